This is an optimization exercise on Yosys and OpenROAD, whose aim is small area and a short achievable clock period, not a production implementation. Where RTL was checked, it was by simulation tests only, not by an equivalence proof against the original. The runs stand in the order in which they began. Some may have run side by side, so a run need not build on the results above it, and the first need not be the original design. Some runs may be left out. An edit can pass the tests and still lose a function that they never use. For runs 3 to 5, only the layout was checked, not whether the RTL still works. Power figures rest on the tool's default switching activity, not on a simulated workload.

===== flow/run.sh =====
#!/bin/bash
# synth_recipe.tcl (not shown) runs the flow's synth.tcl, then flattens the netlist and writes it again
# the make line also repeats each setting of config.mk as NAME=value (left out here)
make -C /OpenROAD-flow-scripts/flow DESIGN_CONFIG=/design/flow/config.mk WORK_HOME=/design/flow/orfs CLKGATE_MAP_FILE= SYNTH_SCRIPT=/design/flow/synth_recipe.tcl finish

===== flow/config.mk =====
export PLATFORM = sky130hd
export DESIGN_NAME = mips_cpu
export DESIGN_NICKNAME = mips_cpu
export VERILOG_FILES = /design/flow/design.v
export SDC_FILE = /design/flow/constraint.sdc
export NUM_CORES = 4
export LEC_CHECK = 0
export CAP_MARGIN = 20
export CORE_MARGIN = 2
export CORE_UTILIZATION = 40
export PLACE_DENSITY = 0.6
export SLEW_MARGIN = 20

===== flow/constraint.sdc =====
create_clock -name core_clock -period 10.5 [get_ports {clk}]
set_input_delay 2.1000 -clock core_clock [delete_from_list [all_inputs] [get_ports {clk}]]
set_output_delay 2.1000 -clock core_clock [all_outputs]
set_load 0.01 [all_outputs]

===== flow/design.v =====
module Adder(
	input [31:0] in1,
	input [31:0] in2, 
	output [31:0] out);
	assign out = in1+in2;
endmodule 
module And(
	input a,
	input b,
	output c);
	assign c = a&b;
endmodule 
module BranchPC (
	input [31:0] pcPlus4,
	input [31:0] imm,
	output reg [31:0] branchPc);
	always @(pcPlus4 or imm) begin
		branchPc = pcPlus4 + (imm<<2);
	end
endmodule
module JumpPC(
	input [31:0] nextPc,
	input [31:0] inst,
	output reg [31:0] jumpPc);
	always @(nextPc or inst) begin
		jumpPc[1:0] = 2'b00;
		jumpPc[27:2] = inst[25:0];
		jumpPc[31:28] = nextPc[31:28];
	end 
endmodule 
module Mux5 (
	input [4:0] in1,
	input [4:0] in2, 
	input sel,
	output reg [4:0] out);
	always @(in1 or in2 or sel) begin
		if(sel == 0) begin out = in1; end
		else begin out = in2; end
	end
endmodule 
module Mux32 (
	input [31:0] in1,
	input [31:0] in2, 
	input sel,
	output reg [31:0] out);
	always @(in1 or in2 or sel) begin
		if(sel == 0) begin out = in1; end
		else begin out = in2; end
	end
endmodule 
module SignExtend16(
	input [15:0] in,
	output reg [31:0] out);
	always @(in) begin
		out[15:0] = in;
		out[31:16] = {16{in[15]}};
	end
endmodule
module ALU_Control(
	input [5:0] opcode,
	input [5:0] funct,
	output reg[5:0] CONTROL_ALU_BITS);
	always @(opcode or funct) begin
		case(opcode)
			6'b000000:  
				begin CONTROL_ALU_BITS = funct; end
			6'b001000:  
				begin CONTROL_ALU_BITS = 6'b100000; end
			6'b001001:  
				begin CONTROL_ALU_BITS = 6'b100001; end
			6'b001100:  
				begin CONTROL_ALU_BITS = 6'b100100; end
			6'b001101:  
				begin CONTROL_ALU_BITS = 6'b100101; end
			6'b001010:  
				begin CONTROL_ALU_BITS = 6'b101010; end
			6'b001011:  
				begin CONTROL_ALU_BITS = 6'b101011; end
			6'b001110:  
				begin CONTROL_ALU_BITS = 6'b100110; end
			6'b100000, 6'b100011, 6'b101000, 6'b101011:  
				begin CONTROL_ALU_BITS = 6'b100001; end
			6'b001111:  
				begin CONTROL_ALU_BITS = 6'b111000; end
			6'b000100:  
				begin CONTROL_ALU_BITS = 6'b110000; end
			6'b000101:  
				begin CONTROL_ALU_BITS = 6'b110001; end
			6'b000111:  
				begin CONTROL_ALU_BITS = 6'b110010; end
			6'b000110:  
				begin CONTROL_ALU_BITS = 6'b110011; end
			6'b000001:  
				begin CONTROL_ALU_BITS = funct; end
			default: CONTROL_ALU_BITS = 6'b111111;
		endcase
	end
endmodule
module ALU (
	input signed [31:0] in1,
	input signed [31:0] in2,
	input [5:0] CONTROL_ALU_BITS,
	output reg[31:0] out, 
	output reg zero);
	reg [31:0] unsigned_in1;
	reg [31:0] unsigned_in2;
	always @(in1 or in2 or CONTROL_ALU_BITS) begin
		unsigned_in1 = in1;
		unsigned_in2 = in2;
		out = 32'd0; zero = 1'b0;
		case(CONTROL_ALU_BITS) 
			6'b100000:    
				begin out = in1 + in2; zero = 1'b0; end
			6'b100001:    
				begin out = in1 + in2; zero = 1'b0; end 
			6'b100100:    
				begin out = in1 & in2; zero = 1'b0; end
			6'b100101:    
				begin out = in1 | in2; zero = 1'b0; end
			6'b100110:    
				begin out = in1 ^ in2; zero = 1'b0; end
			6'b100010:    
				begin out = in1 - in2; zero = 1'b0; end
			6'b100011:    
				begin out = in1 - in2; zero = 1'b0; end
			6'b000000, 6'b000100:    
				begin out = unsigned_in1 << unsigned_in2; zero = 1'b0; end
			6'b000011:    
				begin out = unsigned_in1 >> unsigned_in2; zero = 1'b0; end
			6'b000010:    
				begin out = unsigned_in1 >> unsigned_in2; zero = 1'b0; end
			6'b000110:    
				begin out = unsigned_in1 >> unsigned_in2; zero = 1'b0; end
			6'b101010:   
				begin if (in1<in2) begin out = 32'd1; end else begin out = 32'd0; end zero=1'b0; end
			6'b101011:    
				begin 
					if (unsigned_in1<unsigned_in2) begin out = 32'd1; end else begin out = 32'd0; end zero=1'b0; end
			6'b001000:  
				begin out = in1; zero=1'b0; end
			6'b111000:  
				begin out = {in2[15:0], 16'd0}; zero=1'b0; end
			6'b110000:  
				begin out = 32'd0; zero = in1 == in2; end
			6'b110001:  
				begin out = 32'd0; zero = in1 != in2; end
			6'b110010:  
				begin out = 32'd0; zero = in1 > 0; end
			6'b110011:  
				begin out = 32'd0; zero = in1 <= 0; end
			6'b110100:  
				begin out = 32'd0; zero = in1 >= 0; end
			6'b110101:  
				begin out = 32'd0; zero = in1 < 0; end
			default: begin out = 32'd0; zero = 1'b0; end
		endcase
	end
endmodule 
module RegisterFile(
	input Clk,
	input Rst,
	input [4:0] readReg1,
	input [4:0] readReg2,
	input [4:0] writeReg,
	input [31:0] writeData,
	input CONTROL_REG_WRITE,
	output reg[31:0] readData1,
	output reg[31:0] readData2);
	reg [31:0] memory[7:0];
	integer i;
	always @(posedge Clk) begin
		if (Rst) begin
			for (i = 0; i < 8; i = i + 1) memory[i] <= (i == 1) ? 32'h00000001 : 32'h00000000;
		end else if (CONTROL_REG_WRITE == 1) begin
			memory[writeReg[2:0]] <= writeData;
		end
	end
	always @(*) begin
		readData1 = memory[readReg1[2:0]];
		readData2 = memory[readReg2[2:0]];
	end
endmodule 
module Core
(
  input Clk,
  input Rst,
  input [31:0] instruction,
  input [31:0] regData1,
  input [31:0] regData2,
  input [31:0] ramOutput,
  output reg CONTROL_REG_WRITE,
  output reg CONTROL_MEM_READ,
  output reg CONTROL_MEM_WRITE,
  output reg CONTROL_BRANCH,
  output reg [4:0] readReg1,
  output reg [4:0] readReg2,
  output [4:0] writeReg,
  output [31:0] aluOutput,
  output [31:0] writeRegData,
  output reg [31:0] PC
);
	reg CONTROL_REG_DST, CONTROL_ALU_SRC, CONTROL_MEM_TO_REG;
	reg CONTROL_JUMP, CONTROL_JUMP_REGISTER, CONTROL_LINK;
	wire CONTROL_BRANCH_SELECT;
	wire [5:0] CONTROL_ALU_BITS;
	reg [5:0] funct;
	wire [31:0] aluInput1;
	wire [31:0] aluInput2;
	wire aluZero;
	wire [31:0] pcPlus4;
	wire [31:0] jumpPc;
	wire [31:0] branchPc;
	wire [31:0] afterBranchPc;
	wire [31:0] nextPc;
	wire [31:0] afterJumpPc;
	reg [5:0]opcode;reg [4:0]s;reg [4:0]t;reg [4:0]d;reg [15:0]immediate;reg [4:0] shift;
	wire [31:0] signExtendedImmediate;
	Mux5 writeRegMux(t, d, CONTROL_REG_DST, writeReg);
	Mux32 alu1Mux(regData1, 32'd0, 1'b0, aluInput1);
	Mux32 alu2Mux(regData2, signExtendedImmediate, CONTROL_ALU_SRC, aluInput2);
	SignExtend16 immSignExtend(immediate, signExtendedImmediate);
	ALU_Control aluControl(opcode, funct, CONTROL_ALU_BITS);
	ALU alu(aluInput1, aluInput2, CONTROL_ALU_BITS, aluOutput, aluZero);
	wire [31:0] tempPc = PC;
	wire [31:0] tempIns = instruction;
	Adder pcAdder(tempPc, 32'h00000004, pcPlus4);
	JumpPC gettingJumpPc(pcPlus4, tempIns, jumpPc);
	BranchPC gettingBranchPc(pcPlus4, signExtendedImmediate, branchPc);
	And branchAnd(aluZero, CONTROL_BRANCH, CONTROL_BRANCH_SELECT);
	Mux32 branchSelectPC(pcPlus4, branchPc, CONTROL_BRANCH_SELECT, afterBranchPc);
	Mux32 jumpSelectPC(afterBranchPc, jumpPc, CONTROL_JUMP, afterJumpPc);
	Mux32 jumpRegisterSelectPC(afterJumpPc, aluOutput, CONTROL_JUMP_REGISTER, nextPc);
	wire[31:0] afterMemOutput;
	Mux32 writeRegDataMux(aluOutput, ramOutput, CONTROL_MEM_TO_REG, afterMemOutput);
	Mux32 writeLinkPCMux(afterMemOutput, pcPlus4, CONTROL_LINK, writeRegData);
	always @(posedge Clk) begin
		if (Rst) PC <= 32'h00000000;
		else PC <= nextPc;
	end
	always @(*) begin
		opcode = instruction[31:26];
		s = instruction[25:21];
		readReg1 = instruction[25:21];
		readReg2 = instruction[20:16];
		t = instruction[20:16];
		d = instruction[15:11];
		immediate = instruction[15:0];
		shift = instruction[10:6];
		funct = instruction[5:0];
		CONTROL_REG_DST = 0;
		CONTROL_ALU_SRC = 0;
		CONTROL_REG_WRITE = 0;
		CONTROL_MEM_TO_REG = 0;
		CONTROL_MEM_READ = 0;
		CONTROL_MEM_WRITE = 0;
		CONTROL_BRANCH = 0;
		CONTROL_JUMP = 0;
		CONTROL_LINK = 0;
		CONTROL_JUMP_REGISTER = 0;
		case(opcode)
			6'b000000:  begin      
				CONTROL_REG_DST = 1;
				if(funct == 6'b001000) begin CONTROL_JUMP_REGISTER = 1'b1; CONTROL_REG_WRITE = 1'b0; end
				else begin CONTROL_JUMP_REGISTER = 1'b0; CONTROL_REG_WRITE = 1'b1; end
				end
			6'b001000, 6'b001001, 6'b001100, 6'b001101, 6'b001010, 6'b001011, 6'b001110:  begin      
				CONTROL_ALU_SRC = 1;
				CONTROL_REG_WRITE = 1;
				end
			6'b100000, 6'b100011: begin   
				CONTROL_ALU_SRC = 1;
				CONTROL_REG_WRITE = 1;
				CONTROL_MEM_TO_REG = 1;
				CONTROL_MEM_READ = 1;
				end
			6'b101000, 6'b101011: begin   
				CONTROL_ALU_SRC = 1;
				CONTROL_MEM_WRITE = 1;
				end
			6'b001111: begin   
				CONTROL_ALU_SRC = 1;
				CONTROL_REG_WRITE = 1;
				end
			6'b000010: begin   
				CONTROL_JUMP = 1;
				end
			6'b000011: begin  
				d = 5'h1f;
				CONTROL_REG_DST = 1;
				CONTROL_REG_WRITE = 1;
				CONTROL_JUMP = 1;
				CONTROL_LINK = 1;
				end
			6'b000100, 6'b000111, 6'b000110, 6'b000101: begin  
				CONTROL_BRANCH = 1;
				end
			6'b000001: begin  
				funct = 6'b111111;
				if (t==5'b00000) begin CONTROL_BRANCH = 1; funct=6'b110100; end
				if (t==5'b10000) begin CONTROL_BRANCH = 1; CONTROL_LINK = 1; CONTROL_REG_WRITE = 1; CONTROL_REG_DST = 1; d = 5'h1f; funct=6'b110100; end
				if (t==5'b00001) begin CONTROL_BRANCH = 1; funct=6'b110101; end
				if (t==5'b10001) begin CONTROL_BRANCH = 1; CONTROL_LINK = 1; CONTROL_REG_WRITE = 1; CONTROL_REG_DST = 1; d = 5'h1f; funct=6'b110101; end
				end
			default: ;
		endcase
	end
endmodule
module mips_cpu (
  input         clk,
  input         rst,
  output [31:0] imem_addr,
  input  [31:0] imem_rdata,
  output [31:0] dmem_addr,
  output [31:0] dmem_wdata,
  output        dmem_we,
  output        dmem_re,
  input  [31:0] dmem_rdata,
  output        reg_we,
  output [4:0]  reg_waddr,
  output [31:0] reg_wdata
);
  wire [4:0] readReg1, readReg2;
  wire [31:0] regData1, regData2;
  wire branch;
  RegisterFile register(clk, rst, readReg1, readReg2, reg_waddr, reg_wdata, reg_we, regData1, regData2);
  Core core(clk, rst, imem_rdata, regData1, regData2, dmem_rdata, reg_we, dmem_re, dmem_we,
    branch, readReg1, readReg2, reg_waddr, dmem_addr, reg_wdata, imem_addr);
  assign dmem_wdata = regData2;
endmodule

==> results of run 1 <==
[per-layer routing]
layer | part of all wire | GRT usage | wire (um)
met5 | 0.00028 | 0 | 49
met4 | 0.077 | 0.274 | 13500
met3 | 0.13 | 0.148 | 22500
met1 | 0.38 | 0.583 | 65900
met2 | 0.41 | 0.671 | 72300
[power groups by stage]
stage	sequential [mW]	clock (mW)	combinational [mW]
final	1.32	1.20	2.26
after global routing	1.32	1.24	2.30
after CTS	1.32	1.20	2.13
after detailed placement	1.34	0	2.12
after global placement	1.34	0	2.15
after floorplan	1.33	0	1.09
[area by class of cell]
| type | count | area, um^2 |
|---|---|---|
| Clock inverter | 19 | 277 |
| Fill cell | 6905 | 36800 |
| Sequential cell | 288 | 8330 |
| Timing Repair Buffer | 522 | 4540 |
| Inverter | 118 | 443 |
| Multi-Input combinational cell | 2592 | 18900 |
| Clock buffer | 37 | 798 |
| Tap cell | 950 | 1190 |
| Antenna cell | 4 | 10.0 |
[synthesized netlist by cell type, types with 45 or more instances]
library cell and number:
and2_1 81, nor2_1 377, nand3_1 115, nand4_1 45, nor3_1 86, mux2i_1 95
edfxtp_1 256, mux4_2 96, a211oi_1 46, a21oi_1 197, nand2_1 229, ha_1 134
o211ai_1 85, mux2_2 77, clkbuf_1 161, o21ai_0 184, inv_1 107
[worst min-delay path: cells and delay by family (launching register included)]
family,cells,cell delay (ns)
flip-flops,1,0.34
AO/OA/AOI/OAI,1,0.08
AND/OR/NAND/NOR,1,0.08
[worst min-delay path by stage]
stage | start | end | slack (ns) | cells past startpoint
2_1_floorplan | core.PC[1]$_SDFFE_PP0P_ | core.PC[1]$_SDFFE_PP0P_ | 0.49 | 2
3_3_place_gp | core.PC[0]$_SDFFE_PP0P_ | core.PC[0]$_SDFFE_PP0P_ | 0.50 | 2
3_5_place_dp | core.PC[0]$_SDFFE_PP0P_ | core.PC[0]$_SDFFE_PP0P_ | 0.52 | 2
4_1_cts | core.PC[0]$_SDFFE_PP0P_ | core.PC[0]$_SDFFE_PP0P_ | 0.53 | 2
5_1_grt | core.PC[0]$_SDFFE_PP0P_ | core.PC[0]$_SDFFE_PP0P_ | 0.55 | 2
6_report | core.PC[0]$_SDFFE_PP0P_ | core.PC[0]$_SDFFE_PP0P_ | 0.53 | 2
[flip-flops by register name, indices dropped and copies added (netlist names)]
name	flops
register.memory	256
core.PC	32
[cells by family (layout without fill, tap and decap cells)]
family	count (synthesis)	after routing	synth area share
buffers and inverters	373	696	0.0551
AOI/OAI and AO/OA	983	983	0.240
other	0	4	0
xor gates and xnor gates	66	66	0.0202
DFF	288	288	0.291
and+or+nand+nor	1128	1128	0.190
adders and majority gates	137	137	0.0606
muxes	278	278	0.144
[what timing repair did]
| item | CTS | global route |
|---|---|---|
| gates resized for setup | 4 | 8 |
| gates cloned | 0 | 0 |
| pin swaps | 0 | 1 |
| hold buffers | 0 | 0 |
| setup endpoints to repair | 2 | 6 |
[through the flow]
step / util / cell area (um^2) / setup WS [ns] / hold WS [ns]
global route: 0.484 / 34500 / 0.0341 / 0.553
finish: 0.484 / 34500 / 0.134 / 0.533
floorplan: - / 28700 / 0.965 / 0.493
detailed placement: 0.468 / 33300 / -0.217 / 0.519
CTS: 0.483 / 34400 / 0.0578 / 0.534
global placement: 0.468 / 33300 / -0.279 / 0.498
==> summary.md, run 1 <==
| Metric | Value |
|---|---|
| Status | no timing/DRC/antenna violations |
| Worst path buffer plus inverter count | 7 |
| Core outline area | roughly 0.071 mm^2 |
| Clock network power share | 0.252 |
| DRT antenna net count | 0 |
| Pint | between 2 and 3 mW |
| Die X | about 270 um |
| Initial drt markers | 5803 |
| Mapped Cells | around 3300 |
| Req. time, crit path | 8.40 ns |
| Max Cap Viol | 0 |
| Number of synthesized flops with an enable pin | approximately 260 |
| IO Count | about 200 |
| WS Path Type | primary input to primary output |
| Sequential fraction of the synthesis area | 0.291 |
| Final Skew | just under 0.05 ns |
| Final HPWL from detailed placement | 134000 um |
| CTS tree | done |
| Clock Tree Buf Depth | 3 |
| Syn_area_per_cell | around 8.8 um^2 |
| Sink Count | 288 |
| Crit Reg-Reg Startpoint | register.memory[7][29]$_SDFFCE_PN0P_ |
| Flop-to-flop setup slack | 4.64 ns |
| Number of setup violations in the final report | 0 |
| Total power | roughly 4.8 mW |
| Crit. End Element | primary output |
| Final Hold Vio Count | 0 |
| Reg-to-Reg End | core.PC[26]$_SDFF_PP0_ |
| Post-DR vias/cell | roughly 7 |
| Total GRT Usage | 0.456 |
| Slowest library cell on the worst path | mux4_2 |
| Hold Crit Class | flop to flop |
| DRC violations left | 0 |
| Startpoint Class | primary input |
| WL/cell | slightly below 40 um |
| Worst-path clk slew | approximately 0.06 ns |
| Pin count of the biggest net entering global routing | 64 |
| Most frequent cells in the layout | 371 x nor2_1, 313 x buf_4, 256 x edfxtp_1 |
| Final Non-Filler Cells | between 4000 and 5000 |
| Worst R2R Path Depth | 17 |
| Die area | 0.0738 mm^2 |
| Initial antenna violation count | 9 |
| Fin nets | about 3800 |
| CP Cell Sequence | buf_8 -> buf_4 -> mux4_2 -> mux2i_2 -> buf_4 -> nand2_1 -> o21ai_1 -> ha_1 -> buf_4 -> a21oi_1 -> o31a_1 -> nand3b_1 -> a2111oi_2 -> buf_4 -> o211ai_1 -> a221oi_1 -> mux2_2 -> a211o_1 -> mux2i_4 -> buf_4 -> nand2_1 -> clkdlybuf4s50_1 |
| Dominant synthesized flop cell | edfxtp_1 |
| Final clock period utilization by the worst path | 0.987 |
| CP max stage delay | roughly 0.52 ns |
| Vias in the first global route | between 20000 and 30000 |
| Seq cells post-synth | 288 |
| Setup crit start | imem_rdata[16] |
| Rel. slew slack | 0.198 |
| First-pass GRT wire length | between 200000 and 250000 um |
| Combinational share of power | 0.472 |
| Setup crit end | reg_wdata[26] |
| Max Clock Freq | between 90 and 100 MHz |
| Final WL | between 150000 and 200000 um |
| Most frequent cell on the critical path | buf_4 |
| Max-slew violation total from the final report | 0 |
| Commonest non-fill, non-tap cell in the layout | nor2_1 |
| Crit-path max FO | 31 |
| Cell Area, Synth | 0.0287 mm^2 |
| Ratio of cells with drive above 1 in the final layout | 0.184 |
| Leakage | ~13 nW |
| Async SR Flop Fraction | 0 |
| Worst IR Drop VDD | about 0.18 mV |
| GP Congestion | around 1.1 |
| Root buf cell | clkbuf_16 |
| P_sw | between 2 and 2.5 mW |
| Critical path depth in cells | 22 |
| P per Cell Area | 139 mW/mm^2 |
| P&R area growth vs syn | 20.3% |
| Placed Cells | 4470 |
| H-tree levels | 1 |
| Row cnt | just under 100 |
| Worst path top cell family by delay | buffers and inverters |
| Drt pass-1 iters | 10 |
| Crit path DAT | 8.27 ns |
| RSZ-0062 raised after global routing | no |
| Synth area leader | edfxtp_1 |
| Yosys cell types | around 110 |
| CTS Buf Count | 31 |
| Post-Synthesis Net Count | 3456 |
| Setup TNS | 0 ns |
| Clock Latency Late Sink | between 0.6 and 0.7 ns |
| Fin crit period | ~10 ns |
| Worst-Margin Slew | about 1.2 ns |
| Vias | 31800 |
| I/O Buffers | ~200 |
| Die Height | 272 um |
| Grt total ovfl | 0 |
| Sw Share | 0.423 |
| Ys Warns | 9 |
| Area share of the largest cell type after synthesis | 0.268 |
| Initial Utilization | 0.402 |
| Synth area leaders | edfxtp_1 27%, mux4_2 7.5%, ha_1 5.8% |
| Register share of total power | 0.276 |
| # Post-CTS Setup Buffers | 0 |
==> run 2: changes to the inputs <==
==> flow/design.v (replaced) <==
module mips_cpu (
  input         clk,
  input         rst,
  output [31:0] imem_addr,
  input  [31:0] imem_rdata,
  output [31:0] dmem_addr,
  output [31:0] dmem_wdata,
  output        dmem_we,
  output        dmem_re,
  input  [31:0] dmem_rdata,
  output        reg_we,
  output [4:0]  reg_waddr,
  output [31:0] reg_wdata
);
  reg  [31:0] pc;
  wire [31:0] rf [0:7];
  wire [31:0] ins = imem_rdata;
  wire [5:0]  op  = ins[31:26];
  wire [5:0]  fn  = ins[5:0];
  wire [4:0]  rt  = ins[20:16];
  wire [31:0] se  = {{16{ins[15]}}, ins[15:0]};
  wire [31:0] a = rf[ins[23:21]];
  wire [31:0] b = rf[ins[18:16]];
  wire r_type  = (op == 6'h00);
  wire r_add   = r_type & (fn[5:1] == 5'b10000);
  wire r_sub   = r_type & (fn[5:1] == 5'b10001);
  wire r_and   = r_type & (fn == 6'h24);
  wire r_or    = r_type & (fn == 6'h25);
  wire r_xor   = r_type & (fn == 6'h26);
  wire r_sll   = r_type & (fn == 6'h00 || fn == 6'h04);
  wire r_srl   = r_type & (fn == 6'h02 || fn == 6'h03 || fn == 6'h06);
  wire r_slt   = r_type & (fn == 6'h2a);
  wire r_sltu  = r_type & (fn == 6'h2b);
  wire r_lui   = r_type & (fn == 6'h38);
  wire r_jr    = r_type & (fn == 6'h08);
  wire i_add   = (op[5:1] == 5'b00100);
  wire i_slt   = (op == 6'h0a);
  wire i_sltu  = (op == 6'h0b);
  wire i_and   = (op == 6'h0c);
  wire i_or    = (op == 6'h0d);
  wire i_xor   = (op == 6'h0e);
  wire i_lui   = (op == 6'h0f);
  wire i_alu   = (op[5:3] == 3'b001);
  wire ld      = (op == 6'h20 || op == 6'h23);
  wire st      = (op == 6'h28 || op == 6'h2b);
  wire jmp     = (op[5:1] == 5'b00001);
  wire jal     = (op == 6'h03);
  wire beq     = (op == 6'h04);
  wire bne     = (op == 6'h05);
  wire blez    = (op == 6'h06);
  wire bgtz    = (op == 6'h07);
  wire regimm  = (op == 6'h01);
  wire rim_ge  = regimm & (rt == 5'd0 || rt == 5'd16);
  wire rim_lt  = regimm & (rt == 5'd1 || rt == 5'd17);
  wire rim_lnk = regimm & (rt == 5'd16 || rt == 5'd17);
  wire link    = jal | rim_lnk;
  wire use_imm = i_alu | ld | st;
  wire use_b   = r_type | beq | bne;
  wire sub     = r_sub | r_slt | r_sltu | i_slt | i_sltu | beq | bne;
  wire [31:0] b2 = ({32{use_imm}} & se) | ({32{use_b}} & b);
  wire [32:0] sum = {1'b0, a} + {1'b0, b2 ^ {32{sub}}} + {32'd0, sub};
  wire [31:0] s   = sum[31:0];
  wire lt_s = (a[31] ^ b2[31]) ? a[31] : s[31];
  wire lt_u = ~sum[32];
  wire zero = (s == 32'd0);
  function [31:0] rev(input [31:0] x);
    integer k;
    for (k = 0; k < 32; k = k + 1) rev[k] = x[31-k];
  endfunction
  wire        big = |b[31:5];
  wire [31:0] shin = r_srl ? rev(a) : a;
  wire [31:0] shy  = shin << b[4:0];
  wire sel_add  = r_add | r_sub | i_add;
  wire sel_and  = r_and | i_and;
  wire sel_or   = r_or  | i_or;
  wire sel_xor  = r_xor | i_xor;
  wire sel_sll  = r_sll & ~big;
  wire sel_srl  = r_srl & ~big;
  wire sel_slt  = r_slt | i_slt;
  wire sel_sltu = r_sltu | i_sltu;
  wire sel_lui  = r_lui | i_lui;
  wire [31:0] pc4 = pc + 32'd4;
  assign reg_wdata = ({32{sel_add}} & s)
                   | ({32{sel_and}} & (a & b2))
                   | ({32{sel_or}}  & (a | b2))
                   | ({32{sel_xor}} & (a ^ b2))
                   | ({32{sel_sll}} & shy)
                   | ({32{sel_srl}} & rev(shy))
                   | {31'd0, sel_slt & lt_s | sel_sltu & lt_u}
                   | ({32{sel_lui}} & {b2[15:0], 16'd0})
                   | ({32{ld}} & dmem_rdata)
                   | ({32{link}} & pc4);
  assign reg_we    = (r_type & ~r_jr) | i_alu | ld | jal | rim_lnk;
  assign reg_waddr = link ? 5'd31 : r_type ? ins[15:11] : rt;
  assign dmem_re   = ld;
  assign dmem_we   = st;
  assign dmem_addr = s;
  assign dmem_wdata = b;
  assign imem_addr = pc;
  wire taken = (beq & zero) | (bne & ~zero) | (blez & (a[31] | zero))
             | (bgtz & ~a[31] & ~zero) | (rim_ge & ~a[31]) | (rim_lt & a[31]);
  wire [31:0] bt = pc4 + {se[29:0], 2'b00};
  wire [31:0] jt = {pc4[31:28], ins[25:0], 2'b00};
  wire [31:0] npc = r_jr ? a : jmp ? jt : taken ? bt : pc4;
  always @(posedge clk) begin
    if (rst) pc <= 32'd0;
    else pc <= npc;
  end
  wire [2:0]  wa = reg_waddr[2:0];
  wire [31:0] wd = reg_wdata & {32{~rst}};
  genvar i;
  generate
    for (i = 0; i < 8; i = i + 1) begin : g_rf
      reg [31:0] q;
      wire en = rst | (reg_we & (wa == i));
      always @(posedge clk) begin
        if (en) q <= (i == 1) ? {wd[31:1], wd[0] | rst} : wd;
      end
      assign rf[i] = q;
    end
  endgenerate
endmodule
==> run 2 against run 1 <==
Effect of this change:
- synthesized cell count decreased by 23%
- hold slack better by 0.030 ns
- non-clock buffer count shrank 140
- critical path type unchanged
- largest cell class unchanged
- highest routed layer unchanged
==> summary.md, run 2 <==
| Metric | Value |
|---|---|
| Die Height | 245 um (-9.9%) |
| Number of synthesized flops with an enable pin | 256 (unchanged) |
| Ratio of cells with drive above 1 in the final layout | 0.131 (-0.0531) |
| Post-Synthesis Net Count | 2686 (-22%) |
| Synth area leaders | edfxtp_1 33%, ha_1 6.7%, mux2i_1 5.3% |
| Pint | 2.52 mW (-8.6%) |
| Most frequent cell on the critical path | clkdlybuf4s50_1 |
| Die X | 245 um (-9.9%) |
| Clock Latency Late Sink | 0.56 ns (-0.05 ns) |
| Commonest non-fill, non-tap cell in the layout | edfxtp_1 |
| Min Hold Slack | 0.563 ns (+0.0304 ns) |
| DRT antenna net count | 0 (unchanged) |
| Synth area leader | edfxtp_1 |
| Register share of total power | 0.345 (+0.069) |
| Final Hold Vio Count | 0 (unchanged) |
| Initial Utilization | 0.404 (+0.00128) |
| Vias in the first global route | 22100 (-25%) |
| IO Count | 202 (unchanged) |
| Regs by FF count | g_rf.q x256, pc x32 |
| Met2 WL | 53200 um (-26%) |
| Async SR Flop Fraction | 0 (unchanged) |
| Crit path DAT | 8.06 ns (-0.21 ns) |
| P per Cell Area | 139 mW/mm^2 (+0.30%) |
| Setup crit start | imem_rdata[30] |
| Syn_area_per_cell | 9.31 um^2 (+5.6%) |
| Worst path top cell family by delay | compound AO/OA/AOI/OAI gates |
| Final WL | 120000 um (-31%) |
| Crit. End Element | primary output |
| Combinational share of power | 0.341 (-0.131) |
| Final Skew | 0.0236 ns (-0.0261 ns) |
| Fin nets | 2938 (-22%) |
| CP max stage delay | 0.67 ns (+0.15 ns) |
| Sequential fraction of the synthesis area | 0.359 (+0.0684) |
| CTS tree | done |
| Slowest library cell on the worst path | clkdlybuf4s50_1 |
| Crit Reg-Reg Startpoint | g_rf[7].q[0]$_DFFE_PP_ |
| I/O Buffers | 201 (unchanged) |
| Most common cell in the synthesized netlist | edfxtp_1 |
| Die area | 0.0599 mm^2 (-19%) |
| Placed cell area | 0.0270 mm^2 (-19%) |
| M1 WL | 48800 um (-26%) |
| Sw Share | 0.356 (-0.0677) |
| Cts hold-fix bufs | 0 (unchanged) |
| Synth cell count leaders | 256 x edfxtp_1, 228 x nor2_1, 181 x a21oi_1 |
| Final HPWL from detailed placement | 92000 um (-31%) |
| Number of setup violations in the final report | 0 (unchanged) |
| Status | no timing/DRC/antenna violations |
| Dominant synthesized flop cell | edfxtp_1 |
| Post-DR vias/cell | 6.55 (-6.8%) |
| Worst path buffer plus inverter count | 2 (-5) |
| Clock Tree Buf Depth | 3 (unchanged) |
| Cell Area, Synth | 0.0232 mm^2 (-19%) |
| Final setup margin | 0.340 ns (+0.206 ns) |
| Total GRT Usage | 0.389 (-0.0668) |
| # Post-CTS Setup Buffers | 0 (unchanged) |
| First-pass GRT wire length | 167000 um (-30%) |
| Hold Crit Class | flop to flop |
| Ys Warns | 1 (-8) |
| Sink Count | 288 (unchanged) |
| Row cnt | 88 (-10%) |
| Fill cell count | 5446 (-21%) |
| Initial drt markers | 3230 (-44%) |
| Hold wc startpoint | pc[0]$_SDFFE_PP0P_ |
| Worst-path clk slew | 0.06 ns (about the same) |
| WL/cell | 33.8 um (-12%) |
| Met3 wire len | 10400 um (-54%) |
| Pre-CTS worst setup slack | 0.0676 ns (+0.284 ns) |
| Final instance area | 0.0281 mm^2 (-18%) |
| CP Cell Sequence | clkdlybuf4s50_1 -> nor2_1 -> and3_1 -> a31oi_1 -> and2_4 -> xor2_1 -> ha_1 -> nand2_1 -> a2111oi_2 -> mux2i_4 -> a211oi_1 -> a311oi_1 -> xnor2_1 -> a221oi_1 -> o21ai_0 -> clkdlybuf4s50_1 |
| P_sw | 1.39 mW (-31%) |
| Rel. slew slack | 0.238 (+0.0399) |
| Core outline area | 0.0575 mm^2 (-19%) |
| Worst-Margin Slew | 1.14 ns (-0.0472 ns) |
| Max-slew violation total from the final report | 0 (unchanged) |
| Most flops, register | g_rf.q |
| WS Path Type | primary input to primary output |
| DRC violations left | 0 (unchanged) |
| Startpoint Class | primary input |
| Max Cap Viol | 0 (unchanged) |
| Root buf cell | clkbuf_16 |
| P&R area growth vs syn | 21.2% |
| Final clock period utilization by the worst path | 0.968 (-0.0196) |
| Req. time, crit path | 8.40 ns (about the same) |
| Worst IR Drop VDD | 0.149 mV (-15%) |
| Fin crit period | 10.16 ns (-0.206 ns) |
| Vias | 23200 (-27%) |
| Most frequent cells in the layout | 256 x edfxtp_1, 226 x nor2_1, 194 x clkdlybuf4s50_1 |
| Flop-to-flop setup slack | 3.24 ns (-1.40 ns) |
| Max reg flops | 256 (unchanged) |
| Max Clock Freq | 98.4 MHz (+2.0%) |
| Leakage | 11.2 nW (-15%) |
| Setup TNS | 0 ns (unchanged) |
| Drt pass-1 iters | 8 (-2) |
| Pin count of the biggest net entering global routing | 54 (-16%) |
| Max layer used | met5 |
| H-tree levels | 2 (+1) |
| Mapped Cells | 2493 (-23%) |
| Grt total ovfl | 0 (unchanged) |
| Initial antenna violation count | 5 (-4) |
| Yosys cell types | 94 (-11%) |
| Area share of the largest cell type after synthesis | 0.331 (+0.0632) |
| Crit-path max FO | 12 (-61%) |
| Clock network power share | 0.314 (+0.062) |
| GP Congestion | 1.04 (-4.1%) |
| CTS Buf Count | 34 (+9.7%) |
| Seq cells post-synth | 288 (unchanged) |
run 2: cell count changes in the layout (fill, tap and decap cells not counted), moves of 50 or more:
cell      change
and2_1       -71
nor3_1       -62
o211ai_1     -70
mux4_2       -72
nand2_1      -50
nor2b_1      +61
nor2_1      -145
nand3_1      -91
buf_4       -137
run 2: cell families (layout without fill, tap and decap cells):
| kind of cell | Yosys count | after routing | synth area share |
|---|---|---|---|
| other | 0 | 3 | 0 |
| DFF | 288 | 288 | 0.359 |
| AOI/OAI and AO/OA | 769 | 769 | 0.228 |
| adders and majority gates | 127 | 127 | 0.0691 |
| xor gates and xnor gates | 107 | 107 | 0.0404 |
| and+or+nand+nor | 702 | 702 | 0.149 |
| buffers and inverters | 295 | 573 | 0.0497 |
| muxes | 205 | 205 | 0.105 |
run 2: cell type report:
class / count / area, um^2 / area share
antenna: 3 / 7.51 / 0.000267
clock buffer: 35 / 855 / 0.0304
clock inverter: 27 / 284 / 0.0101
inverter: 129 / 484 / 0.0172
multi-input combinational: 1910 / 13800 / 0.491
sequential: 288 / 8330 / 0.296
tap: 765 / 957 / 0.0340
timing repair buffer: 382 / 3400 / 0.121
run 2: power groups by stage:
stage | clock network, mW | registers (mW) | logic, mW
floorplan | 0 | 1.36 | 0.682
global placement | 0 | 1.37 | 1.29
detailed placement | 0 | 1.37 | 1.29
CTS | 1.23 | 1.35 | 1.30
global route | 1.28 | 1.35 | 1.39
finish | 1.23 | 1.35 | 1.33
run 2: worst paths after layout:
kind	cells past startpoint	to
min reg2reg	2	pc[0]$_SDFFE_PP0P_
max reg2reg	22	pc[10]$_SDFF_PP0_
max	16	reg_wdata[17]
min	2	pc[0]$_SDFFE_PP0P_
run 2: worst register-to-register path, stage by stage, from the launching register on:
cell,delay [ns]
edfxtp_1,0.38
mux2_1,0.30
a221o_1,0.34
a211oi_2,0.53
nor2_2,0.20
o21ai_0,0.26
inv_1,0.10
fa_1,0.45
nand2b_1,0.17
a211o_1,0.30
a21oi_1,0.38
o21ai_0,0.27
a222oi_1,0.70
nand4_1,0.15
or4_1,0.42
nor4_1,0.31
nand4_1,0.13
nand4b_4,0.29
nor2b_1,0.22
nor3_4,0.11
buf_4,0.48
mux2_1,0.41
a221oi_1,0.23
run 2: per-layer routing:
layer | vias up | global-route usage
li1 | 9967 | -
met1 | 11500 | 0.516
met2 | 1394 | 0.614
met3 | 288 | 0.0666
met4 | 2 | 0.194
met5 | - | 0
run 2: metrics by stage:
| step | std cells | util | power, mW |
|---|---|---|---|
| after floorplan | 2493 | - | 2.04 |
| after global placement | 3472 | 0.469 | 2.66 |
| after detailed placement | 3474 | 0.469 | 2.66 |
| after CTS | 3536 | 0.489 | 3.87 |
| after global routing | 3537 | 0.489 | 4.02 |
| final | 3539 | 0.489 | 3.91 |
run 2: timing repair:
item,CTS,global route
hold endpoints to repair,0,0
resized for setup,0,3
setup endpoints to repair,0,4
==> run 3: changes to the inputs <==
--- a/flow/design.v
+++ b/flow/design.v
@@ -55,13 +55,13 @@
   wire rim_lnk = regimm & (rt == 5'd16 || rt == 5'd17);
   wire link    = jal | rim_lnk;
-  wire use_imm = i_alu | ld | st;
-  wire use_b   = r_type | beq | bne;
-  wire sub     = r_sub | r_slt | r_sltu | i_slt | i_sltu | beq | bne;
-  wire [31:0] b2 = ({32{use_imm}} & se) | ({32{use_b}} & b);
+  wire use_imm = op[5] | op[3];
+  wire sub     = r_type ? fn[1] : (~op[5] & (op[3] ? op[1] : op[2]));
+  wire [31:0] b2 = use_imm ? se : b;
   wire [32:0] sum = {1'b0, a} + {1'b0, b2 ^ {32{sub}}} + {32'd0, sub};
   wire [31:0] s   = sum[31:0];
   wire lt_s = (a[31] ^ b2[31]) ? a[31] : s[31];
   wire lt_u = ~sum[32];
-  wire zero = (s == 32'd0);
+  wire eq   = (s == 32'd0);
+  wire az   = (a == 32'd0);
   function [31:0] rev(input [31:0] x);
     integer k;
@@ -98,6 +98,6 @@
   assign dmem_wdata = b;
   assign imem_addr = pc;
-  wire taken = (beq & zero) | (bne & ~zero) | (blez & (a[31] | zero))
-             | (bgtz & ~a[31] & ~zero) | (rim_ge & ~a[31]) | (rim_lt & a[31]);
+  wire taken = (beq & eq) | (bne & ~eq) | (blez & (a[31] | az))
+             | (bgtz & ~a[31] & ~az) | (rim_ge & ~a[31]) | (rim_lt & a[31]);
   wire [31:0] bt = pc4 + {se[29:0], 2'b00};
   wire [31:0] jt = {pc4[31:28], ins[25:0], 2'b00};
--- a/flow/config.mk
+++ b/flow/config.mk
@@ -10,3 +10,4 @@
 export CORE_UTILIZATION = 40
 export PLACE_DENSITY = 0.6
+export SETUP_SLACK_MARGIN = 3.5
 export SLEW_MARGIN = 20
==> run 3 against run 2 <==
Effect of this change:
- still clean on timing, DRC and antenna
- routed wire length rose by 10%
- clock power barely moved
- cell count rose by 9.0%
- first-iteration DRC count rose by 8.6%
- synthesized cell count barely moved
- clock-buffer cell count rose by 10
- via count rose by 9.9%
- sequential share of layout area fell by 5.7 points
- power rose by 35%
- sequential power barely moved
- global-route usage rose by 2.8 points
- clock skew rose by 0.024 ns
- highest routed layer unchanged
==> summary.md, run 3 <==
| Metric | Value |
|---|---|
| Final clock period utilization by the worst path | 0.806 (-0.162) |
| Adder-Cell Fraction of Synth Area | 0.0689 (-0.000208) |
| Sw Share | 0.397 (+0.0414) |
| Status | no timing/DRC/antenna violations |
| Crit. End Element | primary output |
| Most common cell in the synthesized netlist | edfxtp_1 |
| Max reg flops | 256 (unchanged) |
| Clock Latency Late Sink | 0.59 ns (+0.03 ns) |
| Initial Utilization | 0.404 (+0.000445) |
| Worst R2R Path Depth | 27 (+23%) |
| Register share of total power | 0.257 (-0.088) |
| Final Skew | 0.0481 ns (+0.0245 ns) |
| Sink Count | 288 (unchanged) |
| Crit path DAT | 6.36 ns (-1.70 ns) |
| Post-DR vias/cell | 6.60 (+0.82%) |
| Compound-Gate Fraction of Synth Area | 0.230 (+0.00227) |
| Worst IR Drop VDD | 0.169 mV (+13%) |
| Leakage | 13.9 nW (+24%) |
| WL/cell | 34.2 um (+1.2%) |
| Worst path top cell family by delay | compound AO/OA/AOI/OAI gates |
| Fin crit period | 8.46 ns (-1.70 ns) |
| Die area | 0.0601 mm^2 (+0.30%) |
| P_sw | 2.10 mW (+51%) |
| Clock network power share | 0.228 (-0.086) |
| Main combinational cell family by area after synthesis | compound AO/OA/AOI/OAI gates |
| Root buf cell | clkbuf_16 |
| WS Path Type | primary input to primary output |
| Worst path buffer plus inverter count | 7 (+5) |
| Area share of the largest cell type after synthesis | 0.330 (-0.000998) |
| Clock Tree Buf Depth | 3 (unchanged) |
| Synth cell count leaders | 256 x edfxtp_1, 234 x nand2_1, 187 x nor2_1 |
| Max Clock Freq | 118 MHz (+20%) |
| Max-slew violation total from the final report | 0 (unchanged) |
| Number of synthesized flops with an enable pin | 256 (unchanged) |
| Pint | 3.19 mW (+27%) |
| P per Cell Area | 152 mW/mm^2 (+9.5%) |
| Cell Area, Synth | 0.0233 mm^2 (+0.30%) |
| Worst-path clk slew | 0.06 ns (about the same) |
| Slowest library cell on the worst path | mux4_2 |
| IO Count | 202 (unchanged) |
| H-tree levels | 2 (unchanged) |
| Hold Crit Class | flop to flop |
| RSZ-0062 raised after global routing | yes |
| Dominant synthesized flop cell | edfxtp_1 |
| Core outline area | 0.0576 mm^2 (+0.19%) |
| GP Congestion | 1.09 (+4.1%) |
| Most frequent cell on the critical path | buf_6 |
| Ratio of cells with drive above 1 in the final layout | 0.369 (+0.239) |
| Commonest non-fill, non-tap cell in the layout | buf_4 |
| Vias | 25500 (+9.9%) |
| Setup TNS | 0 ns (unchanged) |
| Startpoint Class | primary input |
| Total power | 5.30 mW (+35%) |
| Die X | 245 um (+0.15%) |
| Regs by FF count | g_rf.q x256, pc x32 |
| Cts hold-fix bufs | 0 (unchanged) |
| Drt pass-1 iters | 6 (-2) |
| P&R area growth vs syn | 49.5% |
| Initial antenna violation count | 4 (-1) |
| # diodes | 0 (-3) |
| Final WL | 132000 um (+10%) |
| Placed cell area | 0.0275 mm^2 (+1.8%) |
| DRT antenna net count | 0 (unchanged) |
| Mux cell area share after synthesis | 0.0997 (-0.00532) |
| CTS Buf Count | 36 (+5.9%) |
| Most frequent cells in the layout | 359 x buf_4, 256 x edfxtp_1, 200 x nand2_1 |
| Worst-Margin Slew | 1.09 ns (-0.0533 ns) |
| Max Cap Viol | 0 (unchanged) |
| First-pass GRT wire length | 179000 um (+7.1%) |
| Combinational share of power | 0.516 (+0.175) |
| Async SR Flop Fraction | 0 (unchanged) |
| Sequential fraction of the synthesis area | 0.358 (-0.00108) |
| Rel. slew slack | 0.267 (+0.0290) |
| Xor and xnor area share after synthesis | 0.0440 (+0.00364) |
| CTS tree | done |
| Final Hold Vio Count | 0 (unchanged) |
| Vias in the first global route | 23900 (+8.4%) |
| I/O Buffers | 201 (unchanged) |
| Total GRT Usage | 0.418 (+0.0282) |
| Die Height | 245 um (+0.15%) |
| Number of setup violations in the final report | 0 (unchanged) |
| Post-Synthesis Net Count | 2684 (-0.074%) |
| Yosys cell types | 100 (+6.4%) |
| Pin count of the biggest net entering global routing | 60 (+11%) |
| Most flops, register | g_rf.q |
| CP max stage delay | 0.50 ns (-0.17 ns) |
| Syn_area_per_cell | 9.34 um^2 (+0.38%) |
| Mapped Cells | 2491 (-0.080%) |
| Seq cells post-synth | 288 (unchanged) |
| Fin nets | 3258 (+11%) |
| Final HPWL from detailed placement | 92700 um (+0.74%) |
| Row cnt | 88 (unchanged) |
| Synth area leader | edfxtp_1 |
| Fill cell count | 4815 (-12%) |
| Hold path depth | 2 (unchanged) |
| Ys Warns | 1 (unchanged) |
| Req. time, crit path | 8.40 ns (about the same) |
| Crit-path max FO | 6 (-6) |
| Final instance area | 0.0348 mm^2 (+24%) |
| CP Cell Sequence | buf_16 -> buf_12 -> mux4_2 -> and2_4 -> o22a_1 -> inv_2 -> o21ai_4 -> xnor2_2 -> ha_4 -> or2b_4 -> buf_6 -> buf_6 -> a21oi_2 -> or2b_1 -> a211oi_2 -> nor3_1 -> buf_4 -> a222oi_1 -> o211ai_1 -> a21oi_1 -> o21ai_2 -> buf_2 |
| Synth area leaders | edfxtp_1 33%, ha_1 6.7%, mux2i_1 5.8% |
| Simple-Gate Fraction of Synth Area | 0.144 (-0.00480) |
| Initial drt markers | 3509 (+8.6%) |
| DRC violations left | 0 (unchanged) |
| Critical path depth in cells | 22 (+6) |
| Grt total ovfl | 0 (unchanged) |
==> run 3: power groups by stage <==
stage / logic, mW / registers [mW] / clock network [mW]
floorplan: 0.970 / 1.37 / 0
global placement: 1.84 / 1.38 / 0
detailed placement: 1.84 / 1.38 / 0
CTS: 2.37 / 1.36 / 1.21
global route: 2.79 / 1.37 / 1.26
finish: 2.73 / 1.36 / 1.20
==> run 3: metrics by stage <==
stage	util	hold slack [ns]	std cells	setup slack, ns
2_1_floorplan	-	0.502	2491	2.32
3_3_place_gp	0.477	0.571	3484	0.652
3_5_place_dp	0.477	0.577	3484	0.535
4_1_cts	0.570	0.585	3758	2.19
5_1_grt	0.604	0.611	3858	1.99
6_report	0.604	0.594	3858	2.04
==> run 3: kinds of logic after synthesis <==
group / after synthesis
buffers and inverters: 289
DFF: 288
AOI/OAI and AO/OA: 770
muxes: 196
xor gates and xnor gates: 117
and+or+nand+nor: 704
adders and majority gates: 127
==> run 3: area by class of cell <==
| class | instances | area (um^2) | area share |
|---|---|---|---|
| Multi-Input combinational cell | 1921 | 17300 | 0.498 |
| Sequential cell | 288 | 8330 | 0.239 |
| Timing Repair Buffer | 684 | 6520 | 0.187 |
| Tap cell | 765 | 957 | 0.0275 |
| Clock buffer | 45 | 935 | 0.0269 |
| Inverter | 134 | 533 | 0.0153 |
| Clock inverter | 21 | 193 | 0.00554 |
==> run 3: per-layer routing <==
| layer | GRT usage | share of wire |
|---|---|---|
| met1 | 0.528 | 0.37 |
| met3 | 0.0998 | 0.12 |
| met2 | 0.640 | 0.43 |
| met4 | 0.265 | 0.082 |
| met5 | 0 | 0.00025 |
==> run 3: path summary, 6_finish.rpt <==
check                               from                 end  slack [ns]
hold / removal        pc[0]$_SDFFE_PP0P_  pc[0]$_SDFFE_PP0P_        0.59
setup reg to reg  g_rf[7].q[2]$_DFFE_PP_   pc[25]$_SDFF_PP0_        4.16
setup / recovery          imem_rdata[16]        reg_wdata[6]        2.04
hold reg to reg       pc[0]$_SDFFE_PP0P_  pc[0]$_SDFFE_PP0P_        0.59
==> run 3: worst reg2reg max path, cell delays in order (launching register included) <==
cell	delay [ns]
edfxtp_1	0.39
mux4_2	0.49
and2_4	0.15
o22a_1	0.23
inv_2	0.17
o21ai_4	0.10
xnor2_2	0.21
ha_4	0.23
or2b_4	0.23
a21oi_4	0.08
buf_6	0.13
buf_6	0.10
buf_6	0.11
buf_6	0.11
or3_4	0.34
a21oi_4	0.22
xnor2_4	0.15
or4_1	0.44
or4b_4	0.55
nor4_2	0.22
nand4_1	0.21
nor4_4	0.21
buf_6	0.19
mux2i_4	0.26
buf_12	0.18
nand2_8	0.13
mux2i_4	0.29
o21ai_1	0.17
==> run 3: repair_timing <==
action / in CTS / in global routing
gates resized for setup: 781 / 254
setup buffers: 197 / 95
endpoints found under the setup margin: 198 / 98
pin swaps: 146 / 131
cloned: 11 / 5
==> run 4: changes to the inputs <==
--- a/flow/config.mk
+++ b/flow/config.mk
@@ -10,4 +10,4 @@
 export CORE_UTILIZATION = 40
 export PLACE_DENSITY = 0.6
-export SETUP_SLACK_MARGIN = 3.5
+export SETUP_SLACK_MARGIN = 2
 export SLEW_MARGIN = 20
==> run 4 against run 3 <==
Effect of this change:
- core utilization decreased by 5.2 points
- die area unchanged
- via count decreased by 3.8%
- synthesized area unchanged
- design area decreased by 8.6%
- maximum frequency decreased by 1.6%
- sequential share of layout area increased by 2.3 points
- critical path type unchanged
- clock skew decreased by 0.023 ns
- sequential power about the same
- highest routed layer unchanged
- worst setup slack got worse by 0.14 ns
- largest cell class unchanged
- global-route usage decreased by 1.6 points
- critical path depth unchanged
==> summary.md, run 4 <==
| Metric | Value |
|---|---|
| Fin crit period | 8.60 ns (+0.140 ns) |
| DRT antenna net count | 0 (unchanged) |
| Main combinational cell family by area after synthesis | compound AO/OA/AOI/OAI gates |
| Cell Area, Synth | 0.0233 mm^2 (unchanged) |
| Total power | 4.83 mW (-8.7%) |
| Flop-to-flop setup slack | 3.54 ns (-0.62 ns) |
| Max-slew violation total from the final report | 0 (unchanged) |
| Final Non-Filler Cells | 3735 (-3.2%) |
| Rel. slew slack | 0.142 (-0.125) |
| Register share of total power | 0.281 (+0.024) |
| Grt total ovfl | 0 (unchanged) |
| Vias in the first global route | 22900 (-4.1%) |
| Final HPWL from detailed placement | 92600 um (about the same) |
| Max Clock Freq | 116 MHz (-1.6%) |
| Number of setup violations in the final report | 0 (unchanged) |
| Ratio of cells with drive above 1 in the final layout | 0.281 (-0.0887) |
| P per Cell Area | 152 mW/mm^2 (about the same) |
| H-tree levels | 2 (unchanged) |
| Die Height | 245 um (unchanged) |
| Pre-CTS worst setup slack | 0.415 ns (-0.120 ns) |
| Most flops, register | g_rf.q |
| Final setup margin | 1.90 ns (-0.140 ns) |
| Final clock period utilization by the worst path | 0.819 (+0.0133) |
| Final WL | 125000 um (-5.4%) |
| Hold wc startpoint | pc[1]$_SDFFE_PP0P_ |
| P&R area growth vs syn | 36.6% |
| Simple-Gate Fraction of Synth Area | 0.144 (unchanged) |
| Total GRT Usage | 0.402 (-0.0156) |
| Core outline area | 0.0576 mm^2 (unchanged) |
| Root buf cell | clkbuf_16 |
| Yosys cell types | 100 (unchanged) |
| Final instance area | 0.0318 mm^2 (-8.6%) |
| Cts hold-fix bufs | 0 (unchanged) |
| Setup crit start | imem_rdata[22] |
| Leakage | 12.9 nW (-7.5%) |
| Number of synthesized flops with an enable pin | 256 (unchanged) |
| GP Congestion | 1.12 (+2.7%) |
| Final core occ | 0.552 (-0.0522) |
| P_sw | 1.88 mW (-10%) |
| Post-DR vias/cell | 6.56 (-0.59%) |
| Status | no timing/DRC/antenna violations |
| Commonest non-fill, non-tap cell in the layout | buf_4 |
| Min Hold Slack | 0.564 ns (-0.0299 ns) |
| Compound-Gate Fraction of Synth Area | 0.230 (unchanged) |
| First-pass GRT wire length | 172000 um (-3.8%) |
| Syn_area_per_cell | 9.34 um^2 (unchanged) |
| Die X | 245 um (unchanged) |
| Async SR Flop Fraction | 0 (unchanged) |
| Ys Warns | 1 (unchanged) |
| Pint | 2.95 mW (-7.6%) |
| Mapped Cells | 2491 (unchanged) |
| Hold Crit Class | flop to flop |
| Fin nets | 3139 (-3.7%) |
| Dominant synthesized flop cell | edfxtp_1 |
| Adder-Cell Fraction of Synth Area | 0.0689 (unchanged) |
| RSZ-0062 raised after global routing | yes |
| Initial antenna violation count | 6 (+2) |
| Final Hold Vio Count | 0 (unchanged) |
| Row cnt | 88 (unchanged) |
| Clock Tree Buf Depth | 3 (unchanged) |
| Crit. End Element | primary output |
| I/O Buffers | 201 (unchanged) |
| Sw Share | 0.390 (-0.00749) |
| Startpoint Class | primary input |
| Final Skew | 0.0249 ns (-0.0233 ns) |
| Setup TNS | 0 ns (unchanged) |
| Pin count of the biggest net entering global routing | 60 (unchanged) |
| Initial Utilization | 0.404 (unchanged) |
| Most common cell in the synthesized netlist | edfxtp_1 |
| Vias | 24500 (-3.8%) |
| Max Cap Viol | 0 (unchanged) |
| Area share of the largest cell type after synthesis | 0.330 (unchanged) |
| Placed Cells | 3534 (+1.4%) |
| Req. time, crit path | 8.40 ns (about the same) |
| Crit-path max FO | 37 (+31) |
| DRC violations left | 0 (unchanged) |
| WS Path Type | primary input to primary output |
| WL/cell | 33.4 um (-2.3%) |
| Synth area leaders | edfxtp_1 33%, ha_1 6.7%, mux2i_1 5.8% |
| Clock network power share | 0.251 (+0.023) |
| Worst IR Drop VDD | 0.149 mV (-12%) |
| Initial drt markers | 3168 (-9.7%) |
| Max reg flops | 256 (unchanged) |
| Worst-Margin Slew | 1.28 ns (+0.186 ns) |
| CTS tree | done |
| Placed cell area | 0.0275 mm^2 (about the same) |
| Mux cell area share after synthesis | 0.0997 (unchanged) |
| Xor and xnor area share after synthesis | 0.0440 (unchanged) |
| Synth cell count leaders | 256 x edfxtp_1, 234 x nand2_1, 187 x nor2_1 |
| Die area | 0.0601 mm^2 (unchanged) |
| IO Count | 202 (unchanged) |
| Crit path DAT | 6.50 ns (+0.14 ns) |
| Sequential fraction of the synthesis area | 0.358 (unchanged) |
| Sink Count | 288 (unchanged) |
| Clock Latency Late Sink | 0.57 ns (-0.02 ns) |
| Post-Synthesis Net Count | 2684 (unchanged) |
| Combinational share of power | 0.468 (-0.048) |
| Most frequent cells in the layout | 332 x buf_4, 256 x edfxtp_1, 214 x nand2_1 |
| Worst-path clk slew | 0.05 ns (about the same) |
| Drt pass-1 iters | 9 (+3) |
| Crit Reg-Reg Startpoint | g_rf[6].q[2]$_DFFE_PP_ |
| Regs by FF count | g_rf.q x256, pc x32 |
| Synth area leader | edfxtp_1 |
| Seq cells post-synth | 288 (unchanged) |
| CTS Buf Count | 34 (-5.6%) |
-- run 4: layout make-up --
class / instances / area, um^2
well taps: 765 / 957
multi-input cells: 1916 / 15700
clock inverters: 19 / 223
clock buffers: 40 / 895
repair buffers: 572 / 5170
diodes: 1 / 2.50
inverters: 134 / 515
flip-flops and latches: 288 / 8330
fillers: 5161 / 25800
-- run 4: what timing repair did --
action                     CTS  global route
resized for setup          352           190
setup buffers              100            35
pin swaps                   71            65
setup endpoints to repair   85            80
cloned                       5             0
-- run 4: worst paths after layout --
check                                              end  cells after the start
worst max register to register  g_rf[6].q[3]$_DFFE_PP_                     40
worst min register to register      pc[1]$_SDFFE_PP0P_                      2
worst min-delay path                pc[1]$_SDFFE_PP0P_                      2
worst max-delay path                      reg_wdata[9]                     22
-- run 4: logic make-up (layout without fill, tap and decap cells) --
| family | Yosys count | in the layout |
|---|---|---|
| buf+inv | 289 | 765 |
| compound gates | 770 | 770 |
| fa+ha+maj | 127 | 127 |
| mux | 196 | 196 |
| flops | 288 | 288 |
| other cells | 0 | 1 |
| simple gates | 704 | 706 |
| xor+xnor | 117 | 117 |
-- run 4: critical path, stage by stage --
cell and delay (ns):
buf_12 0.19, buf_12 0.19, mux2_2 0.35, a221oi_2 0.27, a21oi_1 0.09, o22ai_1 0.20
buf_4 0.22, inv_1 0.14, ha_1 0.33, buf_4 0.16, nand4_1 0.17, buf_4 0.19
nor4_4 0.28, nor3_4 0.09, o21bai_1 0.17, xor2_1 0.09, buf_4 0.16, a221oi_2 0.25
buf_4 0.19, o21ai_2 0.10, buf_4 0.19, dlygate4sd2_1 0.29
-- run 4: metal layers --
metal / vias to the layer above / GRT usage / routed length [um]
met5: - / 0 / 46
met4: 8 / 0.240 / 9490
met3: 422 / 0.0984 / 14500
met2: 1751 / 0.629 / 54900
met1: 12000 / 0.502 / 45900
li1: 10400 / - / -
-- run 4: power groups by stage --
stage / combinational, mW / clock [mW] / sequential, mW
2_1_floorplan: 0.908 / 0 / 1.37
3_3_place_gp: 1.83 / 0 / 1.38
3_5_place_dp: 1.83 / 0 / 1.38
4_1_cts: 2.08 / 1.23 / 1.36
5_1_grt: 2.34 / 1.27 / 1.37
6_report: 2.26 / 1.21 / 1.36
==> run 5: changes to the inputs <==
--- a/flow/design.v
+++ b/flow/design.v
@@ -20,6 +20,17 @@
   wire [4:0]  rt  = ins[20:16];
   wire [31:0] se  = {{16{ins[15]}}, ins[15:0]};
-  wire [31:0] a = rf[ins[23:21]];
-  wire [31:0] b = rf[ins[18:16]];
+  wire [7:0] dec_s, dec_t;
+  genvar j;
+  generate
+    for (j = 0; j < 8; j = j + 1) begin : g_dec
+      assign dec_s[j] = (ins[23:21] == j);
+      assign dec_t[j] = (ins[18:16] == j);
+    end
+  endgenerate
+  wire [31:0] a, b;
+  rf_read rd_a (.sel(dec_s), .r0(rf[0]), .r1(rf[1]), .r2(rf[2]), .r3(rf[3]),
+                .r4(rf[4]), .r5(rf[5]), .r6(rf[6]), .r7(rf[7]), .q(a));
+  rf_read rd_b (.sel(dec_t), .r0(rf[0]), .r1(rf[1]), .r2(rf[2]), .r3(rf[3]),
+                .r4(rf[4]), .r5(rf[5]), .r6(rf[6]), .r7(rf[7]), .q(b));
   wire r_type  = (op == 6'h00);
   wire r_add   = r_type & (fn[5:1] == 5'b10000);
@@ -58,8 +69,8 @@
   wire sub     = r_type ? fn[1] : (~op[5] & (op[3] ? op[1] : op[2]));
   wire [31:0] b2 = use_imm ? se : b;
-  wire [32:0] sum = {1'b0, a} + {1'b0, b2 ^ {32{sub}}} + {32'd0, sub};
-  wire [31:0] s   = sum[31:0];
+  wire [33:0] sum = {1'b0, a, 1'b1} + {1'b0, b2 ^ {32{sub}}, sub};
+  wire [31:0] s   = sum[32:1];
   wire lt_s = (a[31] ^ b2[31]) ? a[31] : s[31];
-  wire lt_u = ~sum[32];
+  wire lt_u = ~sum[33];
   wire eq   = (s == 32'd0);
   wire az   = (a == 32'd0);
@@ -121,2 +132,11 @@
   endgenerate
 endmodule
+module rf_read (
+  input  [7:0]  sel,
+  input  [31:0] r0, r1, r2, r3, r4, r5, r6, r7,
+  output [31:0] q
+);
+  assign q = ({32{sel[0]}} & r0) | ({32{sel[1]}} & r1) | ({32{sel[2]}} & r2)
+           | ({32{sel[3]}} & r3) | ({32{sel[4]}} & r4) | ({32{sel[5]}} & r5)
+           | ({32{sel[6]}} & r6) | ({32{sel[7]}} & r7);
+endmodule
==> flow/flow/run.sh (new file) <==
#!/bin/bash
# The standard layout, with the port buffers made of plain buffers instead of
# delay cells.
set -euo pipefail
export BUFFER_PORTS_ARGS="-buffer_cell sky130_fd_sc_hd__buf_2"
bash standard.sh > standard.log 2>&1
==> flow/standard.sh (new file) <==
#!/bin/bash
# synth_recipe.tcl (not shown) runs the flow's synth.tcl, then flattens the netlist and writes it again
# the make line also repeats each setting of config.mk as NAME=value (left out here)
make -C /OpenROAD-flow-scripts/flow DESIGN_CONFIG=/design/flow/config.mk WORK_HOME=/design/flow/orfs CLKGATE_MAP_FILE= SYNTH_SCRIPT=/design/flow/synth_recipe.tcl "${@:-finish}"
--- a/flow/config.mk
+++ b/flow/config.mk
@@ -10,4 +10,4 @@
 export CORE_UTILIZATION = 40
 export PLACE_DENSITY = 0.6
-export SETUP_SLACK_MARGIN = 2
 export SLEW_MARGIN = 20
+export SYNTH_HIERARCHICAL = 1
removed: flow/run.sh
==> run 5 against run 4 <==
Effect of this change:
- largest power group unchanged
- clock skew rose by 0.0061 ns
- flip-flop and latch count unchanged
- worst setup slack lost 1.3 ns
- first-iteration DRC count is 19% higher
- clock power shrank 13%
- critical endpoint is now reg_wdata[27]
- still clean
- clock-buffer cell count down 3
- sequential share of layout area grew 7.1 points
- power shrank 20%
- register-to-register slack about the same
- synthesized area fell by 5.6%
- critical path type unchanged
==> summary.md, run 5 <==
| Metric | Value |
|---|---|
| # Post-CTS Setup Buffers | 0 (-100%) |
| Number of setup violations in the final report | 0 (unchanged) |
| Max Cap Viol | 0 (unchanged) |
| Synth cell count leaders | 283 x a22oi_1, 256 x edfxtp_1, 139 x nand2_1 |
| First-pass GRT wire length | 148000 um (-14%) |
| Final setup margin | 0.562 ns (-1.34 ns) |
| Row cnt | 85 (-3.4%) |
| Fin nets | 2621 (-17%) |
| Initial Utilization | 0.407 (+0.00248) |
| Vias | 22100 (-9.8%) |
| Final Skew | 0.0310 ns (+0.00612 ns) |
| Cts hold-fix bufs | 0 (unchanged) |
| H-tree levels | 1 (-1) |
| Met2 WL | 45200 um (-18%) |
| Setup TNS | 0 ns (unchanged) |
| Commonest non-fill, non-tap cell in the layout | a22oi_1 |
| Final Hold Vio Count | 0 (unchanged) |
| Max Clock Freq | 101 MHz (-13%) |
| Cell Area, Synth | 0.0220 mm^2 (-5.6%) |
| Pin count of the biggest net entering global routing | 57 (-5.0%) |
| Grt total ovfl | 0 (unchanged) |
| Rel. slew slack | 0.235 (+0.0936) |
| I/O Buffers | 201 (unchanged) |
| Total power | 3.89 mW (-20%) |
| Worst-path clk slew | 0.06 ns (about the same) |
| Ys Warns | 7 (+6) |
| Sequential fraction of the synthesis area | 0.379 (+0.0212) |
| Vias in the first global route | 20600 (-10%) |
| Initial drt markers | 3758 (+19%) |
| CTS tree | done |
| IO Count | 202 (unchanged) |
| Seq cells post-synth | 288 (unchanged) |
| RSZ-0062 raised after global routing | no |
| Met3 wire len | 12800 um (-12%) |
| Max layer used | met5 |
| Clock network power share | 0.269 (+0.018) |
| Most common cell in the synthesized netlist | a22oi_1 |
| Most frequent cells in the layout | 283 x a22oi_1, 256 x edfxtp_1, 201 x buf_2 |
| Post-DR vias/cell | 7.01 (+6.9%) |
| Total GRT Usage | 0.359 (-0.0430) |
| CTS Buf Count | 31 (-8.8%) |
| DRC violations left | 0 (unchanged) |
| Pre-CTS worst setup slack | 0.718 ns (+0.303 ns) |
| Root buf cell | clkbuf_16 |
| Status | no timing/DRC/antenna violations |
| Regs by FF count | g_rf.q x256, pc x32 |
| Area share of the largest cell type after synthesis | 0.350 (+0.0196) |
| P per Cell Area | 155 mW/mm^2 (+2.2%) |
| Combinational share of power | 0.383 (-0.085) |
| Crit path DAT | 7.84 ns (+1.34 ns) |
| Core outline area | 0.0540 mm^2 (-6.2%) |
| Syn_area_per_cell | 9.78 um^2 (+4.7%) |
| Startpoint Class | primary input |
| Fin crit period | 9.94 ns (+1.34 ns) |
| WS Path Type | primary input to primary output |
| Yosys cell types | 86 (-14%) |
| Synth area leaders | edfxtp_1 35%, a22oi_1 9.7%, ha_1 7.3% |
| WL/cell | 33.5 um (+0.28%) |
| P&R area growth vs syn | 13.9% |
| Synth area leader | edfxtp_1 |
| Crit-path max FO | 14 (-62%) |
| Die X | 238 um (-2.8%) |
| Ratio of cells with drive above 1 in the final layout | 0.165 (-0.115) |
| P_sw | 1.53 mW (-19%) |
| Final core occ | 0.463 (-0.0887) |
| Leakage | 9.98 nW (-22%) |
| Dominant synthesized flop cell | edfxtp_1 |
| Number of synthesized flops with an enable pin | 256 (unchanged) |
| M1 WL | 40100 um (-13%) |
| Mapped Cells | 2245 (-9.9%) |
| Fill cell count | 5128 (-0.64%) |
| DRT antenna net count | 0 (unchanged) |
| Clock Tree Buf Depth | 3 (unchanged) |
| Max-slew violation total from the final report | 0 (unchanged) |
| Sink Count | 288 (unchanged) |
| Hold Crit Class | flop to flop |
| Final HPWL from detailed placement | 79100 um (-15%) |
| Initial antenna violation count | 5 (-1) |
| Async SR Flop Fraction | 0 (unchanged) |
| Min Hold Slack | 0.545 ns (-0.0187 ns) |
| Clock Latency Late Sink | 0.61 ns (+0.04 ns) |
| Die area | 0.0568 mm^2 (-5.5%) |
| Most flops, register | g_rf.q |
| Pint | 2.36 mW (-20%) |
| Max reg flops | 256 (unchanged) |
| # resized after CTS | 0 (-100%) |
| Final clock period utilization by the worst path | 0.947 (+0.128) |
| Register share of total power | 0.348 (+0.067) |
| GP Congestion | 1.10 (-1.8%) |
| Post-Synthesis Net Count | 2441 (-9.1%) |
| Sw Share | 0.394 (+0.00458) |
| Final WL | 106000 um (-15%) |
| Worst-Margin Slew | 1.14 ns (-0.132 ns) |
| Drt pass-1 iters | 7 (-2) |
| Req. time, crit path | 8.40 ns (about the same) |
| Die Height | 238 um (-2.8%) |
| Worst IR Drop VDD | 0.151 mV (+1.3%) |
| Crit. End Element | primary output |
==> run 5: changes by cell type after synthesis, moves of 22 or more <==
cell | previous run | this run
inv_1 | 129 | 82
a221oi_1 | 65 | 16
mux4_2 | 25 | 3
nor2_1 | 187 | 109
nand4_1 | 17 | 78
nand2_1 | 234 | 139
a22o_1 | 24 | 1
a21oi_1 | 158 | 118
o21ai_0 | 161 | 69
a22oi_1 | 39 | 283
mux2_2 | 36 | 10
==> run 5: area by class of cell <==
| type | instances | area, um^2 | area share |
|---|---|---|---|
| timing repair buffer | 298 | 1780 | 0.0710 |
| inverter | 85 | 319 | 0.0128 |
| multi-input combinational | 1721 | 12800 | 0.510 |
| tap | 696 | 871 | 0.0348 |
| sequential | 288 | 8330 | 0.333 |
| clock inverter | 20 | 153 | 0.00610 |
| clock buffer | 37 | 798 | 0.0319 |
| antenna | 6 | 15.0 | 0.000600 |
==> run 5: power by group through the flow <==
stage | logic (mW) | clock network (mW) | registers (mW)
2_1_floorplan | 0.826 | 0 | 1.37
3_3_place_gp | 1.43 | 0 | 1.37
3_5_place_dp | 1.43 | 0 | 1.37
4_1_cts | 1.43 | 1.05 | 1.35
5_1_grt | 1.55 | 1.10 | 1.36
6_report | 1.49 | 1.05 | 1.35
==> run 5: worst max-delay path, cell delays in order <==
cell	delay [ns]
buf_2	0.21
nor3b_2	0.60
buf_4	0.37
a22oi_1	0.14
nand4_1	0.31
mux2i_1	0.36
xnor2_1	0.32
ha_1	0.37
a21oi_1	0.44
o21ai_1	0.28
nor4_1	0.32
nor2_1	0.13
a31oi_1	0.44
o21ai_0	0.20
xor2_1	0.60
a221o_1	0.43
buf_2	0.18
==> run 5: kinds of logic (layout without fill, tap and decap cells) <==
family,count (synthesis),count (layout),synth area share
buf+inv,236,440,0.0499
compound gates,757,757,0.249
fa+ha+maj,130,130,0.0744
xor+xnor,111,111,0.0446
simple gates,583,583,0.137
other cells,0,6,0
mux,140,140,0.0661
flops,288,288,0.379
==> run 5: path summary, 6_finish.rpt <==
check | slack, ns | depth (start not counted) | to | from
hold / removal | 0.54 | 2 | pc[1]$_SDFFE_PP0P_ | pc[1]$_SDFFE_PP0P_
hold reg to reg | 0.54 | 2 | pc[1]$_SDFFE_PP0P_ | pc[1]$_SDFFE_PP0P_
setup / recovery | 0.56 | 17 | reg_wdata[27] | imem_rdata[17]
setup reg to reg | 3.53 | 18 | pc[12]$_SDFF_PP0_ | g_rf[6].q[8]$_DFFE_PP_
==> run 5: modules after synthesis, one instance, submodules excluded <==
module	area (um^2)	copies in the design	flops+latches
rf_read	1340	2	0
mips_cpu	19300	1	288
==> run 5: per-layer routing <==
| layer | global-route usage | up-vias |
|---|---|---|
| met5 | 0 | - |
| met2 | 0.537 | 1686 |
| met4 | 0.211 | 4 |
| met3 | 0.0827 | 320 |
| met1 | 0.474 | 10800 |
| li1 | - | 9245 |
==> run 5: per-stage QoR <==
step,instance area [um^2],instances
CTS,25000,3144
detailed placement,24000,3087
floorplan,22000,2245
finish,25000,3151
global placement,24000,3087
global route,25000,3145
==> run 6: changes to the inputs <==
--- a/flow/design.v
+++ b/flow/design.v
@@ -67,9 +67,11 @@
   wire link    = jal | rim_lnk;
   wire use_imm = op[5] | op[3];
-  wire sub     = r_type ? fn[1] : (~op[5] & (op[3] ? op[1] : op[2]));
+  wire sub     = r_type ? (fn[1] & ~fn[2])
+                        : (~op[5] & (op[3] ? (op[1] & ~op[2]) : op[2]));
   wire [31:0] b2 = use_imm ? se : b;
-  wire [33:0] sum = {1'b0, a, 1'b1} + {1'b0, b2 ^ {32{sub}}, sub};
+  wire [31:0] bx = b2 ^ {32{sub}};
+  wire [33:0] sum = {1'b0, a, 1'b1} + {1'b0, bx, sub};
   wire [31:0] s   = sum[32:1];
-  wire lt_s = (a[31] ^ b2[31]) ? a[31] : s[31];
+  wire lt_s = ~(a[31] ^ b2[31]) ^ sum[33];
   wire lt_u = ~sum[33];
   wire eq   = (s == 32'd0);
@@ -82,24 +84,36 @@
   wire [31:0] shin = r_srl ? rev(a) : a;
   wire [31:0] shy  = shin << b[4:0];
-  wire sel_add  = r_add | r_sub | i_add;
-  wire sel_and  = r_and | i_and;
-  wire sel_or   = r_or  | i_or;
-  wire sel_xor  = r_xor | i_xor;
-  wire sel_sll  = r_sll & ~big;
-  wire sel_srl  = r_srl & ~big;
-  wire sel_slt  = r_slt | i_slt;
-  wire sel_sltu = r_sltu | i_sltu;
-  wire sel_lui  = r_lui | i_lui;
-  wire [31:0] pc4 = pc + 32'd4;
+  wire nr       = ~rst;
+  wire sel_add  = (r_add | r_sub | i_add) & nr;
+  wire sel_and  = (r_and | i_and) & nr;
+  wire sel_or   = (r_or  | i_or) & nr;
+  wire sel_xor  = (r_xor | i_xor) & nr;
+  wire sel_sll  = r_sll & ~big & nr;
+  wire sel_srl  = r_srl & ~big & nr;
+  wire sel_slt  = (r_slt | i_slt) & nr;
+  wire sel_sltu = (r_sltu | i_sltu) & nr;
+  wire sel_lui  = (r_lui | i_lui) & nr;
+  wire sel_ld   = ld & nr;
+  wire sel_link = link & nr;
+  wire [13:0] pc_hi = pc[31:18];
+  wire [13:0] hinc  = pc_hi + 14'd1;
+  wire [13:0] hdec  = pc_hi - 14'd1;
+  wire [16:0] lo4   = {1'b0, pc[17:2]} + 17'd1;
+  wire [31:0] pc4   = {lo4[16] ? hinc : pc_hi, lo4[15:0], pc[1:0]};
+  wire [17:0] lob   = {1'b0, pc[17:2], 1'b1} + {1'b0, ins[15:0], 1'b1};
+  wire        bc    = lob[17];
+  wire        bs    = ins[15];
+  wire [13:0] bhi   = (bc & ~bs) ? hinc : (~bc & bs) ? hdec : pc_hi;
+  wire [31:0] bt    = {bhi, lob[16:1], pc[1:0]};
   assign reg_wdata = ({32{sel_add}} & s)
-                   | ({32{sel_and}} & (a & b2))
-                   | ({32{sel_or}}  & (a | b2))
-                   | ({32{sel_xor}} & (a ^ b2))
+                   | ({32{sel_and}} & (a & bx))
+                   | ({32{sel_or}}  & (a | bx))
+                   | ({32{sel_xor}} & (a ^ bx))
                    | ({32{sel_sll}} & shy)
                    | ({32{sel_srl}} & rev(shy))
                    | {31'd0, sel_slt & lt_s | sel_sltu & lt_u}
-                   | ({32{sel_lui}} & {b2[15:0], 16'd0})
-                   | ({32{ld}} & dmem_rdata)
-                   | ({32{link}} & pc4);
+                   | ({32{sel_lui}} & {bx[15:0], 16'd0})
+                   | ({32{sel_ld}} & dmem_rdata)
+                   | ({32{sel_link}} & pc4);
   assign reg_we    = (r_type & ~r_jr) | i_alu | ld | jal | rim_lnk;
   assign reg_waddr = link ? 5'd31 : r_type ? ins[15:11] : rt;
@@ -111,13 +125,14 @@
   wire taken = (beq & eq) | (bne & ~eq) | (blez & (a[31] | az))
              | (bgtz & ~a[31] & ~az) | (rim_ge & ~a[31]) | (rim_lt & a[31]);
-  wire [31:0] bt = pc4 + {se[29:0], 2'b00};
   wire [31:0] jt = {pc4[31:28], ins[25:0], 2'b00};
-  wire [31:0] npc = r_jr ? a : jmp ? jt : taken ? bt : pc4;
-  always @(posedge clk) begin
-    if (rst) pc <= 32'd0;
-    else pc <= npc;
-  end
+  wire s_jr  = r_jr & nr;
+  wire s_j   = jmp & nr;
+  wire s_bt  = taken & nr;
+  wire s_seq = ~(r_jr | jmp | taken) & nr;
+  wire [31:0] npc = ({32{s_jr}} & a) | ({32{s_j}} & jt) | ({32{s_bt}} & bt)
+                  | ({32{s_seq}} & pc4);
+  always @(posedge clk) pc <= npc;
   wire [2:0]  wa = reg_waddr[2:0];
-  wire [31:0] wd = reg_wdata & {32{~rst}};
+  wire [31:0] wd = reg_wdata;
   genvar i;
   generate
@@ -137,6 +152,15 @@
   output [31:0] q
 );
-  assign q = ({32{sel[0]}} & r0) | ({32{sel[1]}} & r1) | ({32{sel[2]}} & r2)
-           | ({32{sel[3]}} & r3) | ({32{sel[4]}} & r4) | ({32{sel[5]}} & r5)
-           | ({32{sel[6]}} & r6) | ({32{sel[7]}} & r7);
+  wire [31:0] n0, n1, n2;
+  aoi3 g0 (.s0(sel[0]), .s1(sel[1]), .s2(sel[2]), .r0(r0), .r1(r1), .r2(r2), .qn(n0));
+  aoi3 g1 (.s0(sel[3]), .s1(sel[4]), .s2(sel[5]), .r0(r3), .r1(r4), .r2(r5), .qn(n1));
+  assign n2 = ~(({32{sel[6]}} & r6) | ({32{sel[7]}} & r7));
+  assign q = ~(n0 & n1 & n2);
 endmodule
+module aoi3 (
+  input         s0, s1, s2,
+  input  [31:0] r0, r1, r2,
+  output [31:0] qn
+);
+  assign qn = ~(({32{s0}} & r0) | ({32{s1}} & r1) | ({32{s2}} & r2));
+endmodule
--- a/flow/config.mk
+++ b/flow/config.mk
@@ -8,6 +8,8 @@
 export CAP_MARGIN = 20
 export CORE_MARGIN = 2
-export CORE_UTILIZATION = 40
-export PLACE_DENSITY = 0.6
+export CORE_UTILIZATION = 50
+export PLACE_DENSITY = 0.65
+export SETUP_SLACK_MARGIN = 2
 export SLEW_MARGIN = 20
 export SYNTH_HIERARCHICAL = 1
+export TNS_END_PERCENT = 0
==> run 6 against run 5 <==
Effect of this change:
- register-to-register slack improved by 0.44 ns
- power rose by 4.6%
- first-iteration DRC count increased by 5.6%
- core utilization rose by 15 points
- clock skew shrank 0.0046 ns
- critical path depth unchanged
- largest power group unchanged
- highest routed layer unchanged
==> summary.md, run 6 <==
| Metric | Value |
|---|---|
| Max-slew violation total from the final report | 0 (unchanged) |
| Total power | 4.07 mW (+4.6%) |
| Main combinational cell family by area after synthesis | compound AO/OA/AOI/OAI gates |
| Area share of the largest cell type after synthesis | 0.368 (+0.0180) |
| Min Hold Slack | 0.550 ns (+0.00526 ns) |
| WS Path Type | primary input to primary output |
| Total GRT Usage | 0.432 (+0.0728) |
| Hold path depth | 1 (-1) |
| Final Skew | 0.0264 ns (-0.00459 ns) |
| Initial antenna violation count | 4 (-1) |
| Commonest non-fill, non-tap cell in the layout | edfxtp_1 |
| Simple-Gate Fraction of Synth Area | 0.138 (+0.000406) |
| Vias in the first global route | 20000 (-3.0%) |
| Final WL | 97900 um (-7.3%) |
| Cts hold-fix bufs | 0 (unchanged) |
| Fin crit period | 8.75 ns (-1.18 ns) |
| Worst-path clk slew | 0.06 ns (about the same) |
| Synth area leaders | edfxtp_1 37%, a222oi_1 6.9%, mux2i_1 5.9% |
| IO Count | 202 (unchanged) |
| Max Clock Freq | 114 MHz (+14%) |
| Pin count of the biggest net entering global routing | 44 (-23%) |
| CTS Buf Count | 31 (unchanged) |
| Setup TNS | 0 ns (unchanged) |
| Initial Utilization | 0.509 (+0.103) |
| Post-DR vias/cell | 7.45 (+6.2%) |
| Hold Crit Class | flop to flop |
| Hold wc startpoint | pc[1]$_DFF_P_ |
| Crit. End Element | primary output |
| Crit-path max FO | 6 (-8) |
| Async SR Flop Fraction | 0 (unchanged) |
| H-tree levels | 1 (unchanged) |
| Worst-Margin Slew | 1.15 ns (+0.00335 ns) |
| GP Congestion | 1.07 (-2.3%) |
| Die area | 0.0434 mm^2 (-24%) |
| P per Cell Area | 161 mW/mm^2 (+3.3%) |
| P&R area growth vs syn | 21.2% |
| Worst R2R Path Depth | 21 (+3) |
| Final core occ | 0.618 (+0.154) |
| Worst IR Drop VDD | 0.162 mV (+7.4%) |
| Die X | 208 um (-13%) |
| Synth cell count leaders | 256 x edfxtp_1, 144 x a222oi_1, 125 x nand3_1 |
| Most flops, register | g_rf.q |
| Req. time, crit path | 8.40 ns (about the same) |
| Final HPWL from detailed placement | 70200 um (-11%) |
| DRC violations left | 0 (unchanged) |
| Mux cell area share after synthesis | 0.0637 (-0.00235) |
| WL/cell | 33.7 um (+0.50%) |
| Most frequent cells in the layout | 256 x edfxtp_1, 196 x buf_2, 153 x buf_4 |
| RSZ-0062 raised after global routing | yes |
| Reg area | 0.00833 mm^2 (unchanged) |
| Compound-Gate Fraction of Synth Area | 0.244 (-0.00465) |
| CP max stage delay | 0.70 ns (+0.10 ns) |
| Xor and xnor area share after synthesis | 0.0436 (-0.00100) |
| Die Height | 208 um (-13%) |
| First-pass GRT wire length | 138000 um (-6.6%) |
| Fin nets | 2498 (-4.7%) |
| Number of setup violations in the final report | 0 (unchanged) |
| Leakage | 10.2 nW (+2.2%) |
| Yosys cell types | 89 (+3.5%) |
| Status | no timing/DRC/antenna violations |
| Max Cap Viol | 0 (unchanged) |
| Clock Tree Buf Depth | 3 (unchanged) |
| Reg-to-Reg End | pc[25]$_DFF_P_ |
| Crit Reg-Reg Startpoint | g_rf[3].q[3]$_DFFE_PP_ |
| Fill cell count | 3469 (-32%) |
| Rel. slew slack | 0.235 (about the same) |
| Clock Latency Late Sink | 0.58 ns (-0.03 ns) |
| Vias | 21600 (-2.0%) |
| CP Cell Sequence | buf_12 -> nor3b_4 -> buf_4 -> a222oi_1 -> nand3_2 -> buf_4 -> nor4_1 -> nand3_1 -> nor2_1 -> nand3_1 -> nor3_2 -> buf_4 -> a222oi_1 -> o211ai_1 -> a31oi_1 -> o21ai_4 -> buf_4 |
| Dominant synthesized flop cell | edfxtp_1 |
| Initial drt markers | 3969 (+5.6%) |
| DRT antenna net count | 0 (unchanged) |
| Slowest library cell on the worst path | nor4_1 |
| Row cnt | 74 (-13%) |
| Synth area leader | edfxtp_1 |
| Ys Warns | 7 (unchanged) |
| Mapped Cells | 2103 (-6.3%) |
| I/O Buffers | 201 (unchanged) |
| Adder-Cell Fraction of Synth Area | 0.0507 (-0.0237) |
| Startpoint Class | primary input |
| Max reg flops | 256 (unchanged) |
| Core outline area | 0.0410 mm^2 (-24%) |
| Cell Area, Synth | 0.0209 mm^2 (-4.9%) |
| Drt pass-1 iters | 10 (+3) |
| Multi-input logic area | 0.0125 mm^2 (-2.1%) |
| Most common cell in the synthesized netlist | edfxtp_1 |
| Seq cells post-synth | 288 (unchanged) |
| Post-Synthesis Net Count | 2253 (-7.7%) |
| Crit path DAT | 6.65 ns (-1.19 ns) |
| CTS tree | done |
| Hold EP | pc[1]$_DFF_P_ |
| Sink Count | 288 (unchanged) |
| Sequential fraction of the synthesis area | 0.399 (+0.0195) |
| Final clock period utilization by the worst path | 0.834 (-0.113) |
| Regs by FF count | g_rf.q x256, pc x32 |
| Flop-to-flop setup slack | 3.97 ns (+0.44 ns) |
| Final Hold Vio Count | 0 (unchanged) |
| Root buf cell | clkbuf_16 |
| Syn_area_per_cell | 9.93 um^2 (+1.5%) |
| Grt total ovfl | 0 (unchanged) |
| Most frequent cell on the critical path | buf_4 |
| Number of synthesized flops with an enable pin | 256 (unchanged) |
| Ratio of cells with drive above 1 in the final layout | 0.269 (+0.104) |
run 6: cell count changes in the layout (fill, tap and decap cells not counted), sizes merged, moves of 16 or more:
| cell | delta |
|---|---|
| a22oi | -190 |
| nand2 | -16 |
| ha | -46 |
| a222oi | +121 |
| o221ai | +24 |
| nand3 | +73 |
| nand4 | -60 |
| and2 | -31 |
| inv | +19 |
| buf | +70 |
run 6: worst max-delay path by stage:
stage	start	to	depth (start not counted)
3_5_place_dp	imem_rdata[17]	reg_wdata[0]	19
5_1_grt	imem_rdata[17]	dmem_addr[29]	22
6_report	imem_rdata[18]	reg_wdata[0]	17
4_1_cts	imem_rdata[17]	reg_wdata[26]	19
3_3_place_gp	imem_rdata[16]	reg_wdata[0]	20
2_1_floorplan	imem_rdata[16]	reg_wdata[0]	22
run 6: through the flow:
stage,instance area (um^2),std cells,setup slack [ns]
2_1_floorplan,20900,2103,1.86
3_3_place_gp,22500,2763,0.376
3_5_place_dp,22500,2763,0.243
4_1_cts,24300,2850,1.83
5_1_grt,25300,2899,1.80
6_report,25300,2906,1.75
run 6: final cells by class:
cell class                 instances  area share
multi-input combinational       1553       0.493
tap                              532      0.0263
inverter                         103      0.0154
antenna                            7    0.000691
clock buffer                      39      0.0318
clock inverter                    13     0.00494
timing repair buffer             371      0.0986
sequential                       288       0.329
run 6: critical path: cells and delay by family:
| kind | cells | cell delay [ns] |
|---|---|---|
| AND/OR/NAND/NOR | 7 | 2.49 |
| buffers and inverters | 5 | 0.86 |
| AO/OA/AOI/OAI | 5 | 1.18 |
run 6: kinds of logic after synthesis:
group,after synthesis
AOI/OAI and AO/OA,668
xor gates and xnor gates,104
adders and majority gates,84
buffers and inverters,263
DFF,288
muxes,129
and+or+nand+nor,567
run 6: repair_timing:
item | in CTS | in global routing
cloned | 1 | 3
buffers inserted | 34 | 46
resized for setup | 130 | 121
pin swaps | 40 | 68
setup endpoints to repair | 75 | 46
run 6: modules after synthesis (local to each module, per instance):
module / copies in the design / cell area, um^2 / flip-flops and latches / cells
rf_read: 2 / 452 / 0 / 70
aoi3: 4 / 403 / 0 / 41
mips_cpu: 1 / 18400 / 288 / 1799
run 6: power by group:
group	total, mW	switching (mW)	internal, mW
registers	1.39	0.0588	1.33
clock network	1.03	0.441	0.588
logic	1.65	1.08	0.570
total	4.07	1.58	2.48
run 6: layer usage:
metal	up-vias	track usage	routed length, um
met5	-	0	13
met4	2	0.252	7310
met3	400	0.106	14000
met2	1873	0.642	41300
met1	10400	0.574	35300
li1	8943	-	-
==> run 7: changes to the inputs <==
--- a/flow/design.v
+++ b/flow/design.v
@@ -70,9 +70,9 @@
                         : (~op[5] & (op[3] ? (op[1] & ~op[2]) : op[2]));
   wire [31:0] b2 = use_imm ? se : b;
-  wire [31:0] bx = b2 ^ {32{sub}};
-  wire [33:0] sum = {1'b0, a, 1'b1} + {1'b0, bx, sub};
-  wire [31:0] s   = sum[32:1];
-  wire lt_s = ~(a[31] ^ b2[31]) ^ sum[33];
-  wire lt_u = ~sum[33];
+  wire [31:0] ax = a ^ {32{sub}};
+  wire [32:0] sum = {1'b0, ax} + {1'b0, b2};
+  wire [31:0] s   = sum[31:0] ^ {32{sub}};
+  wire lt_s = a[31] ^ b2[31] ^ sum[32];
+  wire lt_u = sum[32];
   wire eq   = (s == 32'd0);
   wire az   = (a == 32'd0);
@@ -107,11 +107,11 @@
   wire [31:0] bt    = {bhi, lob[16:1], pc[1:0]};
   assign reg_wdata = ({32{sel_add}} & s)
-                   | ({32{sel_and}} & (a & bx))
-                   | ({32{sel_or}}  & (a | bx))
-                   | ({32{sel_xor}} & (a ^ bx))
+                   | ({32{sel_and}} & (ax & b2))
+                   | ({32{sel_or}}  & (ax | b2))
+                   | ({32{sel_xor}} & (ax ^ b2))
                    | ({32{sel_sll}} & shy)
                    | ({32{sel_srl}} & rev(shy))
                    | {31'd0, sel_slt & lt_s | sel_sltu & lt_u}
-                   | ({32{sel_lui}} & {bx[15:0], 16'd0})
+                   | ({32{sel_lui}} & {b2[15:0], 16'd0})
                    | ({32{sel_ld}} & dmem_rdata)
                    | ({32{sel_link}} & pc4);
==> run 7 against run 6 <==
Effect of this change:
- still clean on timing, DRC and antenna
- via count fell by 2.5%
- sequential share of layout area rose by 0.86 points
- power rose by 0.77%
- sequential power barely moved
- clock skew fell by 0.010 ns
- non-clock buffer count fell by 60
- synthesized cell count fell by 1.0%
- largest power group unchanged
- highest routed layer unchanged
==> summary.md, run 7 <==
| Metric | Value |
|---|---|
| Simple-Gate Fraction of Synth Area | 0.127 (-0.0104) |
| Pin count of the biggest net entering global routing | 39 (-11%) |
| DRT antenna net count | 0 (unchanged) |
| Clock Latency Late Sink | 0.58 ns (about the same) |
| Syn_area_per_cell | 10.1 um^2 (+1.3%) |
| Async SR Flop Fraction | 0 (unchanged) |
| Synth area leaders | edfxtp_1 37%, a222oi_1 7.1%, mux2i_1 6.2% |
| RSZ-0062 raised after global routing | yes |
| Fin crit period | 8.77 ns (+0.0188 ns) |
| I/O Buffers | 201 (unchanged) |
| Max Cap Viol | 0 (unchanged) |
| Xor and xnor area share after synthesis | 0.0571 (+0.0135) |
| Most flops, register | g_rf.q |
| Cell Area, Synth | 0.0209 mm^2 (+0.25%) |
| Die Height | 209 um (+0.12%) |
| Ys Warns | 7 (unchanged) |
| Vias | 21100 (-2.5%) |
| Max-slew violation total from the final report | 0 (unchanged) |
| Crit path DAT | 6.67 ns (+0.02 ns) |
| H-tree levels | 1 (unchanged) |
| Most frequent cells in the layout | 256 x edfxtp_1, 197 x buf_2, 148 x a222oi_1 |
| P per Cell Area | 166 mW/mm^2 (+3.4%) |
| Final Skew | 0.0162 ns (-0.0102 ns) |
| CTS tree | done |
| Worst-Margin Slew | 1.01 ns (-0.133 ns) |
| Worst IR Drop VDD | 0.152 mV (-6.2%) |
| Seq cells post-synth | 288 (unchanged) |
| Drt pass-1 iters | 11 (+1) |
| Worst-path clk slew | 0.06 ns (about the same) |
| Compound-Gate Fraction of Synth Area | 0.242 (-0.00233) |
| Post-Synthesis Net Count | 2232 (-0.93%) |
| Startpoint Class | primary input |
| Min Hold Slack | 0.593 ns (+0.0430 ns) |
| Leakage | 9.96 nW (-2.4%) |
| Crit-path max FO | 15 (+9) |
| WS Path Type | primary input to primary output |
| Number of setup violations in the final report | 0 (unchanged) |
| Slowest library cell on the worst path | nor4_2 |
| GP Congestion | 1.02 (-5.1%) |
| Sequential fraction of the synthesis area | 0.398 (-0.000976) |
| DRC violations left | 0 (unchanged) |
| Core outline area | 0.0411 mm^2 (+0.23%) |
| Initial antenna violation count | 4 (unchanged) |
| Final WL | 95900 um (-2.1%) |
| CTS Buf Count | 30 (-3.2%) |
| Adder-Cell Fraction of Synth Area | 0.0515 (+0.000832) |
| Total GRT Usage | 0.422 (-0.0102) |
| Mux cell area share after synthesis | 0.0675 (+0.00379) |
| Critical path depth in cells | 12 (-5) |
| Fin nets | 2427 (-2.8%) |
| Clock Tree Buf Depth | 3 (unchanged) |
| Post-DR vias/cell | 7.45 (about the same) |
| Number of synthesized flops with an enable pin | 256 (unchanged) |
| Initial drt markers | 4173 (+5.1%) |
| CP max stage delay | 0.72 ns (+0.02 ns) |
| Worst path top cell family by delay | simple AND/OR/NAND/NOR gates |
| WL/cell | 33.9 um (+0.48%) |
| P&R area growth vs syn | 17.9% |
| Max reg flops | 256 (unchanged) |
| Final Hold Vio Count | 0 (unchanged) |
| Hold path depth | 1 (unchanged) |
| Die area | 0.0435 mm^2 (+0.24%) |
| Most common cell in the synthesized netlist | edfxtp_1 |
| Max Clock Freq | 114 MHz (-0.21%) |
| First-pass GRT wire length | 136000 um (-1.8%) |
| CP Cell Sequence | clkbuf_4 -> and3b_4 -> buf_4 -> a222oi_1 -> nand3_1 -> nor4_2 -> nand4_1 -> nor2_1 -> nand3_1 -> nor3_2 -> a221o_1 -> buf_2 |
| Hold Crit Class | flop to flop |
| IO Count | 202 (unchanged) |
| Status | no timing/DRC/antenna violations |
| Cts hold-fix bufs | 0 (unchanged) |
| Mapped Cells | 2081 (-1.0%) |
| Rel. slew slack | 0.322 (+0.0864) |
| Ratio of cells with drive above 1 in the final layout | 0.240 (-0.0290) |
| Synth cell count leaders | 256 x edfxtp_1, 148 x a222oi_1, 138 x nand2_1 |
| Commonest non-fill, non-tap cell in the layout | edfxtp_1 |
| Sink Count | 288 (unchanged) |
| Die X | 209 um (+0.12%) |
| Grt total ovfl | 0 (unchanged) |
| Regs by FF count | g_rf.q x256, pc x32 |
| Yosys cell types | 91 (+2.2%) |
| Worst path buffer plus inverter count | 3 (-2) |
| Initial Utilization | 0.509 (about the same) |
| Vias in the first global route | 19500 (-2.3%) |
| Root buf cell | clkbuf_16 |
| Final clock period utilization by the worst path | 0.835 (+0.00179) |
| Most frequent cell on the critical path | nand3_1 |
| Setup TNS | 0 ns (unchanged) |
| Dominant synthesized flop cell | edfxtp_1 |
| Area share of the largest cell type after synthesis | 0.367 (-0.000901) |
| Final HPWL from detailed placement | 69700 um (-0.76%) |
| Main combinational cell family by area after synthesis | compound AO/OA/AOI/OAI gates |
| Row cnt | 74 (unchanged) |
| Req. time, crit path | 8.40 ns (about the same) |
| Synth area leader | edfxtp_1 |
| Worst R2R Path Depth | 18 (-14%) |
| Crit. End Element | primary output |
## run 7: cell types whose count changed after synthesis, moves of 8 or more
cell,previous run,this run
xnor2_1,69,103
nand3_1,125,107
a21o_1,14,31
nand2_1,122,138
a22oi_1,94,79
nor2_1,113,100
nor3_1,31,43
a21oi_1,121,110
o21ai_0,62,73
a221oi_1,20,30
a211oi_1,28,19
o21a_1,14,5
and3_1,28,20
## run 7: repair_timing
action	4_1_cts	5_1_grt
endpoints found under the setup margin	44	40
setup buffers	11	22
gates resized for setup	68	100
gates cloned	2	1
pin swaps	16	36
## run 7: worst paths after layout
| kind | from | end | slack [ns] |
|---|---|---|---|
| max | imem_rdata[17] | reg_wdata[7] | 1.73 |
| min | pc[22]$_DFF_P_ | pc[22]$_DFF_P_ | 0.59 |
| max reg2reg | g_rf[3].q[0]$_DFFE_PP_ | pc[18]$_DFF_P_ | 4.10 |
| min reg2reg | pc[22]$_DFF_P_ | pc[22]$_DFF_P_ | 0.59 |
## run 7: where the power goes
part	internal, mW	total (mW)	switching (mW)
Sequential	1.33	1.40	0.0663
Clock	0.588	1.04	0.456
Combinational	0.568	1.66	1.09
Total	2.49	4.10	1.62
## run 7: logic make-up (layout without fill, tap and decap cells)
kind of cell	Yosys count	in the layout
compound gates	649	651
simple gates	537	538
flops	288	288
buf+inv	248	463
mux	139	139
xor+xnor	135	135
fa+ha+maj	85	85
other cells	0	1
## run 7: through the flow
stage          cell area [um^2]   util  setup slack (ns)  power, mW  instances
2_1_floorplan             21000      -              1.95       2.31       2081
3_3_place_gp              22600  0.550              1.03       2.88       2740
3_5_place_dp              22600  0.550             0.956       2.89       2740
4_1_cts                   24000  0.583              1.67       3.96       2808
5_1_grt                   24700  0.600              1.72       4.22       2831
6_report                  24700  0.600              1.73       4.10       2832
## run 7: area by class of cell
class | instances | area (um^2)
Fill cell | 3564 | 16400
Clock inverter | 22 | 184
Sequential cell | 288 | 8330
Clock buffer | 33 | 783
Tap cell | 532 | 666
Timing Repair Buffer | 311 | 1920
Inverter | 97 | 364
Multi-Input combinational cell | 1548 | 12400
Antenna cell | 1 | 2.50
## run 7: per-layer routing
layer  vias to the layer above  track usage  share of wire
met2                      1780        0.624           0.42
met1                     10200        0.568           0.37
li1                       8730            -              -
met5                         -      0.00445        0.00038
met3                       355        0.109           0.14
met4                         6        0.225          0.065
## run 7: per-module statistics from Yosys (local to each module, per instance)
module    cells  area, um^2
aoi3         41         403
mips_cpu   1777       18400
rf_read      70         452
==> run 8: changes to the inputs <==
--- a/flow/design.v
+++ b/flow/design.v
@@ -81,5 +81,11 @@
     for (k = 0; k < 32; k = k + 1) rev[k] = x[31-k];
   endfunction
-  wire        big = |b[31:5];
+  wire [7:0]  bigr;
+  generate
+    for (j = 0; j < 8; j = j + 1) begin : g_big
+      assign bigr[j] = |rf[j][31:5];
+    end
+  endgenerate
+  wire        big = |(bigr & dec_t);
   wire [31:0] shin = r_srl ? rev(a) : a;
   wire [31:0] shy  = shin << b[4:0];
==> run 8 against run 7 <==
Effect of this change:
- synthesized cell count increased by 2.1%
- global-route usage increased by 0.31 points
- clock power about the same
- routed wire length increased by 2.1%
- clock skew increased by 0.0067 ns
- critical path depth increased by 8
- flip-flop and latch count unchanged
- clock-buffer cell count increased by 5
- synthesized area increased by 2.1%
- sequential power about the same
==> summary.md, run 8 <==
| Metric | Value |
|---|---|
| Worst-Margin Slew | 1.17 ns (+0.154 ns) |
| Drt pass-1 iters | 13 (+2) |
| Most common cell in the synthesized netlist | edfxtp_1 |
| Mapped Cells | 2124 (+2.1%) |
| Final Non-Filler Cells | 2857 (+0.88%) |
| Sink Count | 288 (unchanged) |
| Post-Synthesis Net Count | 2275 (+1.9%) |
| Crit-path max FO | 9 (-6) |
| Crit path DAT | 6.69 ns (+0.02 ns) |
| Final Skew | 0.0229 ns (+0.00671 ns) |
| Die X | 211 um (+1.0%) |
| Worst R2R Path Depth | 18 (unchanged) |
| CP Cell Sequence | buf_4 -> inv_4 -> and3_4 -> buf_12 -> a222oi_1 -> nand3_2 -> mux2i_4 -> inv_1 -> ha_1 -> o21a_1 -> o21a_1 -> a41o_2 -> a21oi_4 -> nand2_1 -> a31oi_1 -> o21bai_1 -> a21oi_2 -> mux2_4 -> o221ai_4 -> buf_4 |
| Ratio of cells with drive above 1 in the final layout | 0.215 (-0.0248) |
| Synth area leader | edfxtp_1 |
| Hold wc startpoint | pc[1]$_DFF_P_ |
| Vias | 21500 (+1.9%) |
| Most flops, register | g_rf.q |
| Clock Latency Late Sink | 0.59 ns (about the same) |
| # diodes | 0 (-1) |
| Number of synthesized flops with an enable pin | 256 (unchanged) |
| Final HPWL from detailed placement | 71900 um (+3.2%) |
| Clock Tree Buf Depth | 3 (unchanged) |
| Hold path depth | 1 (unchanged) |
| Core outline area | 0.0420 mm^2 (+2.3%) |
| Die Height | 211 um (+1.0%) |
| Yosys cell types | 86 (-5.5%) |
| Synth cell count leaders | 256 x edfxtp_1, 146 x a222oi_1, 125 x mux2i_1 |
| Dominant synthesized flop cell | edfxtp_1 |
| Pin count of the biggest net entering global routing | 43 (+10%) |
| Slowest library cell on the worst path | a222oi_1 |
| Sequential fraction of the synthesis area | 0.389 (-0.00814) |
| Crit Reg-Reg Startpoint | g_rf[0].q[6]$_DFFE_PP_ |
| Status | no timing/DRC/antenna violations |
| Commonest non-fill, non-tap cell in the layout | edfxtp_1 |
| Most frequent cells in the layout | 256 x edfxtp_1, 197 x buf_2, 146 x a222oi_1 |
| Row cnt | 75 (+1.4%) |
| P per Cell Area | 158 mW/mm^2 (-4.6%) |
| Number of setup violations in the final report | 0 (unchanged) |
| Final WL | 97900 um (+2.1%) |
| I/O Buffers | 201 (unchanged) |
| Seq cells post-synth | 288 (unchanged) |
| Leakage | 9.49 nW (-4.7%) |
| Final Hold Vio Count | 0 (unchanged) |
| RSZ-0062 raised after global routing | yes |
| Area share of the largest cell type after synthesis | 0.360 (-0.00752) |
| Regs by FF count | g_rf.q x256, pc x32 |
| Flop-to-flop setup slack | 4.23 ns (+0.13 ns) |
| Hold Crit Class | flop to flop |
| Worst path top cell family by delay | compound AO/OA/AOI/OAI gates |
| H-tree levels | 1 (unchanged) |
| Die area | 0.0444 mm^2 (+2.1%) |
| Max Clock Freq | 114 MHz (-0.18%) |
| Final clock period utilization by the worst path | 0.837 (+0.00147) |
| Vias in the first global route | 19400 (-0.37%) |
| Grt total ovfl | 0 (unchanged) |
| CTS Buf Count | 31 (+3.3%) |
| CP max stage delay | 0.38 ns (-0.34 ns) |
| Fill cell count | 3674 (+3.1%) |
| IO Count | 202 (unchanged) |
| Reg-to-Reg End | pc[30]$_DFF_P_ |
| Fin nets | 2446 (+0.78%) |
| Total GRT Usage | 0.425 (+0.00311) |
| Setup TNS | 0 ns (unchanged) |
| Final instance area | 0.0246 mm^2 (-0.42%) |
| Hold EP | pc[1]$_DFF_P_ |
| Fin crit period | 8.79 ns (+0.0154 ns) |
| P&R area growth vs syn | 15.0% |
| WS Path Type | primary input to primary output |
| WL/cell | 34.3 um (+1.2%) |
| Worst-path clk slew | 0.06 ns (about the same) |
| Total power | 3.90 mW (-5.0%) |
| Cell Area, Synth | 0.0214 mm^2 (+2.1%) |
| Async SR Flop Fraction | 0 (unchanged) |
| First-pass GRT wire length | 137000 um (+1.2%) |
| Initial Utilization | 0.509 (-0.000864) |
| Initial drt markers | 4398 (+5.4%) |
| Rel. slew slack | 0.222 (-0.100) |
| Max reg flops | 256 (unchanged) |
| Max-slew violation total from the final report | 0 (unchanged) |
| GP Congestion | 1.03 (+1.1%) |
| Root buf cell | clkbuf_16 |
| CTS tree | done |
| Placed cell area | 0.0229 mm^2 (+1.2%) |
| Startpoint Class | primary input |
| Ys Warns | 7 (unchanged) |
| Worst path buffer plus inverter count | 5 (+2) |
| Post-DR vias/cell | 7.53 (+1.1%) |
| DRT antenna net count | 0 (unchanged) |
| Crit. End Element | primary output |
| Syn_area_per_cell | 10.1 um^2 (about the same) |
| Synth area leaders | edfxtp_1 36%, a222oi_1 6.8%, mux2i_1 5.9% |
| DRC violations left | 0 (unchanged) |
| Initial antenna violation count | 1 (-3) |
| Worst IR Drop VDD | 0.135 mV (-11%) |
| Req. time, crit path | 8.40 ns (about the same) |
| Placed Cells | 2765 (+0.91%) |
| Max Cap Viol | 0 (unchanged) |
-- run 8: cell count changes after synthesis, moves of 15 or more --
cell	before	now
a21o_1	31	10
a21oi_1	110	83
xnor2_1	103	121
nor4_1	20	65
o21ai_0	73	56
nand2_1	138	116
o211ai_1	21	47
o221ai_1	28	13
-- run 8: metrics by stage --
step	hold WS, ns	util	setup WS, ns
2_1_floorplan	0.544	-	2.00
3_3_place_gp	0.610	0.544	1.16
3_5_place_dp	0.615	0.544	1.09
4_1_cts	0.634	0.574	1.68
5_1_grt	0.656	0.585	1.64
6_report	0.634	0.585	1.71
-- run 8: per-layer routing --
| metal | vias up | wire length [um] | track usage |
|---|---|---|---|
| met3 | 331 | 14200 | 0.120 |
| li1 | 8863 | - | - |
| met2 | 1890 | 39900 | 0.602 |
| met1 | 10400 | 37300 | 0.591 |
| met4 | 2 | 6460 | 0.217 |
| met5 | - | 50 | 0.00890 |
-- run 8: kinds of logic (layout without fill, tap and decap cells) --
kind of cell / after synthesis / after routing / share of synthesized area
AO/OA/AOI/OAI: 618 / 618 / 0.225
AND/OR/NAND/NOR: 580 / 581 / 0.140
flip-flops: 288 / 288 / 0.389
buffers and inverters: 265 / 458 / 0.0618
XOR/XNOR: 146 / 146 / 0.0598
multiplexers: 142 / 142 / 0.0737
adder cells (fa/ha/maj): 85 / 85 / 0.0504
-- run 8: how the worst max path moves through the flow --
stage          cells after the start             to            from  slack (ns)
4_1_cts                           16  reg_wdata[30]  imem_rdata[23]        1.68
2_1_floorplan                     23   reg_wdata[0]  imem_rdata[18]        2.00
3_5_place_dp                      19   reg_wdata[0]  imem_rdata[23]        1.09
3_3_place_gp                      19   reg_wdata[0]  imem_rdata[23]        1.16
6_report                          20   reg_wdata[0]  imem_rdata[18]        1.71
5_1_grt                           16  reg_wdata[28]  imem_rdata[23]        1.64
-- run 8: worst register-to-register path, delay by kind of cell (launching register included) --
| family | cells | cell delay, ns |
|---|---|---|
| AOI/OAI and AO/OA | 8 | 2.34 |
| and+or+nand+nor | 5 | 2.02 |
| DFF | 1 | 0.44 |
| buffers and inverters | 2 | 0.42 |
| muxes | 1 | 0.35 |
| adders and majority gates | 1 | 0.35 |
| xor gates and xnor gates | 1 | 0.19 |
-- run 8: area by class of cell --
| class | instances | area [um^2] | area share |
|---|---|---|---|
| Multi-Input combinational cell | 1572 | 12400 | 0.506 |
| Timing Repair Buffer | 306 | 1870 | 0.0759 |
| Clock buffer | 38 | 802 | 0.0326 |
| Clock inverter | 18 | 115 | 0.00468 |
| Tap cell | 539 | 674 | 0.0274 |
| Sequential cell | 288 | 8330 | 0.339 |
| Inverter | 96 | 365 | 0.0149 |
-- run 8: what timing repair did --
action,in CTS,in global routing
hold endpoints to repair,0,0
endpoints found under the setup margin,47,44
buffers inserted,10,25
pin swaps,13,32
gates cloned,1,0
hold buffers,0,0
resized for setup,52,66
-- run 8: modules after synthesis, one instance, submodules excluded --
module | cells inside | times used
mips_cpu | 1820 | 1
rf_read | 70 | 2
aoi3 | 41 | 4
-- run 8: where the power goes --
group,switching (mW),internal (mW)
combinational,0.992,0.509
clock,0.451,0.562
sequential,0.0598,1.32
==> run 9: changes to the inputs <==
--- a/flow/design.v
+++ b/flow/design.v
@@ -81,11 +81,5 @@
     for (k = 0; k < 32; k = k + 1) rev[k] = x[31-k];
   endfunction
-  wire [7:0]  bigr;
-  generate
-    for (j = 0; j < 8; j = j + 1) begin : g_big
-      assign bigr[j] = |rf[j][31:5];
-    end
-  endgenerate
-  wire        big = |(bigr & dec_t);
+  wire        big = |b[31:5];
   wire [31:0] shin = r_srl ? rev(a) : a;
   wire [31:0] shy  = shin << b[4:0];
--- a/flow/config.mk
+++ b/flow/config.mk
@@ -8,6 +8,6 @@
 export CAP_MARGIN = 20
 export CORE_MARGIN = 2
-export CORE_UTILIZATION = 50
-export PLACE_DENSITY = 0.65
+export CORE_UTILIZATION = 55
+export PLACE_DENSITY = 0.7
 export SETUP_SLACK_MARGIN = 2
 export SLEW_MARGIN = 20
==> run 9 against run 8 <==
Effect of this change:
- die area is 11% lower
- routed wire length is 2.4% lower
- sequential power about the same
- critical path depth down 3
- design area grew 0.72%
- cell count down 0.88%
- via count down 0.11%
- maximum frequency down 0.81%
- clock-buffer cell count unchanged
- sequential share of layout area down 0.24 points
- core utilization increased by 7.4 points
- critical endpoint is now reg_wdata[27]
- largest cell class unchanged
- largest power group unchanged
==> summary.md, run 9 <==
| Metric | Value |
|---|---|
| Die Height | 199 um (-5.5%) |
| Final setup margin | 1.64 ns (-0.0721 ns) |
| Clock Tree Buf Depth | 3 (unchanged) |
| Setup TNS | 0 ns (unchanged) |
| Req. time, crit path | 8.40 ns (about the same) |
| Seq cells post-synth | 288 (unchanged) |
| Flop-to-flop setup slack | 3.51 ns (-0.72 ns) |
| Crit. End Element | primary output |
| Ys Warns | 7 (unchanged) |
| Sink Count | 288 (unchanged) |
| Rel. slew slack | 0.147 (-0.0743) |
| Worst IR Drop VDD | 0.162 mV (+20%) |
| Row cnt | 71 (-5.3%) |
| P per Cell Area | 167 mW/mm^2 (+5.2%) |
| Synth area leaders | edfxtp_1 37%, a222oi_1 7.1%, mux2i_1 6.2% |
| Regs by FF count | g_rf.q x256, pc x32 |
| Dominant synthesized flop cell | edfxtp_1 |
| H-tree levels | 1 (unchanged) |
| Leakage | 10.1 nW (+6.0%) |
| Max Cap Viol | 0 (unchanged) |
| Cts hold-fix bufs | 0 (unchanged) |
| Crit-path max FO | 31 (+22) |
| Max reg flops | 256 (unchanged) |
| Max-slew violation total from the final report | 0 (unchanged) |
| Area share of the largest cell type after synthesis | 0.367 (+0.00752) |
| Final HPWL from detailed placement | 68600 um (-4.6%) |
| Total power | 4.13 mW (+5.9%) |
| Hold Crit Class | flop to flop |
| Final core occ | 0.659 (+0.0741) |
| Post-DR vias/cell | 7.59 (+0.77%) |
| I/O Buffers | 201 (unchanged) |
| Mapped Cells | 2081 (-2.0%) |
| Fin nets | 2445 (-0.041%) |
| Final Skew | 0.0292 ns (+0.00630 ns) |
| DRC violations left | 0 (unchanged) |
| Final clock period utilization by the worst path | 0.844 (+0.00686) |
| CTS Buf Count | 31 (unchanged) |
| DRT antenna net count | 0 (unchanged) |
| Fill cell count | 3016 (-18%) |
| Crit path DAT | 6.76 ns (+0.07 ns) |
| Core outline area | 0.0376 mm^2 (-11%) |
| Placed cell area | 0.0225 mm^2 (-1.4%) |
| CP max stage delay | 0.66 ns (+0.28 ns) |
| Final WL | 95600 um (-2.4%) |
| Vias | 21500 (-0.11%) |
| Number of setup violations in the final report | 0 (unchanged) |
| Status | no timing/DRC/antenna violations |
| Synth area leader | edfxtp_1 |
| Most common cell in the synthesized netlist | edfxtp_1 |
| Initial Utilization | 0.557 (+0.0488) |
| Final Non-Filler Cells | 2832 (-0.88%) |
| P&R area growth vs syn | 18.2% |
| Yosys cell types | 91 (+5.8%) |
| Final instance area | 0.0248 mm^2 (+0.72%) |
| Die X | 199 um (-5.5%) |
| WL/cell | 33.7 um (-1.6%) |
| Placed Cells | 2717 (-1.7%) |
| Sequential fraction of the synthesis area | 0.398 (+0.00814) |
| Root buf cell | clkbuf_16 |
| Number of synthesized flops with an enable pin | 256 (unchanged) |
| Max Clock Freq | 113 MHz (-0.81%) |
| Most frequent cells in the layout | 256 x edfxtp_1, 198 x buf_2, 148 x a222oi_1 |
| Pin count of the biggest net entering global routing | 39 (-9.3%) |
| CP Cell Sequence | buf_2 -> nor3b_2 -> buf_12 -> a222oi_1 -> nand3_2 -> xnor2_2 -> inv_1 -> ha_4 -> o21ai_0 -> o21ai_2 -> a32oi_2 -> a21oi_2 -> a21boi_2 -> xnor2_1 -> xnor2_1 -> a221o_2 -> buf_2 |
| Cell Area, Synth | 0.0209 mm^2 (-2.0%) |
| Vias in the first global route | 20000 (+3.2%) |
| Initial drt markers | 4117 (-6.4%) |
| Pre-CTS worst setup slack | 0.876 ns (-0.214 ns) |
| Min Hold Slack | 0.582 ns (-0.0519 ns) |
| Startpoint Class | primary input |
| First-pass GRT wire length | 136000 um (-0.65%) |
| WS Path Type | primary input to primary output |
| Worst-Margin Slew | 1.26 ns (+0.0937 ns) |
| Async SR Flop Fraction | 0 (unchanged) |
| Fin crit period | 8.86 ns (+0.0721 ns) |
| Syn_area_per_cell | 10.1 um^2 (about the same) |
| Most flops, register | g_rf.q |
| Total GRT Usage | 0.474 (+0.0496) |
| Synth cell count leaders | 256 x edfxtp_1, 148 x a222oi_1, 138 x nand2_1 |
| Post-Synthesis Net Count | 2232 (-1.9%) |
| Final Hold Vio Count | 0 (unchanged) |
| IO Count | 202 (unchanged) |
| Worst-path clk slew | 0.07 ns (about the same) |
| Initial antenna violation count | 5 (+4) |
| Slowest library cell on the worst path | a222oi_1 |
| Die area | 0.0397 mm^2 (-11%) |
| Ratio of cells with drive above 1 in the final layout | 0.248 (+0.0332) |
| Commonest non-fill, non-tap cell in the layout | edfxtp_1 |
| Clock Latency Late Sink | 0.59 ns (about the same) |
| Drt pass-1 iters | 11 (-2) |
| Grt total ovfl | 0 (unchanged) |
| GP Congestion | 1.06 (+3.0%) |
| CTS tree | done |
| RSZ-0062 raised after global routing | yes |
[run 9: changes by cell type after synthesis, sizes merged, moves of 18 or more]
cell,delta
a21o,+21
o211ai,-26
xnor2,-18
a21oi,+26
nand2,+23
nor4,-45
[run 9: timing repair]
| item | CTS | global route |
|---|---|---|
| setup buffers | 49 | 5 |
| resized for setup | 161 | 8 |
| gates cloned | 1 | 0 |
| endpoints found under the setup margin | 67 | 39 |
| pin swaps | 48 | 4 |
[run 9: cells by family (layout without fill, tap and decap cells)]
group	Yosys count	after routing	share of synthesized area
AOI/OAI and AO/OA	649	649	0.242
xor gates and xnor gates	135	135	0.0571
DFF	288	288	0.398
muxes	139	139	0.0675
adders and majority gates	85	85	0.0515
buffers and inverters	248	484	0.0574
other	0	3	0
and+or+nand+nor	537	538	0.127
[run 9: final timing paths]
kind                          to                    from  depth (start not counted)
setup / recovery   reg_wdata[27]          imem_rdata[21]                         17
hold / removal     pc[1]$_DFF_P_           pc[1]$_DFF_P_                          1
setup reg to reg  pc[24]$_DFF_P_  g_rf[0].q[0]$_DFFE_PP_                         18
hold reg to reg    pc[1]$_DFF_P_           pc[1]$_DFF_P_                          1
[run 9: metal layers]
layer | GRT usage | share of wire | vias to the layer above
met5 | 0 | 0 | -
met4 | 0.274 | 0.078 | 0
met3 | 0.154 | 0.15 | 473
met2 | 0.699 | 0.42 | 2033
met1 | 0.612 | 0.35 | 10200
li1 | - | - | 8763
[run 9: Yosys stat by module, one instance, submodules excluded]
module	times used	flops+latches
aoi3	4	0
mips_cpu	1	288
rf_read	2	0
[run 9: area by class of cell]
class | instances | area (um^2) | share of cell area
Clock buffer | 38 | 802 | 0.0324
Antenna cell | 3 | 7.51 | 0.000303
Multi-Input combinational cell | 1546 | 12400 | 0.501
Timing Repair Buffer | 330 | 2050 | 0.0828
Sequential cell | 288 | 8330 | 0.336
Inverter | 97 | 364 | 0.0147
Clock inverter | 19 | 161 | 0.00652
Tap cell | 511 | 639 | 0.0258
[run 9: worst max-delay path, delay by kind of cell]
family | cells | cell delay, ns
AOI/OAI and AO/OA | 7 | 2.42
xor gates and xnor gates | 3 | 0.72
buffers and inverters | 4 | 0.63
adders and majority gates | 1 | 0.32
and+or+nand+nor | 2 | 0.54
[run 9: report_power, final]
part / internal (mW) / leakage [nW] / switching [mW]
combinational: 0.580 / 6.70 / 1.10
sequential: 1.33 / 2.90 / 0.0650
clock: 0.592 / 0.466 / 0.465
total: 2.50 / 10.1 / 1.63

[static timing again, ports no longer ideal]
The flow's constraints put no driver on any port. The routed layouts listed below were extracted and timed again, unchanged, in two steps.
Step 1 sets driving cells, clkbuf_16 on the clock port and buf_2 on the other inputs (assumed; they add their load-dependent delay and slew).
Step 2 moves the port delays by t, midway between the first and last clock arrival at a register: inputs arrive t later, outputs are due t later. That takes back most of the time a late clock gives input paths.
Slacks: ideal ports / drivers / drivers and shift; pairs: ideal ports / drivers.
| run | t, ns | setup slack, ns | hold WS [ns] | worst data-port slew with drivers (ns) |
|---|---|---|---|---|
| run 1 | 0.644 | 0.134 / 0.066 / 0.066 | 0.533 / 0.533 / 0.533 | 0.07 |
| run 2 | 0.603 | 0.340 / 0.314 / 0.314 | 0.563 / 0.563 / 0.563 | 0.06 |
| run 3 | 0.626 | 2.040 / 1.797 / 1.797 | 0.594 / 0.594 / 0.594 | 0.30 |
| run 4 | 0.615 | 1.901 / 1.837 / 1.429 | 0.564 / 0.564 / 0.564 | 0.09 |
| run 5 | 0.647 | 0.562 / 0.496 / 0.496 | 0.545 / 0.545 / 0.545 | 0.08 |
| run 6 | 0.627 | 1.746 / 1.657 / 1.657 | 0.550 / 0.550 / 0.550 | 0.19 |
| run 7 | 0.627 | 1.727 / 1.704 / 1.704 | 0.593 / 0.593 / 0.593 | 0.08 |
| run 8 | 0.637 | 1.712 / 1.659 / 1.659 | 0.634 / 0.634 / 0.634 | 0.05 |
| run 9 | 0.640 | 1.640 / 1.603 / 1.344 | 0.582 / 0.582 / 0.582 | 0.06 |
After both steps every run listed still meets setup and hold. The setup slack of run 4, which loses most, moves by -0.064 ns with the drivers and by -0.472 ns with both steps.
